Context: an optimization exercise on an open-source flow, tuned for small area. The choices shown serve that exercise and are no tape-out recipe. RTL that was checked went through simulation tests only; none was proved equivalent to the original. Runs are listed by start time; runs that overlapped did not see each other's results, and the first one shown may already differ from the original design. Not every run is shown, and edits may drop behaviour that the tests do not exercise. No functional check of the RTL was part of run 2. No driver is modelled on the clock port, so clocking that relies on it looks cheaper here than on a real chip. Power is estimated from default activity; no workload was simulated.

<file path="design/flow/constraint.sdc">
create_clock -name core_clock -period 8.0 [get_ports {clk}]
set_input_delay 1.6000 -clock core_clock [delete_from_list [all_inputs] [get_ports {clk}]]
set_output_delay 1.6000 -clock core_clock [all_outputs]
set_load 0.01 [all_outputs]
</file>
<file path="design/flow/design.v">
`timescale 1ns / 1ps
module ClockDivider300hz(input CLK_IN, input RST, output reg CLK_OUT);
    reg [2:0] counter;
    parameter DIVISOR = 3'd6;
    always @(posedge CLK_IN)
    begin
        if (RST) begin
            counter <= 3'd0;
            CLK_OUT <= 1'b0;
        end else begin
            counter <= counter + 3'd1;
            if (counter >= (DIVISOR - 3'd1))
                counter <= 3'd0;
            CLK_OUT <= (counter < (DIVISOR >> 1)) ? 1'b1 : 1'b0;
        end
    end
endmodule
module ClockDivider1by3sec(input CLK_IN, input RST, output reg CLK_OUT);
    reg [5:0] counter;
    parameter DIVISOR = 6'd40;
    always @(posedge CLK_IN)
    begin
        if (RST) begin
            counter <= 6'd0;
            CLK_OUT <= 1'b0;
        end else begin
            counter <= counter + 6'd1;
            if (counter > (DIVISOR - 6'd1))
                counter <= 6'd0;
            CLK_OUT <= (counter < (DIVISOR >> 1)) ? 1'b1 : 1'b0;
        end
    end
endmodule
module ClockDivider_slow(input CLK_IN, input RST, output reg CLK_OUT);
    reg [6:0] counter;
    parameter DIVISOR = 7'd100;
    always @(posedge CLK_IN)
    begin
        if (RST) begin
            counter <= 7'd0;
            CLK_OUT <= 1'b0;
        end else begin
            counter <= counter + 7'd1;
            if (counter > (DIVISOR - 7'd1))
                counter <= 7'd0;
            CLK_OUT <= (counter < (DIVISOR >> 1)) ? 1'b1 : 1'b0;
        end
    end
endmodule
module srcc( clk,reset,level,user1_up,user1_down,user2_up,user2_down ,col,row
        ,centre_r,centre_c,movement
         );
    input clk,user1_up,user1_down,user2_up,user2_down;
    input reset,level;
    output reg [7:0] col, row;
    reg [63:0] mat;
    output reg [2:0] centre_r,centre_c;
    output reg [2:0] movement;        
    localparam [63:0] MAT_INIT  = {8'b00000000, 8'b00000000, 8'b10000001, 8'b10001001,
                                   8'b10000001, 8'b00000000, 8'b00000000, 8'b00000000};
    localparam [63:0] MAT_LWIN  = {8'b00000000, 8'b10000001, 8'b10000001, 8'b10000001,
                                   8'b10011001, 8'b10100101, 8'b11000011, 8'b10000001};
    localparam [63:0] MAT_RWIN  = {8'b10000001, 8'b11000001, 8'b10100001, 8'b10010001,
                                   8'b10001001, 8'b10000101, 8'b10000011, 8'b10000001};
    wire clk_300hz, clk_fast, clk_slow;
    ClockDivider300hz   c00hz(clk, reset, clk_300hz);
    ClockDivider1by3sec c26  (clk, reset, clk_fast);
    ClockDivider_slow   c526 (clk, reset, clk_slow);
    reg clk_300hz_d;
    always @(posedge clk)
        if (reset) clk_300hz_d <= 1'b0;
        else       clk_300hz_d <= clk_300hz;
    wire tick_300hz = clk_300hz & ~clk_300hz_d;
    reg clk_milisec, clk_milisec_d;
    always @(posedge clk)
    begin
        if (reset) begin
            clk_milisec   <= 1'b0;
            clk_milisec_d <= 1'b0;
        end else begin
            if (tick_300hz)
                clk_milisec <= level ? clk_fast : clk_slow;
            clk_milisec_d <= clk_milisec;
        end
    end
    wire tick_game = clk_milisec & ~clk_milisec_d;
    reg [2:0] counter;
    always @(posedge clk)
    begin
        if (reset) begin
            counter <= 3'd0;
            row <= 8'b11111111;
            col <= 8'b00000000;
        end else if (tick_300hz) begin
            row <= ~(8'b00000001 << counter);
            col <= mat[{counter, 3'b000} +: 8];
            counter <= counter + 3'd1;
        end
    end
    wire [3:0] r_up = {1'b0, centre_r} - 4'd1;
    wire [3:0] r_dn = {1'b0, centre_r} + 4'd1;
    wire [2:0] c_l  = centre_c - 3'd1;
    wire [2:0] c_r  = centre_c + 3'd1;
    wire l_mid = mat[{centre_r,  c_l}];
    wire l_up  = r_up[3] ? 1'b0 : mat[{r_up[2:0], c_l}];
    wire l_dn  = r_dn[3] ? 1'b0 : mat[{r_dn[2:0], c_l}];
    wire r_mid = mat[{centre_r,  c_r}];
    wire r_upp = r_up[3] ? 1'b0 : mat[{r_up[2:0], c_r}];
    wire r_dnn = r_dn[3] ? 1'b0 : mat[{r_dn[2:0], c_r}];
    reg [2:0] mv_left, mv_right;
    always @(*)
    begin
        mv_left = movement;
        if (l_mid) begin
            if      ( l_up &&  l_dn) mv_left = 3'b100;
            else if ( l_up && !l_dn) mv_left = 3'b101;
            else if (!l_up &&  l_dn) mv_left = 3'b011;
        end else
            mv_left = 3'b010;
        mv_right = movement;
        if (r_mid) begin
            if      ( r_upp &&  r_dnn) mv_right = 3'b000;
            else if ( r_upp && !r_dnn) mv_right = 3'b111;
            else if (!r_upp &&  r_dnn) mv_right = 3'b001;
        end else
            mv_right = 3'b110;
    end
    reg counter2;
    always @(posedge clk)
    begin
     if (reset)
        begin
            centre_r <= 3'd4;
            centre_c <= 3'd4;
            mat      <= MAT_INIT;
            movement <= 3'b000;
            counter2 <= 1'b0;
        end
     else if (tick_game)
      begin
        counter2 <= ~counter2;
        case (counter2)
        1'b0:
        begin
            case (movement)
            3'b000:  
                if (centre_c == 3'd1) movement <= mv_left;
                else begin
                    mat[{centre_r, centre_c}] <= 1'b0;
                    mat[{centre_r, c_l}]      <= 1'b1;
                    centre_c <= c_l;
                end
            3'b001:  
                if (centre_r == 3'd0) movement <= 3'b111;
                else if (centre_c == 3'd1) movement <= mv_left;
                else begin
                    mat[{centre_r, centre_c}]   <= 1'b0;
                    mat[{r_up[2:0], c_l}]       <= 1'b1;
                    centre_c <= c_l;
                    centre_r <= r_up[2:0];
                end
            3'b010:  
                mat <= MAT_LWIN;
            3'b011:  
                if (centre_r == 3'd0) movement <= 3'b101;
                else if (centre_c == 3'd6) movement <= mv_right;
                else begin
                    mat[{centre_r, centre_c}]   <= 1'b0;
                    mat[{r_up[2:0], c_r}]       <= 1'b1;
                    centre_c <= c_r;
                    centre_r <= r_up[2:0];
                end
            3'b100:  
                if (centre_c == 3'd6) movement <= mv_right;
                else begin
                    mat[{centre_r, centre_c}] <= 1'b0;
                    mat[{centre_r, c_r}]      <= 1'b1;
                    centre_c <= c_r;
                end
            3'b101:  
                if (centre_r == 3'd7) movement <= 3'b011;
                else if (centre_c == 3'd6) movement <= mv_right;
                else begin
                    mat[{centre_r, centre_c}]   <= 1'b0;
                    mat[{r_dn[2:0], c_r}]       <= 1'b1;
                    centre_c <= c_r;
                    centre_r <= r_dn[2:0];
                end
            3'b110:  
                mat <= MAT_RWIN;
            3'b111:  
                if (centre_r == 3'd7) movement <= 3'b001;
                else if (centre_c == 3'd1) movement <= mv_left;
                else begin
                    mat[{centre_r, centre_c}]   <= 1'b0;
                    mat[{r_dn[2:0], c_l}]       <= 1'b1;
                    centre_c <= c_l;
                    centre_r <= r_dn[2:0];
                end
            endcase
        end
        1'b1:
        begin
            if (user1_up) begin
                if (mat[{3'd0,3'd0}] == 1'b0) begin
                    if      (mat[{3'd1,3'd0}]) begin mat[{3'd0,3'd0}] <= 1'b1; mat[{3'd3,3'd0}] <= 1'b0; end
                    else if (mat[{3'd2,3'd0}]) begin mat[{3'd1,3'd0}] <= 1'b1; mat[{3'd4,3'd0}] <= 1'b0; end
                    else if (mat[{3'd3,3'd0}]) begin mat[{3'd2,3'd0}] <= 1'b1; mat[{3'd5,3'd0}] <= 1'b0; end
                    else if (mat[{3'd4,3'd0}]) begin mat[{3'd3,3'd0}] <= 1'b1; mat[{3'd6,3'd0}] <= 1'b0; end
                    else if (mat[{3'd5,3'd0}]) begin mat[{3'd4,3'd0}] <= 1'b1; mat[{3'd7,3'd0}] <= 1'b0; end
                end
            end
            else if (user1_down) begin
                if (mat[{3'd7,3'd0}] == 1'b0) begin
                    if      (mat[{3'd6,3'd0}]) begin mat[{3'd7,3'd0}] <= 1'b1; mat[{3'd4,3'd0}] <= 1'b0; end
                    else if (mat[{3'd5,3'd0}]) begin mat[{3'd6,3'd0}] <= 1'b1; mat[{3'd3,3'd0}] <= 1'b0; end
                    else if (mat[{3'd4,3'd0}]) begin mat[{3'd5,3'd0}] <= 1'b1; mat[{3'd2,3'd0}] <= 1'b0; end
                    else if (mat[{3'd3,3'd0}]) begin mat[{3'd4,3'd0}] <= 1'b1; mat[{3'd1,3'd0}] <= 1'b0; end
                    else if (mat[{3'd2,3'd0}]) begin mat[{3'd3,3'd0}] <= 1'b1; mat[{3'd0,3'd0}] <= 1'b0; end
                end
            end
            if (user2_up) begin
                if (mat[{3'd0,3'd7}] == 1'b0) begin
                    if      (mat[{3'd1,3'd7}]) begin mat[{3'd0,3'd7}] <= 1'b1; mat[{3'd3,3'd7}] <= 1'b0; end
                    else if (mat[{3'd2,3'd7}]) begin mat[{3'd1,3'd7}] <= 1'b1; mat[{3'd4,3'd7}] <= 1'b0; end
                    else if (mat[{3'd3,3'd7}]) begin mat[{3'd2,3'd7}] <= 1'b1; mat[{3'd5,3'd7}] <= 1'b0; end
                    else if (mat[{3'd4,3'd7}]) begin mat[{3'd3,3'd7}] <= 1'b1; mat[{3'd6,3'd7}] <= 1'b0; end
                    else if (mat[{3'd5,3'd7}]) begin mat[{3'd4,3'd7}] <= 1'b1; mat[{3'd7,3'd7}] <= 1'b0; end
                end
            end
            else if (user2_down) begin
                if (mat[{3'd7,3'd7}] == 1'b0) begin
                    if      (mat[{3'd6,3'd7}]) begin mat[{3'd7,3'd7}] <= 1'b1; mat[{3'd4,3'd7}] <= 1'b0; end
                    else if (mat[{3'd5,3'd7}]) begin mat[{3'd6,3'd7}] <= 1'b1; mat[{3'd3,3'd7}] <= 1'b0; end
                    else if (mat[{3'd4,3'd7}]) begin mat[{3'd5,3'd7}] <= 1'b1; mat[{3'd2,3'd7}] <= 1'b0; end
                    else if (mat[{3'd3,3'd7}]) begin mat[{3'd4,3'd7}] <= 1'b1; mat[{3'd1,3'd7}] <= 1'b0; end
                    else if (mat[{3'd2,3'd7}]) begin mat[{3'd3,3'd7}] <= 1'b1; mat[{3'd0,3'd7}] <= 1'b0; end
                end
            end
        end
        endcase
      end
    end
endmodule
</file>
<file path="design/flow/run.sh">
#!/bin/bash
# synth_recipe.tcl (not shown) runs the flow's synth.tcl, then flattens the netlist and writes it again
# the make line also repeats each setting of config.mk as NAME=value (left out here)
make -C /OpenROAD-flow-scripts/flow DESIGN_CONFIG=/design/flow/config.mk WORK_HOME=/design/flow/orfs CLKGATE_MAP_FILE= SYNTH_SCRIPT=/design/flow/synth_recipe.tcl finish
</file>
<file path="design/flow/config.mk">
export PLATFORM = sky130hd
export DESIGN_NAME = srcc
export DESIGN_NICKNAME = srcc
export VERILOG_FILES = /design/flow/design.v
export SDC_FILE = /design/flow/constraint.sdc
export NUM_CORES = 4
export LEC_CHECK = 0
export CAP_MARGIN = 20
export CORE_MARGIN = 2
export CORE_UTILIZATION = 40
export SLEW_MARGIN = 20
</file>
==> results.yml, run 1 <==
logic_synthesis:
  synthTopCellsByArea: "dfxtp_1, a21oi_1, nand2_1"
  syn-num-nets: 2015
  synth_area_leader_cell: "dfxtp_1"
  synth.avg_cell_area_um2: 6.894
  synthCells: 1984
  synthArstFlopShare_pct: 0
  seq_area_frac_synth_pct: 16.83
  synth-main-ff-cell: "dfxtp_1"
  ys_warn_count: 4
  synth_common_cells: "nand2_1, nor2_1, a21oi_1"
  synth_top_area_share_pct: 16.83
  synth_edf_count: 0
  synthDistinctLibCells: 88
  syn_area_um2: 13680
  yosysMostFrequentCell: "nand2_1"
  ys_ff_latch: 115
global_routing:
  overflow: 0
  grt.total_usage_pct: 49.75
  met3_usage_pct: 20.83
  grt_pass1_vias: 17040
  grt_pass1_wl_mm: 127.0
  busiest_layer: "met2"
  grt_max_degree: 82
  use_met1_pct: 62.00
  gr-usage-met2_pct: 68.24
  antenna_found_initial: 5
placed_design:
  gp_congestion: 1.134
  place_area_um2: 14520
  dp_hpwl_mm: 60.02
  io_buffers: 31
setup_path:
  endpoint_kind: "flop"
  cp.required_ns: 8.38
  cp_max_fo: 64
  startpoint_type: "flop"
  slowest_stage: "nand3_1"
  cpPeakStageDelay_ns: 0.86
  arrival_ns: 5.47
  crit_type: "flop to flop"
  crit_chain: "inv_1 -> ha_2 -> buf_4 -> nand2b_1 -> nor4_1 -> nor2_1 -> nand3_1 -> o221ai_1 -> nor3_1 -> or4_1 -> a21oi_1"
route:
  ant_nets: 0
  routedWlPerCell_um: 37.79
  first_iter_violations: 3310
  vias: 18610
  routed_wl_mm: 90.59
  dr.pass1.iters: 8
  drc: 0
  viasPerCell: 7.763
cts:
  clk_latency_ns: 0.48
  cts_hold_buf: 0
  cts-buffers-inserted: 17
  ctsLongestPathBuffers: 2
  cts_setup_buffers: 0
  cts-root-buf: "clkbuf_16"
  clk_pin_slew_worst_paths_ns: 0.08
  clock-sinks: 115
  cts_resized: 0
  cts_htree_levels: 4
  cts_tree: "done"
power:
  p_switching_mw: 1.229
  pwr-share-clk_pct: 32.4
  p_leak_nw: 4.733
  power.share.combinational_pct: 41.8
  pwr-share-seq_pct: 25.8
  sw_frac_of_total_pct: 46.24
  powerDensity_nw_per_um2: 175.2
  p_int_mw: 1.430
  peakVddDrop_mv: 0.1705
hold_path:
  hold_class: "flop to flop"
timing:
  fin_crit_ns: 5.094
  clock_skew_ns: 0.02730
  setup_viol: 0
  maxSlewHeadroom_pct: 13.94
  timing.final.hold_violations: 0
  fin_tns_setup_ns: 0
  finalCritPeriodShare_pct: 63.67
  rsz0062_at_grt: "false"
  clock.fmax_mhz: 196.3
  tightest_slew_ns: 1.286
  slew_violations: 0
layout:
  area.growth.synth_to_final_pct: 10.95
  drive_gt1_share_pct: 9.485
  layout.nets: 1958
  num-fill-cells: 3557
  stdcell_area_um2: 15170
  regArea_um2: 2307
  multi_input_comb_area_um2: 10700
floorplanning:
  die_w_um: 188.9
  row_count: 67
  fp.coreArea_um2: 33620
  fp.dieH_um: 188.9
  initial_utilization_pct: 40.69
  io_pins: 32
  dieArea_um2: 35690
run_status:
  status: "finished clean"
job:
  drv_cap: 0
cell usage in the layout, fill, tap and decap left out, types with 41 or more instances in the layout:
master | synthesis | final
buf_4 | 1 | 74
o21ai_0 | 131 | 131
o21ai_1 | 60 | 59
a21oi_1 | 175 | 174
dfxtp_1 | 115 | 111
nand2_1 | 208 | 207
nor3_1 | 69 | 67
o211ai_1 | 68 | 68
nor2_1 | 184 | 173
nand3_1 | 90 | 90
mux2i_1 | 46 | 46
a31oi_1 | 41 | 41
sequential cells by signal, indices dropped and copies added (netlist names):
register	flops
c526.CLK_OUT	1
col	8
c26.counter	6
clk_300hz_d	1
mat	64
c526.counter	7
c26.CLK_OUT	1
counter2	1
row	8
c00hz.counter	3
movement	3
c00hz.CLK_OUT	1
centre_c	3
clk_milisec_d	1
clk_milisec	1
centre_r	3
counter	3
per-stage QoR:
stage / power, mW / cells / hold slack [ns] / utilization [%] / setup slack (ns)
CTS: 2.590 / 2388 / 0.4522 / 45.01 / 3.076
detailed placement: 1.738 / 2356 / 0.4423 / 43.20 / 3.121
floorplan: 1.351 / 1984 / 0.4179 / - / 4.123
global placement: 1.730 / 2356 / 0.4291 / 43.18 / 3.091
global route: 2.719 / 2388 / 0.4771 / 45.07 / 2.925
finish: 2.659 / 2397 / 0.4498 / 45.14 / 2.906
power by group through the flow:
stage | registers, mW | clock network, mW | logic, mW
final | 0.686 | 0.861 | 1.11
after global routing | 0.685 | 0.886 | 1.15
after CTS | 0.676 | 0.864 | 1.05
after detailed placement | 0.689 | 0 | 1.05
after global placement | 0.688 | 0 | 1.04
after floorplan | 0.648 | 0 | 0.703
cell type report:
cell class	instances	area share, %
inverters	31	0.7668
diodes	9	0.1484
flip-flops and latches	115	15.20
well taps	448	3.694
multi-input cells	1657	70.51
repair buffers	105	5.673
clock buffers	17	2.803
clock inverters	15	1.204
cells by family after synthesis:
family	share of synthesized area (%)
mux	9.048
fa+ha+maj	2.196
flops	16.83
simple gates	25.62
xor+xnor	3.037
buf+inv	6.056
compound gates	37.21
layer usage:
metal	up-vias	routed length [µm]
li1	7497	-
met1	8763	33090
met2	1796	35110
met3	553	14080
met4	0	8308
met5	-	0
worst max-delay path, delay by kind of cell (launching register included):
family / cells / cell delay [ns]
adder cells (fa/ha/maj): 1 / 0.35
AO/OA/AOI/OAI: 2 / 0.67
flip-flops: 1 / 0.58
AND/OR/NAND/NOR: 6 / 2.73
buffers and inverters: 2 / 0.67
final timing paths:
kind	startpoint	endpoint	slack [ns]	cells after the start
setup / recovery	centre_c[1]$_SDFFE_PP0P_	mat[16]$_SDFFE_PP0P_	2.91	11
hold / removal	c26.counter[0]$_SDFF_PP0_	c26.counter[0]$_SDFF_PP0_	0.45	1
setup reg to reg	centre_c[1]$_SDFFE_PP0P_	mat[16]$_SDFFE_PP0P_	2.91	11
hold reg to reg	c26.counter[0]$_SDFF_PP0_	c26.counter[0]$_SDFF_PP0_	0.45	1
==> inputs of run 2 (changes only) <==
==> design/flow/design.v (replaced) <==
`timescale 1ns / 1ps
module srcc( clk,reset,level,user1_up,user1_down,user2_up,user2_down ,col,row
        ,centre_r,centre_c,movement
         );
    input clk,user1_up,user1_down,user2_up,user2_down;
    input reset,level;
    output reg [7:0] col;
    output [7:0] row;
    output reg [2:0] centre_r,centre_c;
    output reg [2:0] movement;
    reg [2:0] js;
    always @(posedge clk)
        if (reset) js <= 3'b000;
        else       js <= {js[1:0], ~js[2]};
    wire tick = js[0] & ~js[1];
    reg [5:0] df;
    always @(posedge clk)
        if (reset)                     df <= 6'd52;
        else if (df[5] & df[4] & df[2]) df <= 6'd12;
        else                           df <= df + 6'd1;
    reg [6:0] ds;
    always @(posedge clk)
        if (reset)                              ds <= 7'd63;
        else if (ds[6] & ds[5] & ds[4] & ds[0]) ds <= 7'd13;
        else                                    ds <= ds + 7'd1;
    reg gclk, gclk_d;
    always @(posedge clk)
        if (reset) begin
            gclk   <= 1'b0;
            gclk_d <= 1'b0;
        end else begin
            if (tick) gclk <= level ? ~df[5] : ds[6];
            gclk_d <= gclk;
        end
    wire tick_game = gclk & ~gclk_d;
    reg [2:0] t1, t2;
    wire loaded = t1[2] & t1[1];
    reg [2:0] counter;
    reg       valid;
    assign row = valid ? ~(8'b00000001 << (counter - 3'd1)) : 8'hFF;
    function lit;
        input [2:0] t;
        input [2:0] s;
        input       rwin;
        reg   [2:0] d;
        begin
            d = s - t;
            if (t[2] & t[1])
                lit = t[0] ? (s != 3'd4) : (rwin | (s != 3'd7));
            else
                lit = (d == 3'd0) | (d == 3'd1) | (d == 3'd2);
        end
    endfunction
    reg [7:0] line;
    integer c;
    always @(*) begin
        line[0] = lit(t1, counter, movement[2]);
        line[7] = lit(t2, counter, movement[2]);
        for (c = 1; c < 7; c = c + 1)
            if (loaded)
                line[c] = (counter == c && (movement[2] || counter <= 3)) ||
                          (!movement[2] && counter == 7 - c && counter >= 1 && counter <= 3);
            else
                line[c] = (centre_r == counter) && (centre_c == c);
    end
    always @(posedge clk)
        if (reset) begin
            counter <= 3'd0;
            valid   <= 1'b0;
            col     <= 8'b00000000;
        end else if (tick) begin
            col     <= line;
            counter <= counter + 3'd1;
            valid   <= 1'b1;
        end
    wire [2:0] dl = centre_r - t1;
    wire [2:0] dr = centre_r - t2;
    reg [2:0] mv_left, mv_right;
    always @(*) begin
        case (dl)
            3'd0:    mv_left = 3'b011;
            3'd1:    mv_left = 3'b100;
            3'd2:    mv_left = 3'b101;
            default: mv_left = 3'b010;
        endcase
        case (dr)
            3'd0:    mv_right = 3'b001;
            3'd1:    mv_right = 3'b000;
            3'd2:    mv_right = 3'b111;
            default: mv_right = 3'b110;
        endcase
    end
    function [2:0] paddle;
        input [2:0] t;
        input       up, down, lwin;
        begin
            paddle = t;
            if (up) begin
                if (!(t[2] & t[1]) && t != 3'd0) paddle = t - 3'd1;
            end else if (down) begin
                if (t[2] & t[1]) begin
                    if (lwin) paddle = 3'd7;
                end else if (t != 3'd5)
                    paddle = t + 3'd1;
            end
        end
    endfunction
    wire [2:0] c_l = centre_c - 3'd1;
    wire [2:0] c_r = centre_c + 3'd1;
    wire [2:0] r_up = centre_r - 3'd1;
    wire [2:0] r_dn = centre_r + 3'd1;
    reg ph;
    always @(posedge clk)
    begin
     if (reset) begin
        centre_r <= 3'd4;
        centre_c <= 3'd4;
        movement <= 3'b000;
        ph       <= 1'b0;
        t1       <= 3'd3;
        t2       <= 3'd3;
     end else if (tick_game) begin
        ph <= ~ph;
        if (!ph) begin
            case (movement)
            3'b000:
                if (centre_c == 3'd1) movement <= mv_left;
                else centre_c <= c_l;
            3'b001:
                if (centre_r == 3'd0) movement <= 3'b111;
                else if (centre_c == 3'd1) movement <= mv_left;
                else begin centre_c <= c_l; centre_r <= r_up; end
            3'b011:
                if (centre_r == 3'd0) movement <= 3'b101;
                else if (centre_c == 3'd6) movement <= mv_right;
                else begin centre_c <= c_r; centre_r <= r_up; end
            3'b100:
                if (centre_c == 3'd6) movement <= mv_right;
                else centre_c <= c_r;
            3'b101:
                if (centre_r == 3'd7) movement <= 3'b011;
                else if (centre_c == 3'd6) movement <= mv_right;
                else begin centre_c <= c_r; centre_r <= r_dn; end
            3'b111:
                if (centre_r == 3'd7) movement <= 3'b001;
                else if (centre_c == 3'd1) movement <= mv_left;
                else begin centre_c <= c_l; centre_r <= r_dn; end
            default: begin  
                t1 <= 3'd6;
                t2 <= 3'd6;
            end
            endcase
        end else begin
            t1 <= paddle(t1, user1_up, user1_down, !movement[2]);
            t2 <= paddle(t2, user2_up, user2_down, !movement[2]);
        end
     end
    end
endmodule
==> results.yml, run 2 <==
logic_synthesis:
  syn-num-nets: 414
  synth_top_area_share_pct: 29.51
  synth.avg_cell_area_um2: 8.344
  synth_area_leader_cell: "dfxtp_1"
  synthCells: 374
  synthArstFlopShare_pct: 0
  synthTopCellsByArea: "dfxtp_1, ha_1, nor2_1"
  syn_area_um2: 3120
  yosysMostFrequentCell: "dfxtp_1"
  synth_edf_count: 0
  synth-main-ff-cell: "dfxtp_1"
  ys_warn_count: 1
  ys_ff_latch: 46
  synth_common_cells: "dfxtp_1, nor2_1, nand2_1"
  synthDistinctLibCells: 63
  seq_area_frac_synth_pct: 29.51
route:
  ant_nets: 0
  routed_wl_mm: 7.153
  dr.pass1.iters: 4
  routedWlPerCell_um: 14.39
  first_iter_violations: 180
  vias: 2654
  drc: 0
  viasPerCell: 5.340
floorplanning:
  row_count: 32
  fp.dieH_um: 92.33
  die_w_um: 92.33
  fp.coreArea_um2: 7647
  io_pins: 32
  initial_utilization_pct: 40.80
  dieArea_um2: 8524
cts:
  cts_setup_buffers: 0
  cts_htree_levels: 2
  ctsLongestPathBuffers: 2
  clock-sinks: 46
  cts_resized: 0
  cts-root-buf: "clkbuf_8"
  cts_hold_buf: 0
  clk_pin_slew_worst_paths_ns: 0.09
  clk_latency_ns: 0.30
  cts_tree: "done"
  cts-buffers-inserted: 5
placed_design:
  io_buffers: 31
  post-place-cells: 489
  dp_slack_ns: 4.423
  gp_congestion: 0.8429
  dp_hpwl_mm: 5.346
setup_path:
  cp_max_fo: 11
  critPathTopFamily: "buffers and inverters"
  endpoint_kind: "output pin"
  startpoint_type: "flop"
  cpPeakStageDelay_ns: 0.61
  worst-path-buf-inv: 2
  slowest_stage: "dfxtp_1"
  crit_chain: "inv_1 -> ha_1 -> xor2_1 -> and2_1 -> nand2_1 -> clkdlybuf4s50_1"
  arrival_ns: 2.31
  cp.required_ns: 6.40
  crit_type: "flop to output pin"
global_routing:
  grt.total_usage_pct: 17.39
  grt_max_degree: 28
  grt_pass1_vias: 2435
  antenna_found_initial: 0
  overflow: 0
  met3_usage_pct: 2.929
  busiest_layer: "met2"
  grt_pass1_wl_mm: 12.04
  use_met1_pct: 23.89
  gr-usage-met2_pct: 28.41
power:
  p_leak_nw: 1.401
  total_power_uw: 632.7
  peakVddDrop_mv: 0.09706
  powerDensity_nw_per_um2: 175.7
timing:
  setup_slack_ns: 4.087
  fin_crit_ns: 3.913
  tightest_slew_ns: 0.8617
  slew_violations: 0
  finalCritPeriodShare_pct: 48.92
  clock.fmax_mhz: 255.5
  maxSlewHeadroom_pct: 42.47
  clock_skew_ns: 0.008643
  setup_viol: 0
  fin_tns_setup_ns: 0
  timing.final.hold_violations: 0
  hold_ws_ns: 0.3977
  rsz0062_at_grt: "false"
layout:
  final_cell_mix: "dfxtp_1, nor2_1, clkdlybuf4s50_1"
  top_regs: "col x8, ds x7, df x6"
  final_common_cell: "dfxtp_1"
  antenna_cells: 0
  stdcell_count: 497
  num-fill-cells: 764
  drive_gt1_share_pct: 4.557
  largest_reg_flops: 8
  area.growth.synth_to_final_pct: 15.40
  layout.nets: 434
  max_flop_register: "col"
run_status:
  status: "finished clean"
hold_path:
  hold_class: "flop to flop"
job:
  drv_cap: 0
## run 2: changes by cell type in the layout (fill, tap and decap cells not counted), moves of 42 or more
cell      previous run  this run
nand2_1            207        30
a21oi_1            174        22
nor2_1             173        35
o21ai_0            131        12
nand3_1             90        14
buf_4               74         2
o211ai_1            68         2
dfxtp_1            111        46
nor3_1              67         5
o21ai_1             59         4
mux2i_1             46         4
## run 2: power by group
group          switching, mW  internal, mW
registers             0.0374         0.256
logic                 0.0790        0.0778
clock network         0.0872        0.0953
total                  0.204         0.429
## run 2: final timing paths
| path | endpoint | start | slack [ns] | cells past startpoint |
|---|---|---|---|---|
| setup / recovery | row[4] | counter[1]$_SDFFE_PP0P_ | 4.09 | 6 |
| setup reg to reg | centre_r[2]$_SDFFE_PP1P_ | movement[2]$_SDFFE_PP0P_ | 5.65 | 5 |
| hold / removal | js[0]$_SDFF_PP0_ | js[2]$_SDFF_PP0_ | 0.40 | 1 |
| hold reg to reg | js[0]$_SDFF_PP0_ | js[2]$_SDFF_PP0_ | 0.40 | 1 |
## run 2: cells by family (layout without fill, tap and decap cells)
kind of cell | Yosys count | after routing | synth area share [%]
DFF | 46 | 46 | 29.51
adders and majority gates | 33 | 33 | 14.43
buffers and inverters | 41 | 62 | 5.413
muxes | 4 | 4 | 1.283
and+or+nand+nor | 134 | 134 | 21.93
AOI/OAI and AO/OA | 98 | 98 | 21.65
xor gates and xnor gates | 18 | 18 | 5.774
## run 2: area by class of cell
type / count / area [µm²] / area share [%]
tap: 102 / 127.6 / 3.544
multi-input combinational: 287 / 2031 / 56.39
clock inverter: 3 / 48.80 / 1.355
clock buffer: 5 / 68.82 / 1.911
timing repair buffer: 33 / 325.3 / 9.034
inverter: 21 / 78.83 / 2.189
sequential: 46 / 920.9 / 25.57
## run 2: worst reg2reg max path, delay by kind of cell (launching register included)
family	cells	cell delay, ns
compound gates	1	0.13
xor+xnor	1	0.21
flops	1	0.90
mux	1	0.11
simple gates	2	0.90
## run 2: stage by stage
| stage | utilization, % | instance area [µm²] |
|---|---|---|
| after CTS | 47.09 | 3601 |
| final | 47.09 | 3601 |
| after detailed placement | 45.55 | 3483 |
| after floorplan | - | 3120 |
| after global routing | 47.09 | 3601 |
| after global placement | 45.55 | 3483 |
## run 2: per-layer routing
| layer | vias up | part of all wire (%) | routed length, µm |
|---|---|---|---|
| met3 | 7 | 2.5 | 181 |
| met5 | - | 0 | 0 |
| met2 | 30 | 47 | 3361 |
| met4 | 0 | 1.1 | 78 |
| met1 | 1241 | 49 | 3532 |
| li1 | 1376 | - | - |
==> inputs of run 3 (changes only) <==
==> design/flow/design.v (replaced) <==
`timescale 1ns / 1ps
module srcc( clk,reset,level,user1_up,user1_down,user2_up,user2_down ,col,row
        ,centre_r,centre_c,movement
         );
    input clk,user1_up,user1_down,user2_up,user2_down;
    input reset,level;
    output reg [7:0] col;
    output reg [7:0] row;
    output reg [2:0] centre_r,centre_c;
    output reg [2:0] movement;
    function [2:0] inc3;
        input [2:0] x;
        case (x)
            3'd0: inc3 = 3'd1; 3'd1: inc3 = 3'd2; 3'd2: inc3 = 3'd3; 3'd3: inc3 = 3'd4;
            3'd4: inc3 = 3'd5; 3'd5: inc3 = 3'd6; 3'd6: inc3 = 3'd7; default: inc3 = 3'd0;
        endcase
    endfunction
    function [2:0] dec3;
        input [2:0] x;
        case (x)
            3'd0: dec3 = 3'd7; 3'd1: dec3 = 3'd0; 3'd2: dec3 = 3'd1; 3'd3: dec3 = 3'd2;
            3'd4: dec3 = 3'd3; 3'd5: dec3 = 3'd4; 3'd6: dec3 = 3'd5; default: dec3 = 3'd6;
        endcase
    endfunction
    reg [2:0] js;
    always @(posedge clk)
        if (reset) js <= 3'b000;
        else       js <= {js[1:0], ~js[2]};
    wire tick = js[0] & ~js[1];
    reg [5:0] df;
    always @(posedge clk)
        if (reset | (df[5] & df[3])) df <= 6'd0;
        else                         df <= df + 6'd1;
    wire fast = ~df[5] & (df != 6'd0) & (~df[4] | (~df[3] & ~(df[2] & (df[1] | df[0]))));
    reg [6:0] ds;
    always @(posedge clk)
        if (reset | (ds[6] & ds[5] & ds[2])) ds <= 7'd0;
        else                                 ds <= ds + 7'd1;
    wire slow = (ds != 7'd0) & (ds <= 7'd50);
    reg gclk, gclk_d;
    always @(posedge clk)
        if (reset) begin
            gclk   <= 1'b0;
            gclk_d <= 1'b0;
        end else begin
            if (tick) gclk <= level ? fast : slow;
            gclk_d <= gclk;
        end
    wire tick_game = gclk & ~gclk_d;
    reg [2:0] t1, t2;
    wire loaded = t1[2] & t1[1];
    wire rwin = movement[2];
    function lit;
        input [2:0] t;
        input [2:0] s;
        input       rwin;
        case (t)
            3'd0: lit = (s == 3'd0) | (s == 3'd1) | (s == 3'd2);
            3'd1: lit = (s == 3'd1) | (s == 3'd2) | (s == 3'd3);
            3'd2: lit = (s == 3'd2) | (s == 3'd3) | (s == 3'd4);
            3'd3: lit = (s == 3'd3) | (s == 3'd4) | (s == 3'd5);
            3'd4: lit = (s == 3'd4) | (s == 3'd5) | (s == 3'd6);
            3'd5: lit = (s == 3'd5) | (s == 3'd6) | (s == 3'd7);
            3'd6: lit = rwin | (s != 3'd7);
            default: lit = (s != 3'd4);
        endcase
    endfunction
    reg [2:0] counter;
    reg       valid;
    always @(*) begin
        case (counter)
            3'd0: row = 8'b01111111; 3'd1: row = 8'b11111110;
            3'd2: row = 8'b11111101; 3'd3: row = 8'b11111011;
            3'd4: row = 8'b11110111; 3'd5: row = 8'b11101111;
            3'd6: row = 8'b11011111; default: row = 8'b10111111;
        endcase
        if (!valid) row = 8'hFF;
    end
    reg [7:0] line;
    integer c;
    always @(*) begin
        line[0] = lit(t1, counter, rwin);
        line[7] = lit(t2, counter, rwin);
        for (c = 1; c < 7; c = c + 1)
            if (loaded)
                line[c] = (counter == c && (rwin || counter <= 3)) ||
                          (!rwin && counter == 7 - c && counter >= 1 && counter <= 3);
            else
                line[c] = (centre_r == counter) && (centre_c == c);
    end
    always @(posedge clk)
        if (reset) begin
            counter <= 3'd0;
            valid   <= 1'b0;
            col     <= 8'b00000000;
        end else if (tick) begin
            col     <= line;
            counter <= inc3(counter);
            valid   <= 1'b1;
        end
    wire vert  = movement[0];
    wire down  = movement[2];
    wire right = movement[0] ? (movement[2] ^ movement[1]) : movement[2];
    wire over  = ~movement[0] & movement[1];
    wire [2:0] tp = right ? t2 : t1;
    reg  [2:0] mv_hit;
    always @(*) begin
        mv_hit = right ? 3'b110 : 3'b010;
        if      (centre_r == tp)                          mv_hit = right ? 3'b001 : 3'b011;
        else if (centre_r == inc3(tp) && tp != 3'd7)      mv_hit = right ? 3'b000 : 3'b100;
        else if (centre_r == inc3(inc3(tp)) && tp <= 3'd5) mv_hit = right ? 3'b111 : 3'b101;
    end
    wire vbounce = vert & (down ? (centre_r == 3'd7) : (centre_r == 3'd0));
    wire edge_c  = right ? (centre_c == 3'd6) : (centre_c == 3'd1);
    function [2:0] paddle;
        input [2:0] t;
        input       up, dn, lwin;
        begin
            paddle = t;
            if (up) begin
                if (!(t[2] & t[1]) && t != 3'd0) paddle = dec3(t);
            end else if (dn) begin
                if (t[2] & t[1]) begin
                    if (lwin) paddle = 3'd7;
                end else if (t != 3'd5)
                    paddle = inc3(t);
            end
        end
    endfunction
    reg ph;
    always @(posedge clk)
    begin
     if (reset) begin
        centre_r <= 3'd4;
        centre_c <= 3'd4;
        movement <= 3'b000;
        ph       <= 1'b0;
        t1       <= 3'd3;
        t2       <= 3'd3;
     end else if (tick_game) begin
        ph <= ~ph;
        if (!ph) begin
            if (over) begin
                t1 <= 3'd6;
                t2 <= 3'd6;
            end else if (vbounce)
                movement <= movement ^ 3'b110;
            else if (edge_c)
                movement <= mv_hit;
            else begin
                centre_c <= right ? inc3(centre_c) : dec3(centre_c);
                if (vert) centre_r <= down ? inc3(centre_r) : dec3(centre_r);
            end
        end else begin
            t1 <= paddle(t1, user1_up, user1_down, !rwin);
            t2 <= paddle(t2, user2_up, user2_down, !rwin);
        end
     end
    end
endmodule
==> results.yml, run 3 <==
cts:
  cts_hold_buf: 0
  cts_resized: 0
  cts-root-buf: "clkbuf_8"
  cts-buffers-inserted: 5
  clk_latency_ns: 0.30
  clk_pin_slew_worst_paths_ns: 0.09
  clock-sinks: 46
  cts_htree_levels: 2
  cts_tree: "done"
  ctsLongestPathBuffers: 2
  cts_setup_buffers: 0
job:
  drv_cap: 0
layout:
  top_regs: "col x8, ds x7, df x6"
  max_flop_register: "col"
  layout.nets: 436
  multi_input_comb_area_um2: 1952
  antenna_cells: 0
  largest_reg_flops: 8
  final_common_cell: "nor2_1"
  drive_gt1_share_pct: 5.981
  area.growth.synth_to_final_pct: 14.09
  final_cell_mix: "nor2_1, dfxtp_1, nand2_1, clkdlybuf4s50_1"
  regArea_um2: 920.9
  num-fill-cells: 733
logic_synthesis:
  synthMuxAreaShare_pct: 0.3268
  synth.avg_cell_area_um2: 7.526
  ys_warn_count: 1
  synthCells: 407
  synth_common_cells: "nor2_1, dfxtp_1, nand2_1"
  synth_edf_count: 0
  syn-num-nets: 426
  synth_top_family_by_area: "simple AND/OR/NAND/NOR gates"
  synth_area_leader_cell: "dfxtp_1"
  synthTopCellsByArea: "dfxtp_1, nor2_1, ha_1"
  yosysMostFrequentCell: "nor2_1"
  synthArstFlopShare_pct: 0
  synthDistinctLibCells: 63
  synth_top_area_share_pct: 30.07
  synth_compound_area_share_pct: 22.67
  synth_xor_xnor_area_share_pct: 6.577
  syn_area_um2: 3063
  synth-main-ff-cell: "dfxtp_1"
  synthAdderAreaFrac_pct: 4.902
  seq_area_frac_synth_pct: 30.07
  ys_ff_latch: 46
  synth_simple_gate_area_share_pct: 29.17
run_status:
  status: "finished clean"
timing:
  rsz0062_at_grt: "false"
  hold_ws_ns: 0.3957
  tightest_slew_ns: 0.7001
  clock.fmax_mhz: 263.4
  fin_crit_ns: 3.797
  setup_viol: 0
  maxSlewHeadroom_pct: 53.26
  timing.final.hold_violations: 0
  slew_violations: 0
  finalCritPeriodShare_pct: 47.46
  fin_tns_setup_ns: 0
  clock_skew_ns: 0.003114
route:
  routedWlPerCell_um: 13.35
  dr.pass1.iters: 4
  vias: 2824
  viasPerCell: 5.462
  routed_wl_mm: 6.903
  drc: 0
  first_iter_violations: 163
  ant_nets: 0
placed_design:
  dp_hpwl_mm: 4.997
  gp_congestion: 0.8134
  io_buffers: 31
floorplanning:
  dieArea_um2: 8373
  die_w_um: 91.51
  row_count: 31
  initial_utilization_pct: 41.78
  fp.dieH_um: 91.51
  fp.coreArea_um2: 7331
  io_pins: 32
global_routing:
  overflow: 0
  grt.total_usage_pct: 16.85
  grt_pass1_vias: 2606
  grt_max_degree: 39
  grt_pass1_wl_mm: 11.94
  antenna_found_initial: 0
power:
  peakVddDrop_mv: 0.09160
  p_leak_nw: 1.281
  powerDensity_nw_per_um2: 149.4
setup_path:
  cp.required_ns: 6.40
  cp_max_fo: 16
  startpoint: "counter[1]$_SDFFE_PP0P_"
  crit_type: "flop to output pin"
  arrival_ns: 2.20
  endpoint_kind: "output pin"
  startpoint_type: "flop"
  r2r_start: "movement[2]$_SDFFE_PP0P_"
hold_path:
  hold_class: "flop to flop"
  min_from: "js[2]$_SDFF_PP0_"
run 3: changes by cell type after synthesis, moves of 7 or more:
cell	before	now
a31oi_1	8	1
nor3_1	5	16
xor2_1	1	10
nor2_1	35	54
nand3_1	14	21
ha_1	28	12
o21ai_0	12	20
nand2b_1	5	13
clkbuf_1	13	21
run 3: cells by family after synthesis:
kind of cell,count (synthesis)
AO/OA/AOI/OAI,98
adder cells (fa/ha/maj),12
XOR/XNOR,23
AND/OR/NAND/NOR,180
multiplexers,1
flip-flops,46
buffers and inverters,47
run 3: routing by layer:
layer,vias to the layer above,wire length (µm),global-route usage (%)
met5,-,0,0
met4,0,75,4.293
met3,10,247,2.573
met2,55,3269,29.23
met1,1303,3310,21.72
li1,1456,-,-
run 3: area by class of cell:
class	count	area share, %
Timing Repair Buffer	32	9.094
Clock buffer	5	1.969
Tap cell	99	3.545
Inverter	18	1.933
Multi-Input combinational cell	314	55.85
Clock inverter	3	1.253
Sequential cell	46	26.35
run 3: worst paths after layout:
path | end | slack, ns | depth (start not counted)
max | row[5] | 4.20 | 3
min | js[0]$_SDFF_PP0_ | 0.40 | 1
max reg2reg | movement[1]$_SDFFE_PP0P_ | 4.52 | 12
min reg2reg | js[0]$_SDFF_PP0_ | 0.40 | 1
run 3: metrics by stage:
stage / area, µm² / setup WS [ns] / std cells / total power, mW / util, %
2_1_floorplan: 3063 / 4.965 / 407 / 0.3238 / -
3_3_place_gp: 3379 / 4.483 / 509 / 0.3495 / 46.10
3_5_place_dp: 3379 / 4.368 / 509 / 0.3515 / 46.10
4_1_cts: 3492 / 4.241 / 517 / 0.5292 / 47.64
5_1_grt: 3495 / 4.072 / 517 / 0.5489 / 47.67
6_report: 3495 / 4.203 / 517 / 0.5220 / 47.67
run 3: where the power goes:
part           switching [mW]  internal [mW]
logic                  0.0451         0.0416
clock network          0.0823         0.0937
registers              0.0184          0.241
run 3: critical path, stage by stage (launching register included):
cell and delay [ns]:
dfxtp_1 0.67, nor2b_1 0.57, nand3_1 0.14, clkdlybuf4s50_1 0.52
==> inputs of run 4 (changes only) <==
==> design/flow/flow/run.sh (new file) <==
#!/bin/bash
# Own layout flow: the standard ORFS flow with
#  - the standard synthesis script, except that adders are left to ABC and
#    ABC runs an area-oriented script (flow/abc_area.script);
#  - the smallest buffer for the port buffers;
#  - small clock buffers and no dummy loads in clock tree synthesis.
# Each tool's output goes to a log file in this folder.
set -euo pipefail
W=$(pwd)
F=$W/flow

# synthesis script: synth_recipe.tcl with ORFS's synth.tcl patched to use our ABC script
sed "s|log_cmd abc {\*}\$abc_args|set abc_args [lreplace \$abc_args 1 1 $F/abc_area.script]\n  log_cmd abc {*}\$abc_args|" \
    "$FLOW_HOME/scripts/synth.tcl" > "$W/synth_own.tcl"
grep -q "$F/abc_area.script" "$W/synth_own.tcl"
sed "s|\$::env(SCRIPTS_DIR)/synth.tcl|$W/synth_own.tcl|" "$W/synth_recipe.tcl" > "$W/synth_top.tcl"
grep -q "$W/synth_own.tcl" "$W/synth_top.tcl"

# standard.sh with our settings added to its make call
sed -e "s|SYNTH_SCRIPT=[^ ]*|SYNTH_SCRIPT=$W/synth_top.tcl ADDER_MAP_FILE= BUFFER_PORTS_ARGS='-buffer_cell sky130_fd_sc_hd__buf_1' CTS_ARGS='-sink_clustering_enable -sink_clustering_size 50 -sink_clustering_max_diameter 300 -repair_clock_nets -dont_use_dummy_load -buf_list sky130_fd_sc_hd__clkbuf_16 -root_buf sky130_fd_sc_hd__clkbuf_16'|" \
    "$W/standard.sh" > "$W/own.sh"
grep -q "synth_top.tcl" "$W/own.sh"

bash "$W/own.sh" > "$W/flow.log" 2>&1
==> design/flow/flow/abc_area.script (new file) <==
strash
&get -n
&deepsyn -T 30
&put
strash
dch -f
map -a
mfs2
strash
dch -f
map -a
==> design/flow/standard.sh (new file) <==
#!/bin/bash
# synth_recipe.tcl (not shown) runs the flow's synth.tcl, then flattens the netlist and writes it again
# the make line also repeats each setting of config.mk as NAME=value (left out here)
make -C /OpenROAD-flow-scripts/flow DESIGN_CONFIG=/design/flow/config.mk WORK_HOME=/design/flow/orfs CLKGATE_MAP_FILE= SYNTH_SCRIPT=/design/flow/synth_recipe.tcl "${@:-finish}"
removed: design/flow/run.sh
==> results.yml, run 4 <==
placed_design:
  dp_hpwl_mm: 4.216
  gp_congestion: 0.8969
  io_buffers: 31
  dp_slack_ns: 4.489
floorplanning:
  row_count: 27
  initial_utilization_pct: 41.24
  dieArea_um2: 6260
  fp.coreArea_um2: 5473
  io_pins: 32
  fp.dieH_um: 79.12
  die_w_um: 79.12
global_routing:
  grt_pass1_wl_mm: 9.377
  grt_pass1_vias: 2063
  overflow: 0
  antenna_found_initial: 0
  grt.total_usage_pct: 18.77
  grt_max_degree: 16
cts:
  cts-buffers-inserted: 5
  cts_setup_buffers: 0
  clock-sinks: 46
  cts_hold_buf: 0
  cts-root-buf: "clkbuf_16"
  cts_tree: "done"
  clk_pin_slew_worst_paths_ns: 0.06
  cts_resized: 0
  clk_latency_ns: 0.28
  cts_htree_levels: 2
  ctsLongestPathBuffers: 2
setup_path:
  cp_max_fo: 10
  cp.required_ns: 6.40
  endpoint_kind: "output pin"
  slowest_stage: "dfxtp_1"
  cpPeakStageDelay_ns: 0.48
  worst-path-buf-inv: 2
  arrival_ns: 1.80
  critPathTopFamily: "simple AND/OR/NAND/NOR gates"
  startpoint_type: "flop"
  crit_chain: "clkinv_1 -> nor2_1 -> nand3_1 -> buf_1"
  crit_type: "flop to output pin"
logic_synthesis:
  synth_area_leader_cell: "dfxtp_1"
  yosysMostFrequentCell: "nor2_1"
  syn-num-nets: 336
  synthDistinctLibCells: 27
  ys_warn_count: 1
  synth_edf_count: 0
  syn_area_um2: 2257
  synthArstFlopShare_pct: 0
  synthTopCellsByArea: "dfxtp_1, nor2_1, clkinv_1"
  synth.avg_cell_area_um2: 6.861
  ys_ff_latch: 46
  synth_top_area_share_pct: 40.80
  synthCells: 329
  synth-main-ff-cell: "dfxtp_1"
  seq_area_frac_synth_pct: 40.80
  synth_common_cells: "nor2_1, clkinv_1, dfxtp_1"
job:
  drv_cap: 0
route:
  viasPerCell: 5.216
  first_iter_violations: 154
  drc: 0
  routed_wl_mm: 5.411
  dr.pass1.iters: 4
  ant_nets: 0
  routedWlPerCell_um: 12.44
  vias: 2269
timing:
  clock_skew_ns: 0.01268
  fin_tns_setup_ns: 0
  fin_crit_ns: 3.395
  maxSlewHeadroom_pct: 53.16
  clock.fmax_mhz: 294.5
  slew_violations: 0
  rsz0062_at_grt: "false"
  tightest_slew_ns: 0.7025
  finalCritPeriodShare_pct: 42.44
  setup_slack_ns: 4.605
  setup_viol: 0
  timing.final.hold_violations: 0
power:
  peakVddDrop_mv: 0.1355
  powerDensity_nw_per_um2: 189.5
  p_leak_nw: 0.9265
layout:
  antenna_cells: 0
  largest_reg_flops: 8
  final_cell_mix: "nor2_1, clkinv_1, dfxtp_1"
  layout.nets: 372
  regArea_um2: 920.9
  drive_gt1_share_pct: 1.928
  top_regs: "col x8, ds x7, df x6"
  final_common_cell: "nor2_1"
  num-fill-cells: 594
  multi_input_comb_area_um2: 1115
  area.growth.synth_to_final_pct: 14.02
  max_flop_register: "col"
hold_path:
  hold_class: "flop to flop"
run_status:
  status: "finished clean"
[run 4: layout make-up]
class / instances / area share (%)
flip-flops and latches: 46 / 35.78
clock buffers: 5 / 4.861
inverters: 55 / 8.021
repair buffers: 31 / 4.521
well taps: 72 / 3.500
multi-input cells: 226 / 43.32
[run 4: metrics by stage]
| stage | utilization, % | std cells | instance area, µm² | hold slack (ns) | total power, mW |
|---|---|---|---|---|---|
| floorplan | - | 329 | 2257 | 0.3654 | 0.2901 |
| CTS | 47.03 | 435 | 2574 | 0.3889 | 0.4927 |
| finish | 47.03 | 435 | 2574 | 0.3859 | 0.4877 |
| global route | 47.03 | 435 | 2574 | 0.4000 | 0.5156 |
| detailed placement | 44.74 | 430 | 2449 | 0.3795 | 0.3061 |
| global placement | 44.74 | 430 | 2449 | 0.3708 | 0.3055 |
[run 4: per-layer routing]
layer  up-vias  global-route usage [%]  share of wire, %  routed length (µm)
met3         2                   4.205               4.8                 261
met1      1027                   24.14                47                2533
met2        48                   31.78                48                2606
met5         -                       0                 0                   0
met4         0                   4.828              0.18                  10
li1       1192                       -                 -                   -
[run 4: worst paths after layout]
kind	cells after the start	startpoint	to	slack, ns
hold reg to reg	1	js[2]$_SDFF_PP0_	js[0]$_SDFF_PP0_	0.39
setup / recovery	4	counter[1]$_SDFFE_PP0P_	row[6]	4.60
hold / removal	1	js[2]$_SDFF_PP0_	js[0]$_SDFF_PP0_	0.39
setup reg to reg	10	movement[2]$_SDFFE_PP0P_	movement[1]$_SDFFE_PP0P_	5.55
[run 4: cells by family (layout without fill, tap and decap cells)]
| group | count (synthesis) | in the layout | synth area share, % |
|---|---|---|---|
| DFF | 46 | 46 | 40.80 |
| buffers and inverters | 57 | 91 | 9.811 |
| AOI/OAI and AO/OA | 91 | 91 | 23.72 |
| and+or+nand+nor | 131 | 131 | 24.11 |
| xor gates and xnor gates | 4 | 4 | 1.552 |
[run 4: power by group]
| group | switching (mW) | internal, mW | total [mW] |
|---|---|---|---|
| combinational | 0.0341 | 0.0170 | 0.0511 |
| clock | 0.0763 | 0.110 | 0.187 |
| sequential | 0.0107 | 0.239 | 0.250 |
| total | 0.121 | 0.367 | 0.488 |
==> inputs of run 5 (changes only) <==
--- a/design/flow/flow/run.sh
+++ b/design/flow/flow/run.sh
@@ -18,5 +18,5 @@
 
 # standard.sh with our settings added to its make call
-sed -e "s|SYNTH_SCRIPT=[^ ]*|SYNTH_SCRIPT=$W/synth_top.tcl ADDER_MAP_FILE= BUFFER_PORTS_ARGS='-buffer_cell sky130_fd_sc_hd__buf_1' CTS_ARGS='-sink_clustering_enable -sink_clustering_size 50 -sink_clustering_max_diameter 300 -repair_clock_nets -dont_use_dummy_load -buf_list sky130_fd_sc_hd__clkbuf_16 -root_buf sky130_fd_sc_hd__clkbuf_16'|" \
+sed -e "s|SYNTH_SCRIPT=[^ ]*|SYNTH_SCRIPT=$W/synth_top.tcl ADDER_MAP_FILE= BUFFER_PORTS_ARGS='-buffer_cell sky130_fd_sc_hd__buf_1' CTS_ARGS='-sink_clustering_enable -repair_clock_nets -dont_use_dummy_load -buf_list sky130_fd_sc_hd__clkbuf_4 -root_buf sky130_fd_sc_hd__clkbuf_8'|" \
     "$W/standard.sh" > "$W/own.sh"
 grep -q "synth_top.tcl" "$W/own.sh"
==> results.yml, run 5 <==
setup_path:
  crit_type: "flop to output pin"
  reg2reg_to: "movement[1]$_SDFFE_PP0P_"
  slowest_stage: "dfxtp_1"
  startpoint: "counter[1]$_SDFFE_PP0P_"
  cp_max_fo: 10
  crit_chain: "clkinv_1 -> nor2_1 -> nand3_1 -> buf_1"
  reg2reg_depth: 10
  startpoint_type: "flop"
  r2r_slack_ns: 5.54
  arrival_ns: 1.77
  r2r_start: "movement[2]$_SDFFE_PP0P_"
  cp.required_ns: 6.40
  critPathCapture: "row[6]"
  cpPeakStageDelay_ns: 0.48
  endpoint_kind: "output pin"
timing:
  fin_crit_ns: 3.373
  setup_slack_ns: 4.627
  maxSlewHeadroom_pct: 53.75
  setup_viol: 0
  slew_violations: 0
  tightest_slew_ns: 0.6938
  timing.final.hold_violations: 0
  clock_skew_ns: 0.01831
  hold_ws_ns: 0.3897
  clock.fmax_mhz: 296.5
  fin_tns_setup_ns: 0
  rsz0062_at_grt: "false"
  finalCritPeriodShare_pct: 42.16
global_routing:
  antenna_found_initial: 0
  grt.total_usage_pct: 18.93
  met3_usage_pct: 5.909
  grt_max_degree: 16
  grt_pass1_vias: 2069
  overflow: 0
  use_met1_pct: 24.21
  busiest_layer: "met2"
  gr-usage-met2_pct: 31.78
  grt_pass1_wl_mm: 9.418
cts:
  cts_resized: 0
  clock-sinks: 46
  clk_pin_slew_worst_paths_ns: 0.09
  clk_latency_ns: 0.30
  cts_hold_buf: 0
  cts-buffers-inserted: 5
  cts_tree: "done"
  ctsLongestPathBuffers: 2
  cts_setup_buffers: 0
  cts_htree_levels: 2
  cts-root-buf: "clkbuf_8"
floorplanning:
  fp.dieH_um: 79.12
  dieArea_um2: 6260
  io_pins: 32
  initial_utilization_pct: 41.24
  die_w_um: 79.12
  row_count: 27
  fp.coreArea_um2: 5473
logic_synthesis:
  synthCells: 329
  synth_top_area_share_pct: 40.80
  syn_area_um2: 2257
  synthDistinctLibCells: 27
  yosysMostFrequentCell: "nor2_1"
  ys_warn_count: 1
  synth_common_cells: "nor2_1, clkinv_1, dfxtp_1"
  synth-main-ff-cell: "dfxtp_1"
  ys_ff_latch: 46
  syn-num-nets: 336
  seq_area_frac_synth_pct: 40.80
  synth_area_leader_cell: "dfxtp_1"
  synthTopCellsByArea: "dfxtp_1, nor2_1, clkinv_1"
  synth_edf_count: 0
  synth.avg_cell_area_um2: 6.861
  synthArstFlopShare_pct: 0
route:
  first_iter_violations: 134
  ant_nets: 0
  routed_wl_mm: 5.455
  routedWlPerCell_um: 12.54
  drc: 0
  vias: 2264
  dr.pass1.iters: 4
  viasPerCell: 5.205
power:
  total_power_uw: 429.9
  p_leak_nw: 0.9008
  powerDensity_nw_per_um2: 170.8
  peakVddDrop_mv: 0.1178
placed_design:
  dp_slack_ns: 4.489
  dp_hpwl_mm: 4.216
  post-place-cells: 430
  place_area_um2: 2449
  io_buffers: 31
  gp_congestion: 0.8969
hold_path:
  hold_class: "flop to flop"
layout:
  final_cell_mix: "nor2_1, clkinv_1, dfxtp_1"
  top_regs: "col x8, ds x7, df x6"
  stdcell_area_um2: 2517
  drive_gt1_share_pct: 1.928
  area.growth.synth_to_final_pct: 11.53
  layout.nets: 372
  stdcell_count: 435
  final_common_cell: "nor2_1"
  final_util_pct: 46.00
  antenna_cells: 0
  max_flop_register: "col"
  largest_reg_flops: 8
run_status:
  status: "finished clean"
job:
  drv_cap: 0
## run 5: logic make-up after synthesis
| family | share of synthesized area, % |
|---|---|
| and+or+nand+nor | 24.11 |
| AOI/OAI and AO/OA | 23.72 |
| buffers and inverters | 9.811 |
| DFF | 40.80 |
| xor gates and xnor gates | 1.552 |
## run 5: cell type report
type | count | area [µm²]
clock buffers | 5 | 68.82
multi-input cells | 226 | 1115
fillers | 603 | 2955
inverters | 55 | 206.4
well taps | 72 | 90.09
repair buffers | 31 | 116.4
flip-flops and latches | 46 | 920.9
## run 5: worst min path at each step
stage / slack, ns / end / depth (start not counted) / startpoint
2_1_floorplan: 0.37 / js[0]$_SDFF_PP0_ / 1 / js[2]$_SDFF_PP0_
3_3_place_gp: 0.37 / js[0]$_SDFF_PP0_ / 1 / js[2]$_SDFF_PP0_
3_5_place_dp: 0.38 / js[0]$_SDFF_PP0_ / 1 / js[2]$_SDFF_PP0_
4_1_cts: 0.39 / js[0]$_SDFF_PP0_ / 1 / js[2]$_SDFF_PP0_
5_1_grt: 0.40 / js[0]$_SDFF_PP0_ / 1 / js[2]$_SDFF_PP0_
6_report: 0.39 / js[0]$_SDFF_PP0_ / 1 / js[2]$_SDFF_PP0_
## run 5: metal layers
metal / up-vias / share of wire [%] / wire length [µm]
li1: 1189 / - / -
met1: 1024 / 47 / 2591
met2: 47 / 47 / 2582
met3: 4 / 4.6 / 251
met4: 0 / 0.53 / 29
met5: - / 0 / 0
## run 5: where the power goes
| part | switching [mW] | internal, mW | total (mW) |
|---|---|---|---|
| logic | 0.0341 | 0.0170 | 0.0512 |
| registers | 0.0106 | 0.239 | 0.249 |
| clock network | 0.0728 | 0.0565 | 0.129 |
| total | 0.118 | 0.312 | 0.430 |
## run 5: critical path: cells and delay by family (launching register included)
family                 cells  cell delay, ns
AND/OR/NAND/NOR            2            0.54
buffers and inverters      2            0.46
flip-flops                 1            0.48
==> inputs of run 6 (changes only) <==
--- a/design/flow/design.v
+++ b/design/flow/design.v
@@ -101,5 +101,5 @@
     wire vert  = movement[0];
     wire down  = movement[2];
-    wire right = movement[0] ? (movement[2] ^ movement[1]) : movement[2];
+    wire right = movement[2] ^ movement[1];
     wire over  = ~movement[0] & movement[1];
     wire [2:0] tp = right ? t2 : t1;
@@ -107,10 +107,10 @@
     always @(*) begin
         mv_hit = right ? 3'b110 : 3'b010;
-        if      (centre_r == tp)                          mv_hit = right ? 3'b001 : 3'b011;
-        else if (centre_r == inc3(tp) && tp != 3'd7)      mv_hit = right ? 3'b000 : 3'b100;
-        else if (centre_r == inc3(inc3(tp)) && tp <= 3'd5) mv_hit = right ? 3'b111 : 3'b101;
+        if      (centre_r == tp)               mv_hit = right ? 3'b001 : 3'b011;
+        else if (centre_r == inc3(tp))         mv_hit = right ? 3'b000 : 3'b100;
+        else if (centre_r == inc3(inc3(tp)))   mv_hit = right ? 3'b111 : 3'b101;
     end
     wire vbounce = vert & (down ? (centre_r == 3'd7) : (centre_r == 3'd0));
-    wire edge_c  = right ? (centre_c == 3'd6) : (centre_c == 3'd1);
+    wire edge_c  = right ? (centre_c[2] & centre_c[1]) : ~(centre_c[2] | centre_c[1]);
     function [2:0] paddle;
         input [2:0] t;
==> design/flow/flow/abc_area.script (replaced) <==
strash
&get -n
&deepsyn -T 30
&put
strash
dch -f
map -a
mfs2
strash
dch -f
map -a
mfs2
strash
dch -f
amap
==> results.yml, run 6 <==
cts:
  cts-root-buf: "clkbuf_8"
  cts_setup_buffers: 0
  clk_latency_ns: 0.30
  cts_tree: "done"
  cts_hold_buf: 0
  clk_pin_slew_worst_paths_ns: 0.09
  cts_resized: 0
  cts_htree_levels: 2
  clock-sinks: 46
  ctsLongestPathBuffers: 2
  cts-buffers-inserted: 5
timing:
  maxSlewHeadroom_pct: 39.56
  rsz0062_at_grt: "false"
  setup_slack_ns: 4.618
  timing.final.hold_violations: 0
  tightest_slew_ns: 0.9065
  setup_viol: 0
  clock_skew_ns: 0.01905
  finalCritPeriodShare_pct: 42.28
  clock.fmax_mhz: 295.7
  fin_crit_ns: 3.382
  fin_tns_setup_ns: 0
  slew_violations: 0
layout:
  antenna_cells: 0
  area.growth.synth_to_final_pct: 11.55
  top_regs: "col x8, ds x7, df x6"
  layout.nets: 353
  largest_reg_flops: 8
  max_flop_register: "col"
  stdcell_area_um2: 2514
  drive_gt1_share_pct: 1.453
  final_cell_mix: "nor2_1, clkinv_1, dfxtp_1"
  final_common_cell: "nor2_1"
route:
  first_iter_violations: 166
  dr.pass1.iters: 4
  ant_nets: 0
  drc: 0
  vias: 2300
  viasPerCell: 5.529
  routed_wl_mm: 5.819
  routedWlPerCell_um: 13.99
power:
  p_switching_uw: 154.8
  peakVddDrop_mv: 0.09082
  pwr-share-clk_pct: 25.7
  p_int_uw: 335.5
  pwr-share-seq_pct: 53.9
  p_leak_nw: 0.7996
  powerDensity_nw_per_um2: 195.0
  total_power_uw: 490.3
  power.share.combinational_pct: 20.3
  sw_frac_of_total_pct: 31.58
logic_synthesis:
  ys_ff_latch: 46
  synthCells: 310
  syn_area_um2: 2253
  synth_top_area_share_pct: 40.87
  synth_edf_count: 0
  synth_common_cells: "nor2_1, clkinv_1, dfxtp_1"
  synth-main-ff-cell: "dfxtp_1"
  synth.avg_cell_area_um2: 7.269
  synth_area_leader_cell: "dfxtp_1"
  seq_area_frac_synth_pct: 40.87
  syn-num-nets: 317
  synthArstFlopShare_pct: 0
  synthTopCellsByArea: "dfxtp_1, nor2_1, clkinv_1"
  yosysMostFrequentCell: "nor2_1"
  synthDistinctLibCells: 36
  ys_warn_count: 1
setup_path:
  critPathTopFamily: "simple AND/OR/NAND/NOR gates"
  arrival_ns: 3.60
  cp.required_ns: 8.21
  worst-path-buf-inv: 2
  crit_type: "input pin to flop"
  r2r_start: "movement[2]$_SDFFE_PP0P_"
  startpoint: "reset"
  startpoint_type: "input pin"
  reg2reg_to: "movement[1]$_SDFFE_PP0P_"
  reg2reg_depth: 11
  cpMostUsedCell: "nor3_1"
  cpPeakStageDelay_ns: 0.71
  cp_max_fo: 19
  r2r_slack_ns: 4.82
  crit_chain: "buf_1 -> nor3_1 -> nand2_1 -> nor2_1 -> clkinv_1 -> nor3_1 -> a21oi_1 -> o221ai_1"
  slowest_stage: "nor3_1"
  endpoint_kind: "flop"
global_routing:
  overflow: 0
  grt.total_usage_pct: 19.39
  antenna_found_initial: 0
  grt_pass1_wl_mm: 9.591
  grt_max_degree: 20
  grt_pass1_vias: 2028
floorplanning:
  row_count: 27
  die_w_um: 79.06
  fp.coreArea_um2: 5473
  initial_utilization_pct: 41.18
  io_pins: 32
  dieArea_um2: 6250
  fp.dieH_um: 79.06
hold_path:
  hold_class: "flop to flop"
  min_from: "js[2]$_SDFF_PP0_"
  holdPathStages: 1
  min_to: "js[0]$_SDFF_PP0_"
job:
  drv_cap: 0
placed_design:
  dp_hpwl_mm: 4.385
  gp_congestion: 0.8599
  dp_slack_ns: 4.352
  place_area_um2: 2445
  io_buffers: 31
run_status:
  status: "finished clean"
[run 6: cell count changes in the layout (fill, tap and decap cells not counted), moves of 8 or more]
| cell | before | now |
|---|---|---|
| a21oi_1 | 33 | 10 |
| o22ai_1 | 1 | 10 |
| clkinv_1 | 55 | 47 |
| nand2_1 | 40 | 25 |
| nand4_1 | 1 | 9 |
| nor3_1 | 8 | 19 |
| nand3_1 | 19 | 9 |
[run 6: cells by family after synthesis]
logic type | count (synthesis) | share of synthesized area [%]
AOI/OAI and AO/OA | 87 | 25.49
and+or+nand+nor | 128 | 25.15
buffers and inverters | 49 | 8.495
DFF | 46 | 40.87
[run 6: through the flow]
step	hold slack, ns	instances	utilization, %
after floorplan	0.3654	310	-
after detailed placement	0.3774	411	44.67
after CTS	0.3910	416	45.93
after global placement	0.3780	411	44.67
final	0.3895	416	45.93
after global routing	0.4273	416	45.93
[run 6: cell type report]
type / instances / area (µm²)
Fill cell: 589 / 2959
Multi-Input combinational cell: 215 / 1141
Sequential cell: 46 / 920.9
Inverter: 47 / 176.4
Timing Repair Buffer: 31 / 116.4
Tap cell: 72 / 90.09
Clock buffer: 5 / 68.82
[run 6: worst reg2reg max path, stage by stage, from the launching register on]
cell and delay, ns:
dfxtp_1 0.55, clkinv_1 0.32, o22ai_1 0.60, clkinv_1 0.28, o22ai_1 0.23, clkinv_1 0.08
o21ai_0 0.25, o21ai_0 0.19, o21ai_0 0.25, clkinv_1 0.08, o21ai_0 0.13, o21ai_0 0.09
[run 6: power groups by stage]
stage	Sequential, mW	Clock (mW)	Combinational [mW]
after floorplan	0.268	0	0.0687
after global placement	0.269	0	0.0992
after detailed placement	0.269	0	0.0987
after CTS	0.264	0.131	0.0992
after global routing	0.267	0.140	0.112
final	0.264	0.126	0.0996
[run 6: per-layer routing]
metal	GRT usage (%)	routed length [µm]
met1	26.96	2723
met2	31.36	2692
met3	3.409	366
met4	4.655	37
met5	0	0
[run 6: worst max-delay path by stage]
stage                               endpoint  slack [ns]  depth (start not counted)
finish                   col[6]$_SDFFE_PP0P_        4.62                          8
global route        movement[1]$_SDFFE_PP0P_        4.36                         11
CTS                      col[6]$_SDFFE_PP0P_        4.65                          8
detailed placement       col[5]$_SDFFE_PP0P_        4.35                          5
global placement         col[5]$_SDFFE_PP0P_        4.48                          5
floorplan                col[6]$_SDFFE_PP0P_        5.16                          7
==> inputs of run 7 (changes only) <==
==> design/flow/design.v (replaced) <==
`timescale 1ns / 1ps
module srcc( clk,reset,level,user1_up,user1_down,user2_up,user2_down ,col,row
        ,centre_r,centre_c,movement
         );
    input clk,user1_up,user1_down,user2_up,user2_down;
    input reset,level;
    output reg [7:0] col;
    output reg [7:0] row;
    output reg [2:0] centre_r,centre_c;
    output reg [2:0] movement;
    function [2:0] inc3;
        input [2:0] x;
        case (x)
            3'd0: inc3 = 3'd1; 3'd1: inc3 = 3'd2; 3'd2: inc3 = 3'd3; 3'd3: inc3 = 3'd4;
            3'd4: inc3 = 3'd5; 3'd5: inc3 = 3'd6; 3'd6: inc3 = 3'd7; default: inc3 = 3'd0;
        endcase
    endfunction
    function [2:0] dec3;
        input [2:0] x;
        case (x)
            3'd0: dec3 = 3'd7; 3'd1: dec3 = 3'd0; 3'd2: dec3 = 3'd1; 3'd3: dec3 = 3'd2;
            3'd4: dec3 = 3'd3; 3'd5: dec3 = 3'd4; 3'd6: dec3 = 3'd5; default: dec3 = 3'd6;
        endcase
    endfunction
    reg [2:0] js;
    always @(posedge clk)
        if (reset) js <= 3'b000;
        else       js <= {js[1:0], ~js[2]};
    wire tick = js[0] & ~js[1];
    reg pf; reg [4:0] qf;
    wire qf_e = ~qf[0] & qf[1] & ~qf[2] & ~qf[4];
    always @(posedge clk)
        if (reset)     begin pf <= 1'b0; qf <= 5'd10; end
        else if (qf_e) begin pf <= ~pf;  qf <= pf ? 5'd24 : 5'd16; end
        else           qf <= {qf[3:0], ~(qf[4] ^ qf[1])};
    reg ps; reg [5:0] qs;
    wire qs_e = qs[1] & ~qs[2] & qs[3] & ~qs[4] & ~qs[5];
    always @(posedge clk)
        if (reset)     begin ps <= 1'b0; qs <= 6'd11; end
        else if (qs_e) begin ps <= ~ps;  qs <= ps ? 6'd6 : 6'd12; end
        else           qs <= {qs[4:0], qs[5] ^ qs[0]};
    wire fast = pf;
    wire slow = ps;
    reg gclk, gclk_d;
    always @(posedge clk)
        if (reset) begin
            gclk   <= 1'b0;
            gclk_d <= 1'b0;
        end else begin
            if (tick) gclk <= level ? fast : slow;
            gclk_d <= gclk;
        end
    wire tick_game = gclk & ~gclk_d;
    reg [2:0] t1, t2;
    wire loaded = t1[2] & t1[1];
    wire rwin = movement[2];
    function lit;
        input [2:0] t;
        input [2:0] s;
        input       rwin;
        reg   [2:0] e;
        begin
            e = s - t;
            if (t[2] & t[1])
                lit = t[0] ? (s != 3'd4) : (rwin | (s != 3'd7));
            else
                lit = ~e[2] & ~(e[1] & e[0]);
        end
    endfunction
    reg [2:0] counter;
    reg       valid;
    always @(*) begin
        case (counter)
            3'd0: row = 8'b01111111; 3'd1: row = 8'b11111110;
            3'd2: row = 8'b11111101; 3'd3: row = 8'b11111011;
            3'd4: row = 8'b11110111; 3'd5: row = 8'b11101111;
            3'd6: row = 8'b11011111; default: row = 8'b10111111;
        endcase
        if (!valid) row = 8'hFF;
    end
    reg       pb1, pb2, hit, ld;
    reg [2:0] cc_s;
    always @(posedge clk)
        if (reset) begin
            counter <= 3'd0;
            valid   <= 1'b0;
            pb1 <= 1'b0; pb2 <= 1'b0; hit <= 1'b0; ld <= 1'b0;
        end else if (tick) begin
            pb1 <= lit(t1, counter, rwin);
            pb2 <= lit(t2, counter, rwin);
            hit <= (centre_r == counter);
            ld  <= loaded;
            counter <= counter + 3'd1;
            valid   <= 1'b1;
        end
    always @(posedge clk)
        if (tick) cc_s <= centre_c;
    always @(*) begin
        col[0] = pb1;
        col[7] = pb2;
        if (ld) begin
            col[1] = ~row[1];
            col[2] = ~row[2];
            col[3] = ~row[3];
            col[4] = rwin ? ~row[4] : ~row[3];
            col[5] = rwin ? ~row[5] : ~row[2];
            col[6] = rwin ? ~row[6] : ~row[1];
        end else begin
            col[1] = hit && (cc_s == 3'd1);
            col[2] = hit && (cc_s == 3'd2);
            col[3] = hit && (cc_s == 3'd3);
            col[4] = hit && (cc_s == 3'd4);
            col[5] = hit && (cc_s == 3'd5);
            col[6] = hit && (cc_s == 3'd6);
        end
    end
    wire vert  = movement[0];
    wire down  = movement[2];
    wire right = movement[2] ^ movement[1];
    wire over  = ~movement[0] & movement[1];
    wire [2:0] tp = right ? t2 : t1;
    wire [2:0] e  = centre_r - tp;
    wire hitp = ~e[2] & ~(e[1] & e[0]);
    wire ha   = right ? (~hitp | e[1]) : (hitp & (e[1] | e[0]));
    wire [2:0] mv_hit = {ha, ha ~^ right, hitp & ~e[0]};
    wire vbounce = vert & (down ? (centre_r == 3'd7) : (centre_r == 3'd0));
    wire edge_c  = right ? (centre_c[2] & centre_c[1]) : ~(centre_c[2] | centre_c[1]);
    function [2:0] paddle;
        input [2:0] t;
        input       up, dn, lwin;
        reg         mv;
        begin
            if (t[2] & t[1])
                mv = ~up & dn & lwin & ~t[0];
            else
                mv = up ? (t != 3'd0) : (dn & (t != 3'd5));
            paddle = mv ? t + {up, up, 1'b1} : t;
        end
    endfunction
    reg ph;
    always @(posedge clk)
    begin
     if (reset) begin
        centre_r <= 3'd4;
        centre_c <= 3'd4;
        movement <= 3'b000;
        ph       <= 1'b0;
        t1       <= 3'd3;
        t2       <= 3'd3;
     end else if (tick_game) begin
        ph <= ~ph;
        if (!ph) begin
            if (over) begin
                t1 <= 3'd6;
                t2 <= 3'd6;
            end else if (vbounce)
                movement <= movement ^ 3'b110;
            else if (edge_c)
                movement <= mv_hit;
            else begin
                centre_c <= centre_c + {~right, ~right, 1'b1};
                if (vert) centre_r <= centre_r + {~down, ~down, 1'b1};
            end
        end else begin
            t1 <= paddle(t1, user1_up, user1_down, !rwin);
            t2 <= paddle(t2, user2_up, user2_down, !rwin);
        end
     end
    end
endmodule
==> design/flow/flow/abc_area.script (replaced) <==
strash
&get -n
&deepsyn -T 20
&put
strash
dch -f
amap
mfs2
strash
dch -f
amap
mfs3 -ae
strash
dch -f
amap
==> results.yml, run 7 <==
power:
  p_leak_nw: 0.7724
  sw_frac_of_total_pct: 24.61
  pwr-share-clk_pct: 29.0
  p_int_uw: 317.4
  powerDensity_nw_per_um2: 175.9
  power.share.combinational_pct: 10.5
  p_switching_uw: 103.6
  pwr-share-seq_pct: 60.5
  peakVddDrop_mv: 0.06760
placed_design:
  io_buffers: 31
  gp_congestion: 0.8622
  place_area_um2: 2325
  dp_hpwl_mm: 3.710
  dp_slack_ns: 4.731
  post-place-cells: 381
route:
  dr.pass1.iters: 5
  routed_wl_mm: 4.885
  ant_nets: 0
  routedWlPerCell_um: 12.66
  first_iter_violations: 115
  drc: 0
  vias: 2003
  viasPerCell: 5.189
logic_synthesis:
  synth_top_area_share_pct: 39.23
  synth_common_cells: "nor2_1, dfxtp_1, clkinv_1"
  synth-main-ff-cell: "dfxtp_1"
  syn-num-nets: 290
  synthTopCellsByArea: "dfxtp_1, nor2_1, clkinv_1"
  synthArstFlopShare_pct: 0
  synth_area_leader_cell: "dfxtp_1"
  ys_ff_latch: 45
  seq_area_frac_synth_pct: 43.43
  synth.avg_cell_area_um2: 7.574
  ys_warn_count: 1
  syn_area_um2: 2143
  synthDistinctLibCells: 31
  synthCells: 283
  yosysMostFrequentCell: "nor2_1"
  synth_edf_count: 3
global_routing:
  antenna_found_initial: 0
  grt.total_usage_pct: 17.03
  overflow: 0
  grt_max_degree: 30
  grt_pass1_vias: 1751
  grt_pass1_wl_mm: 8.273
setup_path:
  cp_max_fo: 13
  arrival_ns: 2.03
  worst-path-buf-inv: 2
  slowest_stage: "dfxtp_1"
  critPathTopFamily: "flip-flops"
  crit_chain: "clkinv_1 -> or3_1 -> o22a_1 -> o21ai_0 -> buf_1"
  startpoint_type: "flop"
  crit_type: "flop to output pin"
  endpoint_kind: "output pin"
  cp.required_ns: 6.40
  cpPeakStageDelay_ns: 0.56
job:
  drv_cap: 0
floorplanning:
  initial_utilization_pct: 41.70
  fp.dieH_um: 77.20
  fp.coreArea_um2: 5140
  die_w_um: 77.20
  io_pins: 32
  row_count: 26
  dieArea_um2: 5960
cts:
  cts-buffers-inserted: 5
  clk_pin_slew_worst_paths_ns: 0.09
  ctsLongestPathBuffers: 2
  cts_setup_buffers: 0
  cts_hold_buf: 0
  clk_latency_ns: 0.29
  cts_tree: "done"
  clock-sinks: 45
  cts_resized: 0
  cts-root-buf: "clkbuf_8"
  cts_htree_levels: 2
layout:
  area.growth.synth_to_final_pct: 11.68
  stdcell_count: 386
  largest_reg_flops: 6
  num-fill-cells: 556
  stdcell_area_um2: 2394
  layout.nets: 325
  drive_gt1_share_pct: 1.899
  antenna_cells: 0
  max_flop_register: "qs"
  final_common_cell: "nor2_1"
  top_regs: "qs x6, qf x5"
  final_cell_mix: "nor2_1, dfxtp_1, clkinv_1"
timing:
  clock.fmax_mhz: 275.7
  clock_skew_ns: 0.02065
  fin_crit_ns: 3.627
  setup_viol: 0
  finalCritPeriodShare_pct: 45.33
  maxSlewHeadroom_pct: 48.45
  setup_slack_ns: 4.373
  timing.final.hold_violations: 0
  rsz0062_at_grt: "false"
  fin_tns_setup_ns: 0
  tightest_slew_ns: 0.7733
  slew_violations: 0
  hold_ws_ns: 0.3928
run_status:
  status: "finished clean"
hold_path:
  hold_class: "flop to flop"
-- run 7: cells by family (layout without fill, tap and decap cells) --
| kind of cell | count (synthesis) | count (layout) | synth area share, % |
|---|---|---|---|
| and+or+nand+nor | 111 | 111 | 23.64 |
| AOI/OAI and AO/OA | 85 | 85 | 24.87 |
| DFF | 45 | 45 | 43.43 |
| buffers and inverters | 42 | 75 | 8.056 |
-- run 7: path summary, 6_finish.rpt --
path / startpoint / endpoint / slack (ns) / cells past startpoint
worst max-delay path: counter[1]$_SDFFE_PP0P_ / col[5] / 4.37 / 5
worst min-delay path: js[2]$_SDFF_PP0_ / js[0]$_SDFF_PP0_ / 0.39 / 1
worst max register to register: movement[2]$_SDFFE_PP0P_ / movement[2]$_SDFFE_PP0P_ / 4.85 / 13
worst min register to register: js[2]$_SDFF_PP0_ / js[0]$_SDFF_PP0_ / 0.39 / 1
-- run 7: final cells by class --
class / count / area (µm²) / share of cell area (%)
Multi-Input combinational cell: 196 / 1040 / 43.44
Sequential cell: 45 / 930.9 / 38.89
Inverter: 38 / 142.6 / 5.959
Timing Repair Buffer: 32 / 123.9 / 5.175
Tap cell: 70 / 87.58 / 3.659
Clock buffer: 5 / 68.82 / 2.875
-- run 7: worst register-to-register path, stage by stage, from the launching register on --
cell	delay, ns
dfxtp_1	0.57
clkinv_1	0.27
o22ai_1	0.65
clkinv_1	0.30
o22ai_1	0.26
nor2_1	0.06
a21oi_1	0.17
nor2_1	0.06
a21oi_1	0.21
a21oi_1	0.06
o21ai_0	0.11
clkinv_1	0.09
o21ai_0	0.13
o21ai_0	0.11
-- run 7: power by group through the flow --
stage | Sequential [mW] | Combinational, mW | Clock, mW
CTS | 0.255 | 0.0446 | 0.127
global placement | 0.259 | 0.0441 | 0
detailed placement | 0.260 | 0.0444 | 0
floorplan | 0.257 | 0.0323 | 0
finish | 0.255 | 0.0443 | 0.122
global route | 0.257 | 0.0510 | 0.137
-- run 7: stage by stage --
step | power [mW] | util (%)
final | 0.4211 | 46.57
after global routing | 0.4448 | 46.57
after CTS | 0.4258 | 46.57
after detailed placement | 0.3041 | 45.23
after global placement | 0.3035 | 45.23
after floorplan | 0.2894 | -
-- run 7: metal layers --
layer | GRT usage (%) | part of all wire (%) | vias up
met3 | 3.647 | 5.4 | 4
met4 | 4.286 | 0.86 | 0
met1 | 24.25 | 53 | 868
met5 | 0 | 0 | -
li1 | - | - | 1074
met2 | 26.17 | 41 | 57
==> inputs of run 8 (changes only) <==
--- a/design/flow/design.v
+++ b/design/flow/design.v
@@ -8,5 +8,5 @@
     output reg [7:0] row;
     output reg [2:0] centre_r,centre_c;
-    output reg [2:0] movement;
+    output [2:0] movement;
     function [2:0] inc3;
         input [2:0] x;
@@ -54,5 +54,5 @@
     reg [2:0] t1, t2;
     wire loaded = t1[2] & t1[1];
-    wire rwin = movement[2];
+    wire rwin;
     function lit;
         input [2:0] t;
@@ -115,13 +115,14 @@
         end
     end
-    wire vert  = movement[0];
-    wire down  = movement[2];
-    wire right = movement[2] ^ movement[1];
-    wire over  = ~movement[0] & movement[1];
+    reg  [2:0] md;
+    wire right = md[2];
+    wire vert  = md[0];
+    wire down  = md[2] ^ md[1];
+    wire over  = ~md[0] & md[1];
+    assign rwin = ~md[2];
+    assign movement = {md[2] ^ md[1], md[1], md[0]};
     wire [2:0] tp = right ? t2 : t1;
     wire [2:0] e  = centre_r - tp;
     wire hitp = ~e[2] & ~(e[1] & e[0]);
-    wire ha   = right ? (~hitp | e[1]) : (hitp & (e[1] | e[0]));
-    wire [2:0] mv_hit = {ha, ha ~^ right, hitp & ~e[0]};
     wire vbounce = vert & (down ? (centre_r == 3'd7) : (centre_r == 3'd0));
     wire edge_c  = right ? (centre_c[2] & centre_c[1]) : ~(centre_c[2] | centre_c[1]);
@@ -144,5 +145,5 @@
         centre_r <= 3'd4;
         centre_c <= 3'd4;
-        movement <= 3'b000;
+        md       <= 3'b000;
         ph       <= 1'b0;
         t1       <= 3'd3;
@@ -155,7 +156,7 @@
                 t2 <= 3'd6;
             end else if (vbounce)
-                movement <= movement ^ 3'b110;
+                md[1] <= ~md[1];
             else if (edge_c)
-                movement <= mv_hit;
+                md <= {~right, ~hitp | (right ? e[1] : ~(e[1] | e[0])), hitp & ~e[0]};
             else begin
                 centre_c <= centre_c + {~right, ~right, 1'b1};
==> design/flow/flow/run.sh (replaced) <==
#!/bin/bash
# Own layout flow: the standard ORFS flow (standard.sh's make call) with
#  - the standard synthesis script, except that adders are left to ABC and
#    ABC runs an area-oriented script (flow/abc_area.script; if ABC fails on
#    it, flow/abc_safe.script);
#  - the smallest buffer for the port buffers;
#  - no dummy loads in clock tree synthesis.
# The make output goes to flow.log; each ORFS step logs to orfs/logs/.
set -euo pipefail
W=$(pwd)
F=$W/flow

mk_synth() {
  sed "s|log_cmd abc {\*}\$abc_args|set abc_args [lreplace \$abc_args 1 1 $1]\n  log_cmd abc {*}\$abc_args|" \
      "$FLOW_HOME/scripts/synth.tcl" > "$W/synth_own.tcl"
  grep -q "$1" "$W/synth_own.tcl"
}
mk_synth "$F/abc_area.script"
sed "s|\$::env(SCRIPTS_DIR)/synth.tcl|$W/synth_own.tcl|" "$W/synth_recipe.tcl" > "$W/synth_top.tcl"
grep -q "$W/synth_own.tcl" "$W/synth_top.tcl"

sed -e "s|SYNTH_SCRIPT=[^ ]*|SYNTH_SCRIPT=$W/synth_top.tcl ADDER_MAP_FILE= BUFFER_PORTS_ARGS='-buffer_cell sky130_fd_sc_hd__buf_1' CTS_ARGS='-sink_clustering_enable -repair_clock_nets -dont_use_dummy_load -buf_list sky130_fd_sc_hd__clkbuf_8 -root_buf sky130_fd_sc_hd__clkbuf_8'|" \
    "$W/standard.sh" > "$W/own.sh"
grep -q "synth_top.tcl" "$W/own.sh"

if ! bash "$W/own.sh" synth > "$W/synth.log" 2>&1; then
  mk_synth "$F/abc_safe.script"
  bash "$W/own.sh" synth > "$W/synth_safe.log" 2>&1
fi
bash "$W/own.sh" > "$W/flow.log" 2>&1
==> design/flow/flow/abc_safe.script (new file) <==
strash
dch -f
amap
mfs2
strash
dch -f
amap
mfs2
strash
dch -f
amap
mfs2
strash
dch -f
amap
==> results.yml, run 8 <==
setup_path:
  startpoint_type: "flop"
  reg2reg_to: "centre_r[0]$_SDFFE_PP0P_"
  critPathTopFamily: "simple AND/OR/NAND/NOR gates"
  arrival_ns: 2.02
  crit_type: "flop to output pin"
  slowest_stage: "dfxtp_1"
  cp.required_ns: 6.40
  endpoint_kind: "output pin"
  worst-path-buf-inv: 2
  cpPeakStageDelay_ns: 0.53
  r2r_start: "md[2]$_SDFFE_PP0P_"
  cp_max_fo: 12
  r2r_slack_ns: 4.97
  crit_chain: "clkinv_1 -> or3_1 -> or2_0 -> o21ai_0 -> buf_1"
  reg2reg_depth: 11
timing:
  fin_crit_ns: 3.625
  fin_tns_setup_ns: 0
  timing.final.hold_violations: 0
  slew_violations: 0
  maxSlewHeadroom_pct: 61.86
  rsz0062_at_grt: "false"
  setup_viol: 0
  clock_skew_ns: 0.007504
  tightest_slew_ns: 0.5668
  finalCritPeriodShare_pct: 45.31
  clock.fmax_mhz: 275.9
route:
  routedWlPerCell_um: 13.06
  routed_wl_mm: 4.961
  first_iter_violations: 143
  drc: 0
  dr.pass1.iters: 4
  vias: 1953
  viasPerCell: 5.139
  ant_nets: 0
hold_path:
  holdPathStages: 1
  min_from: "js[2]$_SDFF_PP0_"
  min_to: "js[0]$_SDFF_PP0_"
  hold_class: "flop to flop"
logic_synthesis:
  synth.avg_cell_area_um2: 7.616
  syn_area_um2: 2110
  syn-num-nets: 284
  synth-main-ff-cell: "dfxtp_1"
  synth_area_leader_cell: "dfxtp_1"
  synthCells: 277
  synthArstFlopShare_pct: 0
  synth_edf_count: 3
  ys_ff_latch: 45
  seq_area_frac_synth_pct: 44.13
  yosysMostFrequentCell: "nor2_1"
  ys_warn_count: 1
  synth_top_area_share_pct: 39.86
  synth_common_cells: "nor2_1, dfxtp_1, clkinv_1"
  synthDistinctLibCells: 32
  synthTopCellsByArea: "dfxtp_1, nor2_1, clkinv_1"
floorplanning:
  io_pins: 32
  initial_utilization_pct: 41.30
  die_w_um: 76.62
  dieArea_um2: 5871
  row_count: 26
  fp.coreArea_um2: 5107
  fp.dieH_um: 76.62
cts:
  cts_hold_buf: 0
  ctsLongestPathBuffers: 2
  clk_latency_ns: 0.29
  cts-root-buf: "clkbuf_8"
  clk_pin_slew_worst_paths_ns: 0.08
  cts_tree: "done"
  clock-sinks: 45
  cts_htree_levels: 2
  cts_resized: 0
  cts_setup_buffers: 0
  cts-buffers-inserted: 5
layout:
  final_cell_mix: "nor2_1, dfxtp_1, clkinv_1"
  final_common_cell: "nor2_1"
  top_regs: "qs x6, qf x5"
  largest_reg_flops: 6
  layout.nets: 319
  antenna_cells: 0
  area.growth.synth_to_final_pct: 11.86
  drive_gt1_share_pct: 1.935
  max_flop_register: "qs"
global_routing:
  grt.total_usage_pct: 17.66
  grt_pass1_wl_mm: 8.383
  antenna_found_initial: 0
  grt_pass1_vias: 1727
  overflow: 0
  grt_max_degree: 29
placed_design:
  dp_hpwl_mm: 3.722
  io_buffers: 31
  gp_congestion: 0.7808
power:
  peakVddDrop_mv: 0.1186
  sw_frac_of_total_pct: 25.42
  pwr-share-clk_pct: 29.2
  p_switching_uw: 108.5
  total_power_uw: 426.9
  power.share.combinational_pct: 11.1
  p_int_uw: 318.3
  pwr-share-seq_pct: 59.7
  p_leak_nw: 0.7587
  powerDensity_nw_per_um2: 180.9
job:
  drv_cap: 0
run_status:
  status: "finished clean"
run 8: per-layer routing:
metal,routed length (µm),vias to the layer above,track usage [%]
li1,-,1057,-
met1,2433,848,23.98
met2,2278,43,28.76
met3,199,5,3.673
met4,49,0,4.364
met5,0,-,0
run 8: metrics by stage:
stage          utilization, %  worst slack [ns]  hold WS, ns  std cells  area [µm²]
2_1_floorplan               -             4.857       0.3627        277        2110
3_3_place_gp            44.86             4.732       0.3692        375        2291
3_5_place_dp            44.86             4.682       0.3712        375        2291
4_1_cts                 46.20             4.373       0.3827        380        2360
5_1_grt                 46.20             4.207       0.3956        380        2360
6_report                46.20             4.375       0.3781        380        2360
run 8: area by class of cell:
cell class | count | area, µm²
multi-input cells | 189 | 1002
flip-flops and latches | 45 | 930.9
clock buffers | 5 | 68.82
repair buffers | 32 | 123.9
inverters | 39 | 146.4
well taps | 70 | 87.58
fillers | 542 | 2748
run 8: power by group through the flow:
stage               Sequential [mW]  Clock (mW)  Combinational, mW
CTS                           0.255       0.129             0.0480
detailed placement            0.260           0             0.0480
floorplan                     0.257           0             0.0347
finish                        0.255       0.125             0.0475
global route                  0.257       0.138             0.0541
global placement              0.260           0             0.0472
run 8: worst max path at each step:
| stage | slack [ns] | cells after the start | end | start |
|---|---|---|---|---|
| global route | 4.21 | 6 | col[6] | counter[1]$_SDFFE_PP0P_ |
| detailed placement | 4.68 | 5 | col[5] | counter[1]$_SDFFE_PP0P_ |
| CTS | 4.37 | 5 | col[4] | counter[2]$_SDFFE_PP0P_ |
| global placement | 4.73 | 5 | col[4] | counter[2]$_SDFFE_PP0P_ |
| finish | 4.38 | 5 | col[5] | counter[1]$_SDFFE_PP0P_ |
| floorplan | 4.86 | 4 | col[5] | counter[1]$_SDFFE_PP0P_ |
run 8: cell families (layout without fill, tap and decap cells):
logic type	count (synthesis)	after routing	synth area share, %
DFF	45	45	44.13
buffers and inverters	43	76	8.363
and+or+nand+nor	119	119	25.33
AOI/OAI and AO/OA	70	70	22.18
==> inputs of run 9 (changes only) <==
--- a/design/flow/flow/run.sh
+++ b/design/flow/flow/run.sh
@@ -5,5 +5,6 @@
 #    it, flow/abc_safe.script);
 #  - the smallest buffer for the port buffers;
-#  - no dummy loads in clock tree synthesis.
+#  - no dummy loads in clock tree synthesis, and clock buffers then sized
+#    down while the clock-pin slew estimate allows (flow/post_cts.tcl).
 # The make output goes to flow.log; each ORFS step logs to orfs/logs/.
 set -euo pipefail
@@ -20,5 +21,5 @@
 grep -q "$W/synth_own.tcl" "$W/synth_top.tcl"
 
-sed -e "s|SYNTH_SCRIPT=[^ ]*|SYNTH_SCRIPT=$W/synth_top.tcl ADDER_MAP_FILE= BUFFER_PORTS_ARGS='-buffer_cell sky130_fd_sc_hd__buf_1' CTS_ARGS='-sink_clustering_enable -repair_clock_nets -dont_use_dummy_load -buf_list sky130_fd_sc_hd__clkbuf_8 -root_buf sky130_fd_sc_hd__clkbuf_8'|" \
+sed -e "s|SYNTH_SCRIPT=[^ ]*|SYNTH_SCRIPT=$W/synth_top.tcl ADDER_MAP_FILE= BUFFER_PORTS_ARGS='-buffer_cell sky130_fd_sc_hd__buf_1' POST_CTS_TCL=$F/post_cts.tcl CTS_ARGS='-sink_clustering_enable -repair_clock_nets -dont_use_dummy_load -buf_list sky130_fd_sc_hd__clkbuf_8 -root_buf sky130_fd_sc_hd__clkbuf_8'|" \
     "$W/standard.sh" > "$W/own.sh"
 grep -q "synth_top.tcl" "$W/own.sh"
==> design/flow/flow/post_cts.tcl (new file) <==
# Post-CTS: clock buffers one at a time are tried at smaller sizes and kept at
# the smallest whose estimated worst clock-pin slew stays under the limit.
proc clk_max_slew {} {
  set mx 0
  foreach i [[ord::get_db_block] getInsts] {
    if {[$i findITerm CLK] != "NULL"} {
      set p [get_pins [$i getName]/CLK]
      foreach rf {rise fall} { set s [get_property $p slew_max_$rf]; if {$s > $mx} {set mx $s} }
    }
  }
  return $mx
}
set slew_limit 0.125
estimate_parasitics -placement
puts "CLKSLEW before [clk_max_slew]"
foreach i [[ord::get_db_block] getInsts] {
  set n [$i getName]
  if {[string match clkbuf_*clk $n]} {
    foreach size {clkbuf_1 clkbuf_2 clkbuf_4} {
      set old [[$i getMaster] getName]
      replace_cell $n sky130_fd_sc_hd__$size
      estimate_parasitics -placement
      set s [clk_max_slew]
      if {$s > $slew_limit} {
        replace_cell $n $old
        estimate_parasitics -placement
      } else {
        puts "clock buffer $n: $size (worst clock-pin slew estimate $s)"
        break
      }
    }
  }
}
detailed_placement
check_placement
estimate_parasitics -placement
puts "CLKSLEW after [clk_max_slew]"
==> results.yml, run 9 <==
run_status:
  status: "finished clean"
layout:
  largest_reg_flops: 6
  stdcell_count: 380
  antenna_cells: 0
  final_util_pct: 45.76
  final_common_cell: "nor2_1"
  layout.nets: 319
  drive_gt1_share_pct: 1.613
  area.growth.synth_to_final_pct: 10.79
  max_flop_register: "qs"
  top_regs: "qs x6, qf x5"
  final_cell_mix: "nor2_1, dfxtp_1, clkinv_1"
timing:
  finalCritPeriodShare_pct: 48.17
  tightest_slew_ns: 0.5689
  setup_slack_ns: 4.147
  hold_ws_ns: 0.3783
  rsz0062_at_grt: "false"
  clock.fmax_mhz: 259.5
  timing.final.hold_violations: 0
  setup_viol: 0
  slew_violations: 0
  fin_tns_setup_ns: 0
  clock_skew_ns: 0.03796
  maxSlewHeadroom_pct: 61.72
  fin_crit_ns: 3.853
setup_path:
  startpoint: "counter[1]$_SDFFE_PP0P_"
  arrival_ns: 2.25
  r2r_slack_ns: 5.02
  crit_type: "flop to output pin"
  reg2reg_depth: 11
  r2r_start: "md[2]$_SDFFE_PP0P_"
  cp.required_ns: 6.40
  endpoint_kind: "output pin"
  reg2reg_to: "centre_r[0]$_SDFFE_PP0P_"
  cp_max_fo: 12
  startpoint_type: "flop"
logic_synthesis:
  synth_common_cells: "nor2_1, dfxtp_1, clkinv_1"
  synth_top_area_share_pct: 39.86
  syn_area_um2: 2110
  synthTopCellsByArea: "dfxtp_1, nor2_1, clkinv_1"
  ys_warn_count: 1
  synthArstFlopShare_pct: 0
  synthDistinctLibCells: 32
  yosysMostFrequentCell: "nor2_1"
  synth_area_leader_cell: "dfxtp_1"
  synth-main-ff-cell: "dfxtp_1"
  syn-num-nets: 284
  synth.avg_cell_area_um2: 7.616
  synth_edf_count: 3
  synthCells: 277
  seq_area_frac_synth_pct: 44.13
  ys_ff_latch: 45
global_routing:
  grt_max_degree: 29
  overflow: 0
  grt_pass1_wl_mm: 8.390
  grt_pass1_vias: 1725
  antenna_found_initial: 0
  grt.total_usage_pct: 17.71
route:
  drc: 0
  routedWlPerCell_um: 13.03
  wl_met2_mm: 2.296
  top_layer: "met4"
  first_iter_violations: 117
  routed_wl_mm: 4.953
  viasPerCell: 5.158
  wl_met1_mm: 2.409
  dr.pass1.iters: 4
  wl_met3_um: 195
  ant_nets: 0
  vias: 1960
power:
  pwr-share-seq_pct: 63.1
  power.share.combinational_pct: 11.7
  powerDensity_nw_per_um2: 172.8
  pwr-share-clk_pct: 25.1
  p_int_uw: 297.4
  p_leak_nw: 0.7476
  sw_frac_of_total_pct: 26.34
  peakVddDrop_mv: 0.1157
  p_switching_uw: 106.4
placed_design:
  io_buffers: 31
  dp_hpwl_mm: 3.722
  gp_congestion: 0.7808
  post-place-cells: 375
  dp_slack_ns: 4.682
floorplanning:
  io_pins: 32
  initial_utilization_pct: 41.30
  die_w_um: 76.62
  fp.dieH_um: 76.62
  fp.coreArea_um2: 5107
  row_count: 26
  dieArea_um2: 5871
cts:
  clock-sinks: 45
  cts_tree: "done"
  clk_pin_slew_worst_paths_ns: 0.10
  clk_latency_ns: 0.51
hold_path:
  min_from: "js[2]$_SDFF_PP0_"
  hold_class: "flop to flop"
  holdPathStages: 1
  min_to: "js[0]$_SDFF_PP0_"
job:
  drv_cap: 0
## run 9: layout make-up
cell class	instances	area (µm²)
clock buffer	5	46.29
fill	544	2770
timing repair buffer	32	123.9
sequential	45	930.9
multi-input combinational	189	1002
inverter	39	146.4
tap	70	87.58
## run 9: kinds of logic (layout without fill, tap and decap cells)
family	count (synthesis)	count (layout)	synth area share, %
flops	45	45	44.13
buf+inv	43	76	8.363
simple gates	119	119	25.33
compound gates	70	70	22.18
## run 9: how the worst max path moves through the flow
stage             end  slack [ns]  cells after the start
2_1_floorplan  col[5]        4.86                      4
3_3_place_gp   col[4]        4.73                      5
3_5_place_dp   col[5]        4.68                      5
5_1_grt        col[6]        3.93                      6
6_report       col[5]        4.15                      5
## run 9: power groups by stage
| stage | clock network, mW | logic (mW) | registers (mW) |
|---|---|---|---|
| final | 0.101 | 0.0474 | 0.255 |
| after detailed placement | 0 | 0.0480 | 0.260 |
| after global placement | 0 | 0.0472 | 0.260 |
| after floorplan | 0 | 0.0347 | 0.257 |
| after global routing | 0.116 | 0.0541 | 0.257 |
## run 9: layer usage
layer | vias to the layer above | GRT usage (%)
met5 | - | 0
met4 | 0 | 4.364
met3 | 5 | 4.028
met2 | 47 | 28.67
met1 | 853 | 23.98
li1 | 1055 | -
## run 9: worst max-delay path: stages, from the launching register on
cell and delay [ns]:
dfxtp_1 0.54, clkinv_1 0.27, or3_1 0.38, or2_0 0.23, o21ai_0 0.16, buf_1 0.17
## run 9: through the flow
step | total power, mW | area [µm²]
after floorplan | 0.2922 | 2110
after global routing | 0.4271 | 2337
after detailed placement | 0.3077 | 2291
after global placement | 0.3070 | 2291
final | 0.4038 | 2337
==> inputs of run 10 (changes only) <==
--- a/design/flow/flow/post_cts.tcl
+++ b/design/flow/flow/post_cts.tcl
@@ -11,5 +11,5 @@
   return $mx
 }
-set slew_limit 0.125
+set slew_limit 0.112
 estimate_parasitics -placement
 puts "CLKSLEW before [clk_max_slew]"
--- a/design/flow/config.mk
+++ b/design/flow/config.mk
@@ -6,6 +6,6 @@
 export NUM_CORES = 4
 export LEC_CHECK = 0
-export CAP_MARGIN = 20
+export CAP_MARGIN = 0
 export CORE_MARGIN = 2
 export CORE_UTILIZATION = 40
-export SLEW_MARGIN = 20
+export SLEW_MARGIN = 0
==> results.yml, run 10 <==
timing:
  tightest_slew_ns: 0.5666
  hold_ws_ns: 0.3784
  timing.final.hold_violations: 0
  fin_crit_ns: 3.871
  clock.fmax_mhz: 258.4
  maxSlewHeadroom_pct: 61.88
  fin_tns_setup_ns: 0
  finalCritPeriodShare_pct: 48.38
  setup_slack_ns: 4.129
  rsz0062_at_grt: "false"
  setup_viol: 0
  slew_violations: 0
  clock_skew_ns: 0.02787
setup_path:
  cpPeakStageDelay_ns: 0.54
  arrival_ns: 2.27
  endpoint_kind: "output pin"
  cp_max_fo: 12
  crit_type: "flop to output pin"
  slowest_stage: "dfxtp_1"
  cp.required_ns: 6.40
  crit_chain: "clkinv_1 -> or3_1 -> or2_0 -> o21ai_0 -> buf_1"
  startpoint_type: "flop"
  critPathTopFamily: "simple AND/OR/NAND/NOR gates"
  worst-path-buf-inv: 2
layout:
  regArea_um2: 930.9
  stdcell_area_um2: 2344
  largest_reg_flops: 6
  antenna_cells: 0
  final_cell_mix: "nor2_1, dfxtp_1, clkinv_1"
  top_regs: "qs x6, qf x5"
  final_common_cell: "nor2_1"
  area.growth.synth_to_final_pct: 11.09
  max_flop_register: "qs"
  drive_gt1_share_pct: 1.613
  num-fill-cells: 545
  multi_input_comb_area_um2: 1002
  layout.nets: 319
logic_synthesis:
  synth_top_family_by_area: "simple AND/OR/NAND/NOR gates"
  synthMuxAreaShare_pct: 0
  synth_edf_count: 3
  synth.avg_cell_area_um2: 7.616
  synth-main-ff-cell: "dfxtp_1"
  syn-num-nets: 284
  ys_warn_count: 1
  synth_compound_area_share_pct: 22.18
  synthTopCellsByArea: "dfxtp_1, nor2_1, clkinv_1"
  synth_common_cells: "nor2_1, dfxtp_1, clkinv_1"
  yosysMostFrequentCell: "nor2_1"
  seq_area_frac_synth_pct: 44.13
  synth_top_area_share_pct: 39.86
  ys_ff_latch: 45
  synth_area_leader_cell: "dfxtp_1"
  synth_simple_gate_area_share_pct: 25.33
  synthAdderAreaFrac_pct: 0
  synthDistinctLibCells: 32
  synthCells: 277
  synthArstFlopShare_pct: 0
  synth_xor_xnor_area_share_pct: 0
  syn_area_um2: 2110
job:
  drv_cap: 0
power:
  powerDensity_nw_per_um2: 175.2
  p_leak_nw: 0.7501
  pwr-share-clk_pct: 26.4
  sw_frac_of_total_pct: 26.31
  power.share.combinational_pct: 11.6
  peakVddDrop_mv: 0.1184
  p_switching_uw: 108.1
  pwr-share-seq_pct: 62.0
  p_int_uw: 302.6
floorplanning:
  io_pins: 32
  fp.coreArea_um2: 5107
  fp.dieH_um: 76.62
  dieArea_um2: 5871
  initial_utilization_pct: 41.30
  row_count: 26
  die_w_um: 76.62
placed_design:
  dp_slack_ns: 4.682
  dp_hpwl_mm: 3.722
  gp_congestion: 0.7808
  io_buffers: 31
  place_area_um2: 2291
global_routing:
  grt_pass1_vias: 1725
  antenna_found_initial: 0
  grt_pass1_wl_mm: 8.390
  grt_max_degree: 29
  overflow: 0
  grt.total_usage_pct: 17.71
route:
  ant_nets: 0
  drc: 0
  first_iter_violations: 107
  routed_wl_mm: 4.947
  routedWlPerCell_um: 13.02
  dr.pass1.iters: 4
  viasPerCell: 5.234
  vias: 1989
cts:
  cts_tree: "done"
  clk_latency_ns: 0.52
  clk_pin_slew_worst_paths_ns: 0.10
  clock-sinks: 45
run_status:
  status: "finished clean"
hold_path:
  hold_class: "flop to flop"
==> run 10: cell types whose count changed in the layout (fill, tap and decap cells not counted) <==
cell,delta
clkbuf_4,-1
clkbuf_8,+1
==> run 10: worst reg2reg max path: cells and delay by family, from the launching register on <==
kind | cells | cell delay, ns
compound gates | 3 | 0.85
simple gates | 5 | 0.75
buf+inv | 3 | 0.69
flops | 1 | 0.64
==> run 10: final timing paths <==
check	slack, ns	from	to	cells after the start
worst max-delay path	4.13	counter[1]$_SDFFE_PP0P_	col[5]	5
worst min-delay path	0.38	js[2]$_SDFF_PP0_	js[0]$_SDFF_PP0_	1
worst min register to register	0.38	js[2]$_SDFF_PP0_	js[0]$_SDFF_PP0_	1
worst max register to register	4.98	md[2]$_SDFFE_PP0P_	centre_r[0]$_SDFFE_PP0P_	11
==> run 10: per-stage QoR <==
step | std cells | util (%) | total power, mW
after floorplan | 277 | - | 0.2922
after global placement | 375 | 44.86 | 0.3070
after detailed placement | 375 | 44.86 | 0.3077
after global routing | 380 | 45.88 | 0.4333
final | 380 | 45.88 | 0.4107
==> run 10: per-layer routing <==
layer	wire [µm]	track usage, %	vias up
li1	-	-	1056
met1	2389	23.98	871
met2	2288	28.67	57
met3	219	4.028	5
met4	49	4.364	0
met5	0	0	-
==> run 10: power by group through the flow <==
stage / Sequential [mW] / Clock [mW] / Combinational, mW
after floorplan: 0.257 / 0 / 0.0347
after global placement: 0.260 / 0 / 0.0472
after detailed placement: 0.260 / 0 / 0.0480
after global routing: 0.257 / 0.122 / 0.0541
final: 0.255 / 0.108 / 0.0475
==> run 10: layout make-up <==
| cell class | instances | area share, % |
|---|---|---|
| clock buffer | 5 | 2.242 |
| inverter | 39 | 6.247 |
| multi-input combinational | 189 | 42.77 |
| sequential | 45 | 39.72 |
| tap | 70 | 3.737 |
| timing repair buffer | 32 | 5.286 |
==> run 10: logic make-up after synthesis <==
| logic type | Yosys count |
|---|---|
| simple gates | 119 |
| compound gates | 70 |
| flops | 45 |
| buf+inv | 43 |
==> inputs of run 11 (changes only) <==
--- a/design/flow/config.mk
+++ b/design/flow/config.mk
@@ -6,6 +6,6 @@
 export NUM_CORES = 4
 export LEC_CHECK = 0
-export CAP_MARGIN = 0
+export CAP_MARGIN = 20
 export CORE_MARGIN = 2
 export CORE_UTILIZATION = 40
-export SLEW_MARGIN = 0
+export SLEW_MARGIN = 20
==> results.yml, run 11 <==
global_routing:
  grt_pass1_vias: 1725
  grt_pass1_wl_mm: 8.390
  overflow: 0
  grt.total_usage_pct: 17.71
  grt_max_degree: 29
  antenna_found_initial: 0
placed_design:
  post-place-cells: 375
  gp_congestion: 0.7808
  io_buffers: 31
  dp_hpwl_mm: 3.722
timing:
  fin_crit_ns: 3.871
  clock.fmax_mhz: 258.4
  setup_viol: 0
  rsz0062_at_grt: "false"
  timing.final.hold_violations: 0
  maxSlewHeadroom_pct: 61.88
  tightest_slew_ns: 0.5666
  finalCritPeriodShare_pct: 48.38
  slew_violations: 0
  fin_tns_setup_ns: 0
  clock_skew_ns: 0.02787
cts:
  clk_latency_ns: 0.52
  clock-sinks: 45
  cts_tree: "done"
  clk_pin_slew_worst_paths_ns: 0.10
route:
  dr.pass1.iters: 4
  routedWlPerCell_um: 13.02
  viasPerCell: 5.234
  first_iter_violations: 107
  vias: 1989
  routed_wl_mm: 4.947
  drc: 0
  ant_nets: 0
power:
  total_power_uw: 410.7
  peakVddDrop_mv: 0.1184
  powerDensity_nw_per_um2: 175.2
  p_leak_nw: 0.7501
logic_synthesis:
  synthCells: 277
  yosysMostFrequentCell: "nor2_1"
  synthDistinctLibCells: 32
  syn_area_um2: 2110
  synth_edf_count: 3
  syn-num-nets: 284
  ys_ff_latch: 45
  synth_common_cells: "nor2_1, dfxtp_1, clkinv_1"
  synth-main-ff-cell: "dfxtp_1"
  synth_top_area_share_pct: 39.86
  synthTopCellsByArea: "dfxtp_1, nor2_1, clkinv_1"
  synth.avg_cell_area_um2: 7.616
  synthArstFlopShare_pct: 0
  seq_area_frac_synth_pct: 44.13
  ys_warn_count: 1
  synth_area_leader_cell: "dfxtp_1"
setup_path:
  crit_type: "flop to output pin"
  slowest_stage: "dfxtp_1"
  arrival_ns: 2.27
  cp.required_ns: 6.40
  startpoint_type: "flop"
  cp_max_fo: 12
  endpoint_kind: "output pin"
  crit_chain: "clkinv_1 -> or3_1 -> or2_0 -> o21ai_0 -> buf_1"
  cpPeakStageDelay_ns: 0.54
layout:
  max_flop_register: "qs"
  antenna_cells: 0
  largest_reg_flops: 6
  layout.nets: 319
  drive_gt1_share_pct: 1.613
  final_common_cell: "nor2_1"
  final_cell_mix: "nor2_1, dfxtp_1, clkinv_1"
  area.growth.synth_to_final_pct: 11.09
  stdcell_count: 380
  top_regs: "qs x6, qf x5"
floorplanning:
  fp.dieH_um: 76.62
  row_count: 26
  die_w_um: 76.62
  initial_utilization_pct: 41.30
  io_pins: 32
  dieArea_um2: 5871
  fp.coreArea_um2: 5107
run_status:
  status: "finished clean"
hold_path:
  hold_class: "flop to flop"
job:
  drv_cap: 0
==> run 11: cell counts after synthesis <==
No cell type changed its count.
==> run 11: cells by family (layout without fill, tap and decap cells) <==
group           after synthesis  in the layout  synth area share, %
compound gates               70             70                22.18
buf+inv                      43             76                8.363
flops                        45             45                44.13
simple gates                119            119                25.33
==> run 11: path summary, 6_finish.rpt <==
kind / slack, ns / from / endpoint / cells after the start
max reg2reg: 4.98 / md[2]$_SDFFE_PP0P_ / centre_r[0]$_SDFFE_PP0P_ / 11
max: 4.13 / counter[1]$_SDFFE_PP0P_ / col[5] / 5
min reg2reg: 0.38 / js[2]$_SDFF_PP0_ / js[0]$_SDFF_PP0_ / 1
min: 0.38 / js[2]$_SDFF_PP0_ / js[0]$_SDFF_PP0_ / 1
==> run 11: power by group <==
group | switching [mW] | internal, mW | leakage, nW
logic | 0.0289 | 0.0186 | 0.352
clock network | 0.0677 | 0.0407 | 0.0274
registers | 0.0115 | 0.243 | 0.371
total | 0.108 | 0.303 | 0.750
==> run 11: per-stage QoR <==
| stage | utilization (%) | hold slack [ns] | instance area (µm²) | worst slack [ns] |
|---|---|---|---|---|
| 2_1_floorplan | - | 0.3627 | 2110 | 4.857 |
| 3_3_place_gp | 44.86 | 0.3692 | 2291 | 4.732 |
| 5_1_grt | 45.88 | 0.3961 | 2344 | 3.906 |
| 3_5_place_dp | 44.86 | 0.3712 | 2291 | 4.682 |
| 6_report | 45.88 | 0.3784 | 2344 | 4.129 |
==> run 11: final cells by class <==
type | instances | area (µm²)
well taps | 70 | 87.58
flip-flops and latches | 45 | 930.9
multi-input cells | 189 | 1002
inverters | 39 | 146.4
clock buffers | 5 | 52.55
repair buffers | 32 | 123.9
fillers | 545 | 2764
==> run 11: metal layers <==
metal	up-vias	wire length, µm	global-route usage, %
li1	1056	-	-
met1	871	2389	23.98
met2	57	2288	28.67
met3	5	219	4.028
met4	0	49	4.364
met5	-	0	0
==> run 11: critical path, delay by kind of cell (launching register included) <==
| family | cells | cell delay, ns |
|---|---|---|
| simple gates | 2 | 0.61 |
| flops | 1 | 0.54 |
| buf+inv | 2 | 0.44 |
| compound gates | 1 | 0.16 |
==> inputs of run 12 (changes only) <==
--- a/design/flow/design.v
+++ b/design/flow/design.v
@@ -69,5 +69,5 @@
     endfunction
     reg [2:0] counter;
-    reg       valid;
+    wire      valid;
     always @(*) begin
         case (counter)
@@ -80,17 +80,16 @@
     end
     reg       pb1, pb2, hit, ld;
+    assign valid = ~(hit & ld);
     reg [2:0] cc_s;
     always @(posedge clk)
         if (reset) begin
             counter <= 3'd0;
-            valid   <= 1'b0;
-            pb1 <= 1'b0; pb2 <= 1'b0; hit <= 1'b0; ld <= 1'b0;
+            pb1 <= 1'b0; pb2 <= 1'b0; hit <= 1'b1; ld <= 1'b1;
         end else if (tick) begin
             pb1 <= lit(t1, counter, rwin);
             pb2 <= lit(t2, counter, rwin);
-            hit <= (centre_r == counter);
+            hit <= ~loaded & (centre_r == counter);
             ld  <= loaded;
             counter <= counter + 3'd1;
-            valid   <= 1'b1;
         end
     always @(posedge clk)
==> results.yml, run 12 <==
run_status:
  status: "finished clean"
global_routing:
  busiest_layer: "met2"
  antenna_found_initial: 0
  met3_usage_pct: 5.095
  use_met1_pct: 22.57
  overflow: 0
  grt_pass1_vias: 1858
  grt_max_degree: 33
  grt.total_usage_pct: 17.65
  gr-usage-met2_pct: 29.29
  grt_pass1_wl_mm: 8.369
layout:
  multi_input_comb_area_um2: 1006
  top_regs: "qs x6, qf x5"
  final_cell_mix: "dfxtp_1, clkinv_1, nor2_1"
  regArea_um2: 910.9
  layout.nets: 315
  drive_gt1_share_pct: 1.961
  max_flop_register: "qs"
  largest_reg_flops: 6
  num-fill-cells: 557
  antenna_cells: 0
  final_common_cell: "dfxtp_1"
  area.growth.synth_to_final_pct: 11.28
power:
  p_switching_uw: 112.0
  p_int_uw: 298.7
  sw_frac_of_total_pct: 27.27
  power.share.combinational_pct: 14.1
  pwr-share-clk_pct: 24.1
  p_leak_nw: 0.7746
  powerDensity_nw_per_um2: 177.0
  pwr-share-seq_pct: 61.7
  peakVddDrop_mv: 0.1084
floorplanning:
  fp.coreArea_um2: 5075
  initial_utilization_pct: 41.10
  io_pins: 32
  dieArea_um2: 5808
  die_w_um: 76.21
  row_count: 26
  fp.dieH_um: 76.21
route:
  routedWlPerCell_um: 12.85
  ant_nets: 0
  dr.pass1.iters: 5
  vias: 1994
  routed_wl_mm: 4.833
  drc: 0
  first_iter_violations: 77
  viasPerCell: 5.303
timing:
  setup_viol: 0
  timing.final.hold_violations: 0
  finalCritPeriodShare_pct: 48.32
  maxSlewHeadroom_pct: 58.61
  rsz0062_at_grt: "false"
  clock_skew_ns: 0.02994
  fin_tns_setup_ns: 0
  fin_crit_ns: 3.866
  hold_ws_ns: 0.3773
  slew_violations: 0
  tightest_slew_ns: 0.6162
  clock.fmax_mhz: 258.7
logic_synthesis:
  synthTopCellsByArea: "dfxtp_1, clkinv_1, nor2_1"
  syn_area_um2: 2086
  yosysMostFrequentCell: "dfxtp_1"
  synth.avg_cell_area_um2: 7.668
  synth_area_leader_cell: "dfxtp_1"
  synth_common_cells: "dfxtp_1, clkinv_1, nor2_1"
  synthCells: 272
  synth_top_area_share_pct: 39.35
  synthDistinctLibCells: 30
  ys_warn_count: 1
  synth-main-ff-cell: "dfxtp_1"
  synthArstFlopShare_pct: 0
  ys_ff_latch: 44
  syn-num-nets: 279
  seq_area_frac_synth_pct: 43.67
  synth_edf_count: 3
placed_design:
  io_buffers: 31
  dp_hpwl_mm: 3.598
  gp_congestion: 0.8108
setup_path:
  crit_type: "flop to output pin"
  cp_max_fo: 11
  cp.required_ns: 6.40
  startpoint_type: "flop"
  endpoint_kind: "output pin"
  r2r_slack_ns: 5.09
  arrival_ns: 2.27
hold_path:
  hold_class: "flop to flop"
cts:
  cts_tree: "done"
  clock-sinks: 44
  clk_pin_slew_worst_paths_ns: 0.10
  clk_latency_ns: 0.52
job:
  drv_cap: 0
## run 12: changes by cell type after synthesis, moves of 4 or more
| cell | delta |
|---|---|
| or3_1 | +4 |
| o221ai_1 | -4 |
| nor2_1 | -17 |
| a21oi_1 | -5 |
| o21ai_0 | +14 |
## run 12: metrics by stage
step	setup slack [ns]	power, mW	cells	instance area (µm²)	utilization, %
2_1_floorplan	4.928	0.2989	272	2086	-
3_3_place_gp	4.719	0.3165	371	2275	44.82
3_5_place_dp	4.695	0.3170	371	2275	44.82
5_1_grt	3.918	0.4384	376	2321	45.73
6_report	4.134	0.4107	376	2321	45.73
## run 12: final cells by class
class / count / area share, %
Clock buffer: 5 / 1.995
Inverter: 37 / 5.984
Multi-Input combinational cell: 187 / 43.34
Sequential cell: 44 / 39.25
Tap cell: 70 / 3.774
Timing Repair Buffer: 33 / 5.660
## run 12: worst max-delay path, cell delays in order, from the launching register on
cell      delay (ns)
dfxtp_1         0.52
clkinv_1        0.30
or3_1           0.46
o22a_1          0.23
o21ai_0         0.06
buf_1           0.16
## run 12: cells by family after synthesis
logic type | synth area share [%]
simple gates | 24.42
compound gates | 23.82
flops | 43.67
buf+inv | 8.098
## run 12: worst paths after layout
kind,from,to,depth (start not counted)
worst max register to register,md[2]$_SDFFE_PP0P_,centre_c[1]$_SDFFE_PP0P_,11
worst max-delay path,counter[1]$_SDFFE_PP0P_,col[6],5
worst min register to register,js[2]$_SDFF_PP0_,js[0]$_SDFF_PP0_,1
worst min-delay path,js[2]$_SDFF_PP0_,js[0]$_SDFF_PP0_,1
## run 12: power by group through the flow
| stage | Combinational [mW] | Clock (mW) | Sequential, mW |
|---|---|---|---|
| after floorplan | 0.0427 | 0 | 0.256 |
| after global routing | 0.0669 | 0.115 | 0.257 |
| after global placement | 0.0579 | 0 | 0.259 |
| after detailed placement | 0.0585 | 0 | 0.259 |
| final | 0.0581 | 0.0992 | 0.253 |
## run 12: metal layers
metal | part of all wire, % | wire (µm)
met1 | 49 | 2377
met2 | 46 | 2234
met3 | 4.2 | 201
met4 | 0.41 | 20
met5 | 0 | 0
==> inputs of run 13 (changes only) <==
--- a/design/flow/config.mk
+++ b/design/flow/config.mk
@@ -8,4 +8,4 @@
 export CAP_MARGIN = 20
 export CORE_MARGIN = 2
-export CORE_UTILIZATION = 40
+export CORE_UTILIZATION = 55
 export SLEW_MARGIN = 20
==> results.yml, run 13 <==
run_status:
  status: "finished clean"
global_routing:
  overflow: 0
  grt_max_degree: 33
  antenna_found_initial: 0
  grt.total_usage_pct: 24.49
  grt_pass1_wl_mm: 8.155
  grt_pass1_vias: 1764
logic_synthesis:
  syn-num-nets: 279
  seq_area_frac_synth_pct: 43.67
  synthArstFlopShare_pct: 0
  synth_area_leader_cell: "dfxtp_1"
  synth-main-ff-cell: "dfxtp_1"
  synth.avg_cell_area_um2: 7.668
  ys_ff_latch: 44
  synth_top_area_share_pct: 39.35
  syn_area_um2: 2086
  ys_warn_count: 1
  synthDistinctLibCells: 30
  synth_common_cells: "dfxtp_1, clkinv_1, nor2_1"
  synthCells: 272
  synthTopCellsByArea: "dfxtp_1, clkinv_1, nor2_1"
  synth_edf_count: 3
  yosysMostFrequentCell: "dfxtp_1"
hold_path:
  hold_class: "flop to flop"
cts:
  clk_pin_slew_worst_paths_ns: 0.10
  clk_latency_ns: 0.53
  cts_tree: "done"
  clock-sinks: 44
floorplanning:
  fp.coreArea_um2: 3661
  die_w_um: 65.58
  dieArea_um2: 4301
  fp.dieH_um: 65.58
  io_pins: 32
  initial_utilization_pct: 56.97
  row_count: 22
timing:
  setup_viol: 0
  fin_crit_ns: 3.880
  slew_violations: 0
  timing.final.hold_violations: 0
  finalCritPeriodShare_pct: 48.50
  maxSlewHeadroom_pct: 51.96
  tightest_slew_ns: 0.7151
  clock.fmax_mhz: 257.8
  fin_tns_setup_ns: 0
  rsz0062_at_grt: "false"
  clock_skew_ns: 0.02949
setup_path:
  crit_type: "flop to output pin"
  arrival_ns: 2.28
  endpoint_kind: "output pin"
  cp_max_fo: 11
  startpoint_type: "flop"
  cp.required_ns: 6.40
placed_design:
  dp_hpwl_mm: 3.461
  gp_congestion: 0.8634
  place_area_um2: 2247
  io_buffers: 31
layout:
  stdcell_area_um2: 2293
  max_flop_register: "qs"
  antenna_cells: 0
  top_regs: "qs x6, qf x5"
  final_common_cell: "dfxtp_1"
  area.growth.synth_to_final_pct: 9.958
  drive_gt1_share_pct: 1.961
  largest_reg_flops: 6
  final_cell_mix: "dfxtp_1, clkinv_1, nor2_1"
  layout.nets: 315
route:
  routedWlPerCell_um: 13.46
  dr.pass1.iters: 4
  viasPerCell: 5.556
  vias: 1967
  routed_wl_mm: 4.766
  drc: 0
  ant_nets: 0
  first_iter_violations: 99
power:
  p_leak_nw: 0.7746
  powerDensity_nw_per_um2: 180.5
  total_power_uw: 414.1
  peakVddDrop_mv: 0.1326
job:
  drv_cap: 0
[run 13: cell counts after synthesis]
Identical to the previous run, type by type.
[run 13: logic make-up after synthesis]
kind of cell    after synthesis  synth area share [%]
simple gates                109                 24.42
compound gates               78                 23.82
flops                        44                 43.67
buf+inv                      41                 8.098
[run 13: final cells by class]
class | count | area (µm²)
fillers | 329 | 1368
multi-input cells | 187 | 1006
flip-flops and latches | 44 | 910.9
inverters | 37 | 138.9
repair buffers | 33 | 131.4
well taps | 48 | 60.06
clock buffers | 5 | 46.29
[run 13: final timing paths]
kind | from | endpoint | slack (ns) | cells past startpoint
max | counter[1]$_SDFFE_PP0P_ | col[6] | 4.12 | 5
min reg2reg | js[2]$_SDFF_PP0_ | js[0]$_SDFF_PP0_ | 0.38 | 1
min | js[2]$_SDFF_PP0_ | js[0]$_SDFF_PP0_ | 0.38 | 1
max reg2reg | md[2]$_SDFFE_PP0P_ | centre_r[0]$_SDFFE_PP0P_ | 5.15 | 10
[run 13: metrics by stage]
step	util [%]	hold slack [ns]	instances	worst slack, ns
6_report	62.65	0.3776	354	4.120
5_1_grt	62.65	0.3798	354	3.933
3_5_place_dp	61.38	0.3657	349	4.701
3_3_place_gp	61.38	0.3658	349	4.761
2_1_floorplan	-	0.3627	272	4.928
[run 13: routing by layer]
layer / track usage, % / part of all wire (%) / vias up
li1: - / - / 1030
met2: 37.88 / 44 / 41
met4: 7.031 / 1.2 / 0
met5: 0 / 0 / -
met1: 34.48 / 51 / 891
met3: 5.137 / 4.3 / 5
[run 13: critical path: stages, from the launching register on]
cell and delay, ns:
dfxtp_1 0.54, clkinv_1 0.30, or3_1 0.45, o22a_1 0.23, o21ai_0 0.07, buf_1 0.17
[run 13: power breakdown]
part / internal (mW) / switching (mW)
Sequential: 0.241 / 0.0129
Combinational: 0.0226 / 0.0362
Clock: 0.0354 / 0.0661

port drivers added, routing unchanged:
The flow's constraints put no driver on any port. The routed layouts listed below were extracted and timed again, unchanged, in two steps.
Step 1 sets driving cells, clkbuf_16 on the clock port and buf_2 on the other inputs (assumed; they add their load-dependent delay and slew).
Step 2 times the ports against the registers' clock, not the clock port: input delays grow and output delays shrink by t, the midpoint of the rising clock arrivals with the driver on.
a / b / c = no drivers / after step 1 / after step 2; a / b = the first two.
run	shift t [ns]	setup slack, ns	worst setup path at the end	worst data-port slew with drivers (ns)	cell pins on the clock port's net
run 1	0.516	2.906 / 2.906 / 2.624	input to register	0.09	1
run 2	0.330	4.087 / 4.056 / 4.386	register to output	0.04	1
run 3	0.326	4.203 / 4.176 / 4.355	input to register	0.06	1
run 4	0.303	4.605 / 4.576 / 4.468	input to register	0.03	1
run 5	0.315	4.627 / 4.603 / 4.456	input to register	0.03	1
run 6	0.315	4.618 / 4.612 / 4.307	input to register	0.03	1
run 7	0.308	4.373 / 4.345 / 4.653	register to output	0.03	1
run 8	0.313	4.375 / 4.347 / 4.660	register to output	0.03	1
run 9	0.516	4.147 / 4.121 / 4.637	register to output	0.03	1
run 10	0.529	4.129 / 4.104 / 4.633	register to output	0.03	1
run 11	0.529	4.129 / 4.104 / 4.633	register to output	0.03	1
run 12	0.532	4.134 / 4.111 / 4.643	register to output	0.03	1
run 13	0.536	4.120 / 4.097 / 4.633	register to output	0.03	1
After both steps every run listed still meets setup and hold. The setup slack of run 6, which loses most, moves by -0.006 ns with the drivers and by -0.311 ns with both steps.
